Source: an optimization exercise on an open RTL-to-GDS flow (aim: small area, a short achievable clock period and few clock cycles). Production flows keep margins and buffers that such runs may drop. Where RTL was checked, it was by simulation tests only, not by an equivalence proof against the original. The runs stand in the order in which they began. Some may have run side by side, so a run need not build on the results above it, and the first need not be the original design. Not every run is shown, and edits may drop behaviour that the tests do not exercise. Function not checked in runs 2 and 3: the RTL went through the layout flow alone. No activity file was given, so power comes from the tool's default toggle rates.

$ cat flow/run.sh
#!/bin/bash
# synth_recipe.tcl (not shown) runs the flow's synth.tcl, then flattens the netlist and writes it again
# the make line also repeats each setting of config.mk as NAME=value (left out here)
make -C /OpenROAD-flow-scripts/flow DESIGN_CONFIG=/design/flow/config.mk WORK_HOME=/design/flow/orfs CLKGATE_MAP_FILE= SYNTH_SCRIPT=/design/flow/synth_recipe.tcl finish
$ cat flow/config.mk
export PLATFORM = sky130hd
export DESIGN_NAME = processor
export DESIGN_NICKNAME = processor
export VERILOG_FILES = /design/flow/design.v
export SDC_FILE = /design/flow/constraint.sdc
export NUM_CORES = 4
export LEC_CHECK = 0
export CAP_MARGIN = 20
export CORE_MARGIN = 2
export CORE_UTILIZATION = 40
export SETUP_SLACK_MARGIN = 0.2
export SLEW_MARGIN = 20
$ cat flow/constraint.sdc
create_clock -name core_clock -period 11.0 [get_ports {clk}]
set_input_delay 2.2000 -clock core_clock [delete_from_list [all_inputs] [get_ports {clk}]]
set_output_delay 2.2000 -clock core_clock [all_outputs]
set_load 0.01 [all_outputs]
$ cat flow/design.v
`default_nettype none
module processor( input         clk, reset,
                  output [31:0] PC,
                  input  [31:0] instruction,
                  output        WE,
                  output [31:0] address_to_mem,
                  output [31:0] data_to_mem,
                  input  [31:0] data_from_mem
                );
    wire branchBlt,branchBeq,branchJal,branchJalr,regWrite,memToReg, ALUSrc;
    wire [2:0] ALUControl;
    wire [2:0] ImmControl;
    wire [31:0] res;  
    wire [31:0] rs1; 
    wire [31:0] immOp;
    wire zero;
    wire aSmaller;
    wire [31:0] srcB;
    wire [31:0] constFour = 4;
    wire [31:0] PCn;
    wire [31:0] PCPlus4;
    wire [31:0] sum2Out;
    wire [31:0] branchTarget;
    wire [31:0] mux5Out;
    wire branchJalx;
    wire branchOutcome;
    controlUnit cUnit (instruction,branchBlt,branchBeq,branchJal,branchJalr,regWrite,memToReg,WE,ALUControl,ALUSrc, ImmControl);
    soubor3Port reg3(instruction [19:15],instruction [24:20], instruction [11:7], 
                   clk, regWrite, 
                   res, 
                   rs1,data_to_mem);
    immDecode iDecode (instruction[31:7], ImmControl, immOp);
    alu32Bit alu(rs1, srcB, 
                ALUControl, 
                address_to_mem, 
                zero,
                aSmaller
               );
    branchJalxCirc branchJalxC (branchJal, branchJalr, branchJalx);
    branchOutcomeCirc branchOutcomeC (branchBlt, zero, aSmaller, branchBeq, branchJalx, branchOutcome);           
    multiplexor mux1 (PCPlus4,branchTarget,branchOutcome,PCn);          
    pcRegistr pcReg (clk,reset, PCn,  PC);
    multiplexor mux2 (data_to_mem,immOp,ALUSrc, srcB);
    multiplexor mux3 (sum2Out, address_to_mem, branchJalr, branchTarget);
    multiplexor mux4 (mux5Out,data_from_mem,memToReg, res);
    multiplexor mux5 (address_to_mem,PCPlus4, branchJalx, mux5Out);
    adder sum1 (constFour,PC,PCPlus4);
    adder sum2 (immOp, PC, sum2Out);
endmodule
module alu32Bit(  input [31:0] SrcA , SrcB, 
                  input [2:0] ALUControl, 
                  output reg [31:0] ALUResult, 
                  output reg Zero,
                  output reg aSmaller
               );
    always@(*) begin 
        ALUResult = 0;
        if (ALUControl == 0) ALUResult = SrcA + SrcB;
        if (ALUControl== 1) ALUResult = SrcA - SrcB;
        if (ALUControl== 2) ALUResult = SrcA & SrcB;
        if (ALUControl== 3) ALUResult = $unsigned(SrcA) >> SrcB;
        if (ALUControl== 4) begin
            ALUResult[31:24] = SrcA[31:24] + SrcB[31:24];
            ALUResult[23:16] = SrcA[23:16] + SrcB[23:16];
            ALUResult[15:8] = SrcA[15:8] + SrcB[15:8];
            ALUResult[7:0] = SrcA[7:0] + SrcB[7:0];
        end
        if (ALUControl== 5) begin
            ALUResult[31:24] = (SrcA[31:24] + SrcB[31:24])/2;
            ALUResult[23:16] = (SrcA[23:16] + SrcB[23:16])/2;
            ALUResult[15:8] = (SrcA[15:8] + SrcB[15:8])/2;
            ALUResult[7:0] = (SrcA[7:0] + SrcB[7:0])/2;
        end
        if (ALUResult == 0) Zero =1;
        else Zero = 0;
        if ($signed(SrcA) < $signed(SrcB)) aSmaller = 1;
        else aSmaller = 0;
    end
endmodule
module soubor3Port(input [4:0] A1 , A2, A3, 
                   input clk, WE3,
                   input [31:0] WD3, 
                   output reg [31:0] rd1,rd2
                  );
    reg [31:0] rf[31:1];
    always@(*) begin 
        if (A1 != 0 ) rd1 = rf[A1] ;
        else rd1 = 0;
        if (A2 != 0 ) rd2 = rf[A2];
        else rd2 = 0;
    end
    always@(posedge clk) begin 
        if (WE3 == 1 && A3 != 0) rf[A3] = WD3;
    end
endmodule
module pcRegistr (input clk, reset,
                  input [31:0] PCn, 
                  output reg [31:0] PC
                 );
    always@(posedge clk or posedge reset) begin 
        if (reset) PC <= 0;
        else PC <= PCn;
    end
endmodule
module controlUnit(input [31:0] instruction,
                   output reg branchBlt,
                   output reg branchBeq,
                   output reg branchJal,
                   output reg branchJalr,
                   output reg regWrite,
                   output reg memToReg,
                   output reg memWrite,
                   output reg [2:0] ALUControl,
                   output reg ALUSrc,
                   output reg [2:0] ImmControl  
                  );
    always@(*) begin 
        branchBeq <= 0;
        branchBlt <= 0;
        branchJal <= 0;
        branchJalr <= 0;
        regWrite <= 0;
        memToReg <= 0;
        memWrite <= 0;
        ALUControl <= 0;
        ALUSrc <= 0;
        ImmControl <= 0;
        if (instruction[6:0] == 7'b0110011) begin  
            branchBeq <= 0;
            branchBlt <= 0;
            branchJal <= 0;
            branchJalr <= 0;
            regWrite <= 1;
            memToReg <= 0;
            memWrite <= 0;
            ALUSrc <= 0;
            ImmControl <= 0;  
            if (instruction[31:25] == 7'b0000000 && instruction[14:12] == 3'b000) ALUControl <= 0;
            if (instruction[31:25] == 7'b0000000 && instruction[14:12] == 3'b111) ALUControl <= 2;
            if (instruction[31:25] == 7'b0100000 && instruction[14:12] == 3'b000) ALUControl <= 1;
            if (instruction[31:25] == 7'b0000000 && instruction[14:12] == 3'b101) ALUControl <= 3;
        end
        if (instruction[6:0] == 7'b0010011) begin  
            branchBeq <= 0;
            branchBlt <= 0;
            branchJal <= 0;
            branchJalr <= 0;
            regWrite <= 1;
            memToReg <= 0;
            memWrite <= 0;
            ALUControl <= 0;
            ALUSrc <= 1;
            ImmControl <= 1;
        end
        if (instruction[6:0] == 7'b1100011) begin  
            branchJal <= 0;
            branchJalr <= 0;
            regWrite <= 0;
            memToReg <= 0; 
            memWrite <= 0;
            ALUControl <= 1;
            ALUSrc <= 0;
            ImmControl <=3;
            if (instruction[14:12] == 3'b000) begin
                branchBeq <= 1;
                branchBlt <= 0;
            end
            if (instruction[14:12] == 3'b100) begin
                branchBeq <= 0;
                branchBlt <= 1;
            end
        end
        if (instruction[6:0] == 7'b0000011) begin  
             branchBeq <= 0;
            branchBlt <= 0;
            branchJal <= 0;
            branchJalr <= 0;
            regWrite <= 1;
            memToReg <= 1;
            memWrite <= 0;
            ALUControl <= 0;
            ALUSrc <= 1;
            ImmControl <= 1;
        end
        if (instruction[6:0] == 7'b0100011) begin  
            branchBeq <= 0;
            branchBlt <= 0;
            branchJal <= 0;
            branchJalr <= 0;
            regWrite <= 0;
            memToReg <= 1;
            memWrite <= 1;
            ALUControl <= 0;
            ALUSrc <= 1;
            ImmControl <= 2; 
        end
        if (instruction[6:0] == 7'b1101111) begin  
            branchBeq <= 0;
            branchBlt <= 0;
            branchJal <= 1;
            branchJalr <= 0;
            regWrite <= 1;
            memToReg <= 0;
            memWrite <= 0;
            ALUControl <= 0; 
            ALUSrc <= 0; 
            ImmControl <= 5; 
        end
        if (instruction[6:0] == 7'b1100111) begin  
            branchBeq <= 0;
            branchBlt <= 0;
            branchJal <= 0;
            branchJalr <= 1;
            regWrite <= 1;
            memToReg <= 0;
            memWrite <= 0;
            ALUControl <= 0;
            ALUSrc <= 1;
            ImmControl <= 1; 
        end
        if (instruction[6:0] == 7'b0001011) begin  
            branchBeq <= 0;
            branchBlt <= 0;
            branchJal <= 0;
            branchJalr <= 0;
            regWrite <= 1;
            memToReg <= 0;
            memWrite <= 0;
            ALUSrc <= 0;
            ImmControl <= 0; 
            if (instruction[31:25] == 7'b0000000 && instruction[14:12] == 3'b000) ALUControl <= 4;
            if (instruction[31:25] == 7'b0000000 && instruction[14:12] == 3'b001) ALUControl <= 5;
        end
    end
endmodule
module immDecode (input [24:0] immInstruction, 
                  input [2:0] immControl,
                  output reg[31:0] immOp);
    always@(*) begin 
        immOp = 0;
        if (immControl == 0) begin
            immOp = 0;
        end
        if (immControl == 1) begin
            immOp = 0;
            immOp[11:0] = immInstruction[24:13];
        end
        if (immControl == 2) begin
            immOp = 0;
            immOp[11:5] = immInstruction[24:18];
            immOp[4:0] = immInstruction[4:0];
        end
        if (immControl == 3) begin
            immOp = 0;
            immOp[12] = immInstruction[24];
            immOp[10:5] = immInstruction[23:18];
            immOp[4:1] = immInstruction[4:1];
            immOp[11] = immInstruction[0];
        end
        if (immControl == 4) begin
            immOp = 0;
            immOp[19:0] = immInstruction[24:5];
        end
        if (immControl == 5) begin
            immOp = 0;
            immOp[20] = immInstruction[24];
            immOp[10:1] = immInstruction[23:14];
            immOp[11] = immInstruction[13];
            immOp[19:12] = immInstruction[12:5];
        end
    end
endmodule
module multiplexor (input [31:0] in0, in1, 
             input select,
             output reg [31:0] out
            );
    always@(*) begin
        if (select == 1) out = in1;
        else out = in0;
    end
endmodule
module adder (input [31:0] in0, in1,
              output [31:0] out);
    assign out = in0 + in1;
endmodule
module branchJalxCirc (input branchJal, branchJalr,
              output branchJalx);
    assign branchJalx = branchJal | branchJalr;
endmodule
module branchOutcomeCirc (input branchBlt, ALUzero, ALUaSmaller, branchBeq, branchJalx,
                          output branchOutcome);
    assign branchOutcome = (branchBlt & ALUaSmaller) | ((branchBeq & ALUzero)| branchJalx);
endmodule
`default_nettype wire
==> reports/metrics.cfg, run 1 <==
[sta]
drv_slew = 0
final_hold_viol_count = 0
grt_setup_unrepaired = false
worstMarginPinSlew_ps = 1360
fin_ws_ps = 381
fmax_mhz = 94.2
period_share = 0.965
clock_skew_ps = 54.4
finalSetupViolCount = 0
period_needed_ps = 10620
slew_headroom = 0.0881
tns_ps = 0

[synthesis]
ys_warn_count = 6
syn_area_um2 = 57500
ys.flop_type = edfxtp_1
synthCells = 4160
synth-seq-area-share = 0.532
syn_nets = 4318
avgSynthCellArea_um2 = 13.8
synth_seq_cells = 1024
synth-async-reset-ratio = 0.0313
ys_types = 107
synth_edf_count = 992

[floorplan]
die_area_um2 = 147000
initial_core_util = 0.402
io-pin-count = 163
num_rows = 139
die_x_um = 383
core_um2 = 143000
dieHeight_um = 383

[pwr]
ir_drop_mv = 0.141
power_density_nw_per_um2 = 182
p_leak_nw = 23.0

[critical_path]
crit_buf_inv = 8
crit_type = input port to output pin
slowest_delay_ps = 600
cpMostUsedCell = buf_4
cp_cell_sequence = buf_6 -> buf_4 -> buf_4 -> nand3b_1 -> o221a_2 -> a22oi_1 -> o211ai_1 -> nor2_1 -> inv_1 -> ha_1 -> buf_4 -> nor2b_1 -> a21oi_1 -> a21oi_1 -> nor4_1 -> o21ai_0 -> buf_4 -> nand3_1 -> a21oi_1 -> a2111oi_0 -> buf_4 -> xnor2_1 -> o21ai_1 -> clkdlybuf4s50_1
critPathCaptureType = output pin
worstPathMaxFanout = 21
critPathLaunchType = input port
cp.arrival_ps = 8420
required_ps = 8800
cp_top_family = compound AO/OA/AOI/OAI gates
crit_slowest_cell = clkdlybuf4s50_1

[status]
run_status = timing/DRC/antenna clean

[clocking]
clock_path_buffers = 3
worstSkewPairLatency_ps = 760
cts_sinks = 1024
cts_tree = done
htreeDepth = 3
numCtsBuffers = 108
cts_root_buffer = clkbuf_16
clk_pin_slew_worst_paths_ps = 70

[layout]
nets = 4675
final_util = 0.469
area_growth_pct = 16.6
drive_above_1_share = 0.242
design_area_um2 = 67100
antenna_cells = 0

[drt]
drc = 0
wl_per_cell_um = 35.7
drtPass1Iterations = 6
vias_per_cell = 6.69
antenna_left = 0
vias = 43600
drt_wl_total_mm = 233
drtIter0Drc = 6440

[grt]
track_usage = 0.311
grt.overflow.total = 0
grt_max_degree = 65
grt_pass1_wl_mm = 322
grt_pass1_vias = 41800
antenna_found_initial = 5

[placement]
pre_cts_ws_ps = 280
place_hpwl_mm = 155
numPortBuffers = 162
gp_congestion = 0.987
place_area_um2 = 63500

[run]
drv_cap = 0

[hold_path]
hp-class = register to register

[flip-flops by register name, summed over array words and instances (netlist names)]
name and flops:
reg3.rf 992, pcReg.PC 32
[where the power goes]
group	switching (mW)	total, mW	leakage, nW	internal (mW)
clock network	1.60	3.64	1.69	2.04
registers	0.0899	4.99	9.25	4.90
logic	2.34	3.58	12.1	1.24
total	4.03	12.2	23.0	8.18
[worst paths after layout]
kind,from,end,slack (ps),cells past startpoint
max,instruction[21],address_to_mem[25],380,24
min,pcReg.PC[0],pcReg.PC[0],630,2
max reg2reg,reg3.rf[3][2],pcReg.PC[10],3680,32
min reg2reg,pcReg.PC[0],pcReg.PC[0],630,2
max in group asynchronous,reset,pcReg.PC[9],8800,3
min in group asynchronous,reset,pcReg.PC[28],1850,3
[synthesized netlist by cell type, types with 15 or more instances]
cell type,instances,share of area
a21o_1,35,0.0046
mux2_2,40,0.0078
nand3b_1,15,0.0020
o21bai_1,20,0.0026
inv_1,92,0.0060
clkbuf_1,136,0.0089
a21oi_1,170,0.015
a211oi_1,105,0.014
xnor2_1,61,0.0093
buf_6,31,0.0061
and2_1,29,0.0032
a31oi_1,30,0.0033
nand4_1,29,0.0032
a211o_1,19,0.0029
buf_4,40,0.0052
nor4_1,28,0.0030
o22ai_1,55,0.0060
a221oi_1,24,0.0037
buf_2,66,0.0057
buf_1,21,0.0014
dfrtp_1,32,0.014
nor2b_1,30,0.0033
o221ai_1,26,0.0040
nand3_1,71,0.0062
ha_1,86,0.019
nand2_1,222,0.014
nor2_1,277,0.018
mux4_2,372,0.15
o31ai_1,17,0.0022
o211ai_1,31,0.0040
edfxtp_1,992,0.52
nand2b_1,33,0.0036
or2_2,16,0.0017
xor2_1,32,0.0049
a22oi_1,49,0.0064
mux2i_1,285,0.050
or3_1,19,0.0021
a22o_1,36,0.0055
nor3_1,58,0.0050
o21ai_0,159,0.014
and3_1,29,0.0032
[placed cells by master (no fill, tap or decap), types with 20 or more instances in the layout]
master,synthesis,layout
mux4_2,372,372
o211ai_1,31,31
o21ai_0,159,126
nor4_1,28,25
a211oi_1,105,103
edfxtp_1,992,992
inv_1,92,92
a22oi_1,49,49
clkinv_1,1,23
a21oi_1,170,169
ha_1,86,86
buf_12,1,26
dfrtp_1,32,32
nand4_1,29,29
o21bai_1,20,20
o221ai_1,26,26
xnor2_1,61,61
xor2_1,32,32
clkdlybuf4s50_1,0,152
a221oi_1,24,24
and2_1,29,30
a22o_1,36,36
mux2_2,40,40
o22ai_1,55,54
a31oi_1,30,29
nor2_1,277,242
nand2_1,222,222
buf_4,40,364
nand3_1,71,71
o21ai_2,0,27
nand2b_1,33,33
clkbuf_16,0,109
nor2b_1,30,28
nor2_4,1,34
clkinv_2,0,25
and3_1,29,29
mux2i_1,285,284
nor3_1,58,56
a21o_1,35,35
[logic make-up after synthesis]
group	count (synthesis)	synth area share
fa+ha+maj	92	0.0208
xor+xnor	93	0.0142
compound gates	931	0.112
buf+inv	402	0.0364
flops	1024	0.532
simple gates	909	0.0772
mux	709	0.208
[through the flow]
| step | hold slack [ps] | instances | power, mW |
|---|---|---|---|
| 6_report | 633 | 6512 | 12.2 |
| 5_1_grt | 662 | 6512 | 12.6 |
| 4_1_cts | 617 | 6511 | 12.1 |
| 3_5_place_dp | 604 | 6309 | 8.56 |
| 3_3_place_gp | 587 | 6308 | 8.53 |
| 2_1_floorplan | 551 | 4160 | 6.82 |
[area by class of cell]
cell class,instances,area (µm²)
Clock inverter,76,701
Tap cell,1903,2380
Sequential cell,1024,30600
Multi-Input combinational cell,2734,25400
Clock buffer,126,2790
Timing Repair Buffer,551,4880
Inverter,98,374
Fill cell,12500,76000
[worst min-delay path: cells and delay by family, from the launching register on]
family,cells,cell delay [ps]
simple gates,1,70
compound gates,1,60
flops,1,470
[routing by layer]
layer | wire length [µm] | part of all wire | global-route usage | vias up
li1 | - | - | - | 17500
met1 | 85700 | 0.37 | 0.409 | 22200
met3 | 27900 | 0.12 | 0.0690 | 649
met4 | 14800 | 0.064 | 0.173 | 6
met2 | 104000 | 0.45 | 0.478 | 3199
met5 | 40 | 0.00017 | 0 | -
[timing repair]
action,CTS,global route
hold buffers,0,0
setup endpoints to repair,0,12
gates resized for setup,0,11
buffers inserted,0,1
Testbench counts, summed over its fixed seeds: cycles 44,715.
==> run 2: changes to the inputs <==
==> flow/design.v (replaced) <==
`default_nettype none
module processor( input         clk, reset,
                  output [31:0] PC,
                  input  [31:0] instruction,
                  output        WE,
                  output [31:0] address_to_mem,
                  output [31:0] data_to_mem,
                  input  [31:0] data_from_mem
                );
    reg  [31:0] pc_q;
    reg  [31:0] rf [1:31];
    reg  [31:0] a_e, b_e, pc_e;
    reg  [20:0] imm_e;
    reg  [4:0]  rd_e;
    reg         wen_e, load_e, store_e, beq_e, blt_e, jal_e, jalr_e;
    reg         sel_sum_e, sub_e, kill_e, sel_avg_e, sel_and_e, sel_srl_e, sel_addr_e;
    reg  [31:0] res_m, data_m;
    reg  [4:0]  rd_m;
    reg         wen_m, load_m, we_m;
    assign PC             = pc_q;
    assign WE             = we_m;
    assign address_to_mem = res_m;
    assign data_to_mem    = data_m;
    wire [6:0] op  = instruction[6:0];
    wire [2:0] f3  = instruction[14:12];
    wire [4:0] rs1 = instruction[19:15];
    wire [4:0] rs2 = instruction[24:20];
    wire [4:0] rd  = instruction[11:7];
    wire       f7z = instruction[31:25] == 7'b0000000;
    wire       f7s = instruction[31:25] == 7'b0100000;
    wire d_r    = op == 7'b0110011;
    wire d_v    = op == 7'b0001011;
    wire d_i    = op == 7'b0010011;
    wire d_l    = op == 7'b0000011;
    wire d_s    = op == 7'b0100011;
    wire d_b    = op == 7'b1100011;
    wire d_jal  = op == 7'b1101111;
    wire d_jalr = op == 7'b1100111;
    wire d_add  = d_r & f7z & (f3 == 3'b000);
    wire d_sub  = d_r & f7s & (f3 == 3'b000);
    wire d_and  = d_r & f7z & (f3 == 3'b111);
    wire d_srl  = d_r & f7z & (f3 == 3'b101);
    wire d_addv = d_v & f7z & (f3 == 3'b000);
    wire d_avgv = d_v & f7z & (f3 == 3'b001);
    wire d_beq  = d_b & (f3 == 3'b000);
    wire d_blt  = d_b & (f3 == 3'b100);
    wire d_use1 = d_r | d_v | d_i | d_l | d_s | d_b | d_jalr;
    wire d_use2 = d_r | d_v | d_s | d_b;
    wire d_wen  = (d_add | d_sub | d_and | d_srl | d_addv | d_avgv | d_i | d_l | d_jal | d_jalr)
                  & (rd != 5'd0);
    reg [20:0] d_imm;
    always @(*) begin
        if (d_s)        d_imm = {9'd0, instruction[31:25], instruction[11:7]};
        else if (d_b)   d_imm = {8'd0, instruction[31], instruction[7], instruction[30:25],
                                 instruction[11:8], 1'b0};
        else if (d_jal) d_imm = {instruction[31], instruction[19:12], instruction[20],
                                 instruction[30:21], 1'b0};
        else            d_imm = {9'd0, instruction[31:20]};
    end
    wire [31:0] bi = sub_e ? ~b_e : b_e;
    wire        pk = ~kill_e;
    wire [35:0] sx = {1'b0, a_e[31:24], pk, a_e[23:16], pk, a_e[15:8], pk, a_e[7:0]}
                   + {1'b0, bi[31:24], 1'b0, bi[23:16], 1'b0, bi[15:8], 1'b0, bi[7:0]}
                   + {35'd0, sub_e};
    wire [31:0] sum_r = {sx[34:27], sx[25:18], sx[16:9], sx[7:0]};
    wire [31:0] avg_r = {sx[35:28], sx[26:19], sx[17:10], sx[8:1]};
    wire [31:0] and_r = a_e & b_e;
    wire [31:0] srl_r = (|b_e[31:5]) ? 32'd0 : (a_e >> b_e[4:0]);
    wire [31:0] addr  = a_e + {20'd0, imm_e[11:0]};
    wire [31:0] link  = pc_e + 32'd4;
    wire [31:0] tgt   = pc_e + {11'd0, imm_e};
    wire [31:0] res_e = ({32{sel_sum_e}}  & sum_r)
                      | ({32{sel_avg_e}}  & avg_r)
                      | ({32{sel_and_e}}  & and_r)
                      | ({32{sel_srl_e}}  & srl_r)
                      | ({32{sel_addr_e}} & addr)
                      | ({32{jal_e | jalr_e}} & link);
    wire eq = a_e == b_e;
    wire lt = (a_e[31] ^ b_e[31]) ? a_e[31] : sx[34];
    wire redirect = (beq_e & eq) | (blt_e & lt) | jal_e | jalr_e;
    wire [31:0] target = jalr_e ? addr : tgt;
    wire [31:0] wb = load_m ? data_from_mem : res_m;
    always @(posedge clk) begin
        if (wen_m) rf[rd_m] <= wb;
    end
    wire [31:0] rf1 = (rs1 == 5'd0) ? 32'd0 : rf[rs1];
    wire [31:0] rf2 = (rs2 == 5'd0) ? 32'd0 : rf[rs2];
    wire hit1e = wen_e & (rd_e == rs1);
    wire hit2e = wen_e & (rd_e == rs2);
    wire hit1m = wen_m & (rd_m == rs1);
    wire hit2m = wen_m & (rd_m == rs2);
    wire [31:0] fwd1 = hit1e ? res_e : hit1m ? wb : rf1;
    wire [31:0] fwd2 = hit2e ? res_e : hit2m ? wb : rf2;
    wire stall = load_e & ((d_use1 & hit1e) | (d_use2 & hit2e));
    wire bubble = redirect | stall;
    always @(posedge clk or posedge reset) begin
        if (reset) begin
            pc_q <= 32'd0;
            wen_e <= 1'b0; load_e <= 1'b0; store_e <= 1'b0;
            beq_e <= 1'b0; blt_e <= 1'b0; jal_e <= 1'b0; jalr_e <= 1'b0;
            wen_m <= 1'b0; load_m <= 1'b0; we_m <= 1'b0;
        end else begin
            pc_q <= redirect ? target : stall ? pc_q : pc_q + 32'd4;
            wen_e   <= ~bubble & d_wen;
            load_e  <= ~bubble & d_l;
            store_e <= ~bubble & d_s;
            beq_e   <= ~bubble & d_beq;
            blt_e   <= ~bubble & d_blt;
            jal_e   <= ~bubble & d_jal;
            jalr_e  <= ~bubble & d_jalr;
            wen_m   <= wen_e;
            load_m  <= load_e;
            we_m    <= store_e;
        end
    end
    always @(posedge clk) begin
        a_e <= fwd1;
        b_e <= fwd2;
        pc_e <= pc_q;
        imm_e <= d_imm;
        rd_e <= rd;
        sel_sum_e  <= d_add | d_sub | d_addv | d_b;
        sub_e      <= d_sub | d_b;
        kill_e     <= d_addv | d_avgv;
        sel_avg_e  <= d_avgv;
        sel_and_e  <= d_and;
        sel_srl_e  <= d_srl;
        sel_addr_e <= d_i | d_l | d_s;
        res_m  <= res_e;
        data_m <= b_e;
        rd_m   <= rd_e;
    end
endmodule
`default_nettype wire
==> run 2 against run 1 <==
Effect of this change:
- synthesized cell count increased by 2.3%
- die area increased by 10%
- register-to-register slack improved by 2700 ps
- total power decreased by 3.3%
- non-clock buffer count decreased by 290
- global-route usage decreased by 3.3 points
- critical path depth decreased by 13
- sequential power increased by 7.6%
- fmax increased by 91%
- critical path type is now input port to register
- critical endpoint is now pc_q[13]
- largest cell class unchanged
- largest power group unchanged
==> reports/metrics.cfg, run 2 <==
[critical_path]
critPathCaptureType = register
crit_type = input port to register
crit_slowest_cell = a32o_1
endpoint = pc_q[13]
critPathLaunchType = input port
startpoint = instruction[16]
required_ps = 11680  ; +2880 ps
cp_cell_sequence = buf_8 -> buf_12 -> xor2_1 -> nor4_1 -> and3_2 -> buf_4 -> a32o_1 -> nor2_1 -> nand4_1 -> xnor2_1 -> mux2_1
slowest_delay_ps = 690  ; +90 ps
reg2reg_depth = 11  ; -66%
reg2reg_slack_ps = 6400  ; +2720 ps
r2r-end = a_e[31]
worstPathMaxFanout = 90  ; +330%
timing.rr.start = sub_e
cp.arrival_ps = 6230  ; -2190 ps

[synthesis]
synth-seq-area-share = 0.549  ; +0.0177
ys_types = 93  ; -13%
syn_nets = 4425  ; +2.5%
synth_fa_ha_area_frac = 0.0207  ; -0.0000930
synth_seq_cells = 1232  ; +20%
synthSimpleGateAreaFrac = 0.0619  ; -0.0153
synth_compound_area_frac = 0.0803  ; -0.0319
ys.flop_type = edfxtp_1
synthCells = 4256  ; +2.3%
synth_top_cell_area_share = 0.470  ; -0.0476
yosysTopAreaCell = edfxtp_1
synthMuxAreaShare = 0.238  ; +0.0298
synth_commonest_cells = 992 x edfxtp_1, 517 x mux4_2, 252 x mux2i_1
synth_top_family_by_area = multiplexers
synth_edf_count = 992  ; unchanged
synth_xor_area_frac = 0.0252  ; +0.0110
avgSynthCellArea_um2 = 14.9  ; +7.6%
synth.area.top_cells = edfxtp_1 47%, mux4_2 18%, dfxtp_1 6.3%
ys_warn_count = 1  ; -5
syn_area_um2 = 63400  ; +10%
synth-async-reset-ratio = 0.0341  ; +0.00284
yosysMostFrequentCell = edfxtp_1

[run]
drv_cap = 0  ; unchanged

[floorplan]
core_um2 = 158000  ; +10%
die_area_um2 = 162000  ; +10%
die_x_um = 402  ; +4.9%
dieHeight_um = 402  ; +4.9%
io-pin-count = 163  ; unchanged
initial_core_util = 0.401  ; -0.000556
num_rows = 146  ; +5.0%

[layout]
area.sequential_um2 = 34800  ; +14%
area_growth_pct = 13.2
nets = 4513  ; -3.5%
fillCellCount = 13900  ; +11%
final_common_cell = edfxtp_1
largest_reg_flops = 992  ; unchanged
drive_above_1_share = 0.224  ; -0.0182
mostFrequentLayoutCells = 992 x edfxtp_1, 517 x mux4_2, 252 x mux2i_1, 226 x a21oi_1, 212 x nor2_1
multi_input_area_um2 = 27300  ; +7.5%

[clocking]
htreeDepth = 4  ; +1
numCtsBuffers = 130  ; +20%
cts_hold_buffers = 0  ; unchanged
cts_tree = done
cts_resized = 0  ; unchanged
worstSkewPairLatency_ps = 810  ; +50 ps
clk_pin_slew_worst_paths_ps = 60  ; about the same
cts_sinks = 1232  ; +20%
cts_root_buffer = clkbuf_16
post-cts-setup-buffers = 0  ; unchanged
clock_path_buffers = 3  ; unchanged

[grt]
track_usage = 0.278  ; -0.0333
grt.overflow.total = 0  ; unchanged
grt_pass1_wl_mm = 318  ; -1.4%
grt_max_degree = 135  ; +110%
grt_pass1_vias = 41600  ; -0.49%
antenna_found_initial = 9  ; +4

[sta]
clock_skew_ps = 36.0  ; -18.4 ps
final_hold_viol_count = 0  ; unchanged
slew_headroom = 0.201  ; +0.113
tns_ps = 0  ; unchanged
finalSetupViolCount = 0  ; unchanged
worstMarginPinSlew_ps = 1170  ; -196 ps
grt_setup_unrepaired = false
drv_slew = 0  ; unchanged
fmax_mhz = 180  ; +91%
hold_slack_ps = 370  ; -263 ps
period_needed_ps = 5550  ; -5070 ps
period_share = 0.504  ; -0.461

[placement]
numPortBuffers = 162  ; unchanged
gp_congestion = 0.986  ; -0.11%
place_hpwl_mm = 143  ; -8.0%

[pwr]
ir_drop_mv = 0.164  ; +16%
power.total_mw = 11.8  ; -3.3%
power_density_nw_per_um2 = 165  ; -9.5%
p_leak_nw = 24.6  ; +6.8%

[drt]
antenna_left = 0  ; unchanged
drt_wl_total_mm = 228  ; -1.9%
vias = 42500  ; -2.4%
wl_per_cell_um = 34.9  ; -2.2%
drc = 0  ; unchanged
drtPass1Iterations = 6  ; unchanged
vias_per_cell = 6.51  ; -2.7%
drtIter0Drc = 5605  ; -13%

[hold_path]
hp-class = register to register

[status]
run_status = timing/DRC/antenna clean

[run 2: changes by cell type in the layout (fill, tap and decap cells not counted), sizes merged, moves of 40 or more]
cell / change
buf: -292
dfxtp: +198
mux4: +137
xor2: +78
a21oi: +60
o21ai: -59
nand2: -58
clkbuf: +42
inv: -40
[run 2: how the worst min path moves through the flow]
stage,from,endpoint,slack [ps],depth (start not counted)
2_1_floorplan,store_e,we_m,330,0
3_3_place_gp,store_e,we_m,330,0
3_5_place_dp,store_e,we_m,350,0
4_1_cts,store_e,we_m,370,0
5_1_grt,store_e,we_m,380,0
6_report,store_e,we_m,370,0
[run 2: routing by layer]
layer,track usage,routed length [µm]
met1,0.365,88700
met2,0.446,108000
met3,0.0572,21100
met4,0.122,10300
met5,0,27
[run 2: where the power goes]
group | total [mW] | leakage, nW | switching (mW) | internal, mW
registers | 5.37 | 11.6 | 0.251 | 5.11
clock network | 4.53 | 2.13 | 1.93 | 2.60
logic | 1.91 | 10.9 | 1.12 | 0.788
[run 2: layout make-up]
type,count,area share
antenna,11,0.000384
sequential,1232,0.485
inverter,52,0.00274
timing repair buffer,261,0.0341
tap,2072,0.0361
clock buffer,166,0.0493
clock inverter,75,0.0113
multi-input combinational,2667,0.381
[run 2: cells by family after synthesis]
| kind of cell | after synthesis |
|---|---|
| AO/OA/AOI/OAI | 748 |
| flip-flops | 1232 |
| XOR/XNOR | 182 |
| adder cells (fa/ha/maj) | 103 |
| multiplexers | 847 |
| buffers and inverters | 357 |
| AND/OR/NAND/NOR | 787 |
[run 2: worst max-delay path: cells and delay by family]
family | cells | cell delay, ps
buf+inv | 3 | 1380
simple gates | 4 | 1190
compound gates | 1 | 690
mux | 1 | 280
xor+xnor | 2 | 240
[run 2: stage by stage]
stage	setup slack [ps]	util	std cells	cell area (µm²)
finish	5450	0.454	6536	71700
global route	5350	0.454	6525	71700
CTS	5600	0.454	6523	71700
detailed placement	4760	0.427	6282	67300
global placement	4530	0.426	6277	67200
floorplan	6590	-	4256	63400
==> run 3: changes to the inputs <==
--- a/flow/config.mk
+++ b/flow/config.mk
@@ -10,3 +10,3 @@
 export CORE_UTILIZATION = 40
-export SETUP_SLACK_MARGIN = 0.2
+export SETUP_SLACK_MARGIN = 5
 export SLEW_MARGIN = 20
==> run 3 against run 2 <==
Effect of this change:
- non-clock buffer count did not move
- design area did not move
- combinational power barely moved
- count of clock-buffer cells in the layout did not move
- cell count did not move
- setup slack did not move
- sequential power barely moved
- area after synthesis did not move
- first-iteration DRC count did not move
==> reports/metrics.cfg, run 3 <==
[status]
run_status = timing/DRC/antenna clean

[synthesis]
synth_edf_count = 992  ; unchanged
synth_top_cell_area_share = 0.470  ; unchanged
avgSynthCellArea_um2 = 14.9  ; unchanged
ys_warn_count = 1  ; unchanged
yosysMostFrequentCell = edfxtp_1
syn_nets = 4425  ; unchanged
yosysTopAreaCell = edfxtp_1
ys.flop_type = edfxtp_1
synth.area.top_cells = edfxtp_1 47%, mux4_2 18%, dfxtp_1 6.3%
ys_types = 93  ; unchanged
synth-async-reset-ratio = 0.0341  ; unchanged
synthCells = 4256  ; unchanged
synth_seq_cells = 1232  ; unchanged
synth_commonest_cells = 992 x edfxtp_1, 517 x mux4_2, 252 x mux2i_1
syn_area_um2 = 63400  ; unchanged
synth-seq-area-share = 0.549  ; unchanged

[drt]
vias_per_cell = 6.51  ; unchanged
routed.top_layer = met5
drt_wl_total_mm = 228  ; unchanged
drtPass1Iterations = 6  ; unchanged
vias = 42500  ; unchanged
met2_length_mm = 108  ; unchanged
drtIter0Drc = 5605  ; unchanged
wl_per_cell_um = 34.9  ; unchanged
drc = 0  ; unchanged
antenna_left = 0  ; unchanged
routed-wl-met3_mm = 21.1  ; unchanged
wl_met1_mm = 88.7  ; unchanged

[placement]
pre_cts_ws_ps = 4760  ; unchanged
place_inst = 6282  ; unchanged
gp_congestion = 0.986  ; unchanged
place_hpwl_mm = 143  ; unchanged
numPortBuffers = 162  ; unchanged

[pwr]
p_leak_nw = 24.6  ; unchanged
power_density_nw_per_um2 = 165  ; unchanged
ir_drop_mv = 0.164  ; unchanged

[floorplan]
core_um2 = 158000  ; unchanged
die_x_um = 402  ; unchanged
initial_core_util = 0.401  ; unchanged
num_rows = 146  ; unchanged
io-pin-count = 163  ; unchanged
die_area_um2 = 162000  ; unchanged
dieHeight_um = 402  ; unchanged

[clocking]
clk_pin_slew_worst_paths_ps = 60  ; about the same
htreeDepth = 4  ; unchanged
worstSkewPairLatency_ps = 810  ; about the same
cts_tree = done
clock_path_buffers = 3  ; unchanged
post-cts-setup-buffers = 0  ; unchanged
cts_sinks = 1232  ; unchanged
cts_resized = 0  ; unchanged
cts_hold_buffers = 0  ; unchanged
cts_root_buffer = clkbuf_16
numCtsBuffers = 130  ; unchanged

[layout]
largest_reg_flops = 992  ; unchanged
area_growth_pct = 13.2  ; unchanged
final_cells = 6536  ; unchanged
drive_above_1_share = 0.224  ; unchanged
final_common_cell = edfxtp_1
mostFrequentLayoutCells = 992 x edfxtp_1, 517 x mux4_2, 252 x mux2i_1, 226 x a21oi_1, 212 x nor2_1
nets = 4513  ; unchanged

[grt]
grt.overflow.total = 0  ; unchanged
track_usage = 0.278  ; unchanged
grt_pass1_wl_mm = 318  ; unchanged
grt_max_degree = 135  ; unchanged
antenna_found_initial = 9  ; unchanged
grt_pass1_vias = 41600  ; unchanged

[sta]
fin_ws_ps = 5450  ; unchanged
grt_setup_unrepaired = false
period_needed_ps = 5550  ; unchanged
tns_ps = 0  ; unchanged
worstMarginPinSlew_ps = 1170  ; unchanged
final_hold_viol_count = 0  ; unchanged
drv_slew = 0  ; unchanged
slew_headroom = 0.201  ; unchanged
hold_slack_ps = 370  ; unchanged
finalSetupViolCount = 0  ; unchanged
clock_skew_ps = 36.0  ; unchanged
period_share = 0.504  ; unchanged
fmax_mhz = 180  ; unchanged

[critical_path]
worstPathMaxFanout = 90  ; unchanged
critPathCaptureType = register
crit_type = input port to register
required_ps = 11680  ; about the same
cp.arrival_ps = 6230  ; about the same
critPathLaunchType = input port

[run]
drv_cap = 0  ; unchanged

[hold_path]
hp-class = register to register

-- run 3: cell counts after synthesis --
No cell type changed its count.
-- run 3: stage by stage --
step / total power, mW / util / area (µm²)
2_1_floorplan: 6.60 / - / 63400
3_3_place_gp: 7.32 / 0.426 / 67200
3_5_place_dp: 7.32 / 0.427 / 67300
4_1_cts: 11.8 / 0.454 / 71700
5_1_grt: 12.1 / 0.454 / 71700
6_report: 11.8 / 0.454 / 71700
-- run 3: routing by layer --
metal / vias up / GRT usage
li1: 17500 / -
met1: 22200 / 0.365
met2: 2368 / 0.446
met3: 451 / 0.0572
met4: 4 / 0.122
met5: - / 0
-- run 3: final cells by class --
class / count / area [µm²]
Clock inverter: 75 / 807
Clock buffer: 166 / 3530
Antenna cell: 11 / 27.5
Fill cell: 13900 / 86100
Inverter: 52 / 196
Tap cell: 2072 / 2590
Timing Repair Buffer: 261 / 2450
Multi-Input combinational cell: 2667 / 27300
Sequential cell: 1232 / 34800
-- run 3: logic make-up (layout without fill, tap and decap cells) --
logic type      count (synthesis)  after routing  synth area share
mux                           847            847             0.238
other cells                     0             11                 0
buf+inv                       357            554            0.0252
compound gates                748            748            0.0803
xor+xnor                      182            182            0.0252
flops                        1232           1232             0.549
simple gates                  787            787            0.0619
fa+ha+maj                     103            103            0.0207
-- run 3: power by group --
part	internal [mW]	switching, mW
clock network	2.60	1.93
logic	0.788	1.12
registers	5.11	0.251
-- run 3: worst paths after layout --
kind	startpoint	end	slack (ps)	depth (start not counted)
worst max-delay path	instruction[16]	pc_q[13]	5450	11
worst min-delay path	store_e	we_m	370	0
worst max register to register	sub_e	a_e[31]	6400	11
worst min register to register	store_e	we_m	370	0
max in group asynchronous	reset	load_m	8560	2
min in group asynchronous	reset	pc_q[3]	1880	2
-- run 3: worst max-delay path, stage by stage --
cell     delay, ps
buf_8          450
buf_12         480
xor2_1         170
nor4_1         400
and3_2         240
buf_4          450
a32o_1         690
nor2_1         350
nand4_1        200
xnor2_1         70
mux2_1         280
==> run 4: changes to the inputs <==
--- a/flow/design.v
+++ b/flow/design.v
@@ -11,6 +11,6 @@
     reg  [31:0] rf [1:31];
-    reg  [31:0] a_e, b_e, pc_e;
-    reg  [20:0] imm_e;
+    reg  [31:0] a_e, b_e, alt_e;
+    reg  [11:0] imm_e;
     reg  [4:0]  rd_e;
-    reg         wen_e, load_e, store_e, beq_e, blt_e, jal_e, jalr_e;
+    reg         wen_e, load_e, store_e, br_e, beq_e, blt_e, jal_e, jalr_e, pred_e;
     reg         sel_sum_e, sub_e, kill_e, sel_avg_e, sel_and_e, sel_srl_e, sel_addr_e;
@@ -50,16 +50,19 @@
                   & (rd != 5'd0);
-    reg [20:0] d_imm;
-    always @(*) begin
-        if (d_s)        d_imm = {9'd0, instruction[31:25], instruction[11:7]};
-        else if (d_b)   d_imm = {8'd0, instruction[31], instruction[7], instruction[30:25],
-                                 instruction[11:8], 1'b0};
-        else if (d_jal) d_imm = {instruction[31], instruction[19:12], instruction[20],
-                                 instruction[30:21], 1'b0};
-        else            d_imm = {9'd0, instruction[31:20]};
-    end
+    wire [11:0] d_imm = d_s ? {instruction[31:25], instruction[11:7]} : instruction[31:20];
+    wire [20:0] f_off = instruction[3]
+                      ? {instruction[31], instruction[19:12], instruction[20], instruction[30:21], 1'b0}
+                      : {8'd0, instruction[31], instruction[7], instruction[30:25], instruction[11:8], 1'b0};
+    wire [31:0] f_tgt, f_pc4;
+    pfx_add #(32) u_tgt (.a(pc_q), .b({11'd0, f_off}), .cin(1'b0), .s(f_tgt), .cout());
+    pfx_add #(30) u_pc4 (.a(pc_q[31:2]), .b(30'd1), .cin(1'b0), .s(f_pc4[31:2]), .cout());
+    assign f_pc4[1:0] = pc_q[1:0];
+    wire        d_pred = d_jal | (d_b & instruction[31]);
+    wire [31:0] d_alt  = (d_b & ~d_pred) ? f_tgt : f_pc4;
     wire [31:0] bi = sub_e ? ~b_e : b_e;
     wire        pk = ~kill_e;
-    wire [35:0] sx = {1'b0, a_e[31:24], pk, a_e[23:16], pk, a_e[15:8], pk, a_e[7:0]}
-                   + {1'b0, bi[31:24], 1'b0, bi[23:16], 1'b0, bi[15:8], 1'b0, bi[7:0]}
-                   + {35'd0, sub_e};
+    wire [35:0] sx;
+    pfx_add #(35) u_sum (
+        .a({a_e[31:24], pk, a_e[23:16], pk, a_e[15:8], pk, a_e[7:0]}),
+        .b({bi[31:24], 1'b0, bi[23:16], 1'b0, bi[15:8], 1'b0, bi[7:0]}),
+        .cin(sub_e), .s(sx[34:0]), .cout(sx[35]));
     wire [31:0] sum_r = {sx[34:27], sx[25:18], sx[16:9], sx[7:0]};
@@ -68,5 +71,5 @@
     wire [31:0] srl_r = (|b_e[31:5]) ? 32'd0 : (a_e >> b_e[4:0]);
-    wire [31:0] addr  = a_e + {20'd0, imm_e[11:0]};
-    wire [31:0] link  = pc_e + 32'd4;
-    wire [31:0] tgt   = pc_e + {11'd0, imm_e};
+    wire [31:0] addr;
+    pfx_add #(32) u_addr (.a(a_e), .b({20'd0, imm_e}), .cin(1'b0), .s(addr), .cout());
+    wire [31:0] link  = alt_e;
     wire [31:0] res_e = ({32{sel_sum_e}}  & sum_r)
@@ -79,4 +82,5 @@
     wire lt = (a_e[31] ^ b_e[31]) ? a_e[31] : sx[34];
-    wire redirect = (beq_e & eq) | (blt_e & lt) | jal_e | jalr_e;
-    wire [31:0] target = jalr_e ? addr : tgt;
+    wire taken    = (beq_e & eq) | (blt_e & lt);
+    wire redirect = (br_e & (taken ^ pred_e)) | jalr_e;
+    wire [31:0] target = jalr_e ? addr : alt_e;
     wire [31:0] wb = load_m ? data_from_mem : res_m;
@@ -85,4 +89,12 @@
     end
-    wire [31:0] rf1 = (rs1 == 5'd0) ? 32'd0 : rf[rs1];
-    wire [31:0] rf2 = (rs2 == 5'd0) ? 32'd0 : rf[rs2];
+    reg  [31:0] rf1, rf2;
+    integer k;
+    always @(*) begin
+        rf1 = 32'd0;
+        rf2 = 32'd0;
+        for (k = 1; k < 32; k = k + 1) begin
+            rf1 = rf1 | ({32{rs1 == k}} & rf[k]);
+            rf2 = rf2 | ({32{rs2 == k}} & rf[k]);
+        end
+    end
     wire hit1e = wen_e & (rd_e == rs1);
@@ -98,7 +110,7 @@
             pc_q <= 32'd0;
-            wen_e <= 1'b0; load_e <= 1'b0; store_e <= 1'b0;
-            beq_e <= 1'b0; blt_e <= 1'b0; jal_e <= 1'b0; jalr_e <= 1'b0;
+            wen_e <= 1'b0; load_e <= 1'b0; store_e <= 1'b0; br_e <= 1'b0;
+            beq_e <= 1'b0; blt_e <= 1'b0; jal_e <= 1'b0; jalr_e <= 1'b0; pred_e <= 1'b0;
             wen_m <= 1'b0; load_m <= 1'b0; we_m <= 1'b0;
         end else begin
-            pc_q <= redirect ? target : stall ? pc_q : pc_q + 32'd4;
+            pc_q <= redirect ? target : stall ? pc_q : d_pred ? f_tgt : f_pc4;
             wen_e   <= ~bubble & d_wen;
@@ -106,2 +118,3 @@
             store_e <= ~bubble & d_s;
+            br_e    <= ~bubble & d_b;
             beq_e   <= ~bubble & d_beq;
@@ -110,2 +123,3 @@
             jalr_e  <= ~bubble & d_jalr;
+            pred_e  <= ~bubble & d_pred;
             wen_m   <= wen_e;
@@ -118,3 +132,3 @@
         b_e <= fwd2;
-        pc_e <= pc_q;
+        alt_e <= d_alt;
         imm_e <= d_imm;
@@ -133,2 +147,32 @@
 endmodule
+module pfx_add #(parameter N = 32) (
+    input  [N-1:0] a, b,
+    input          cin,
+    output [N-1:0] s,
+    output         cout
+);
+    localparam L = (N > 32) ? 6 : (N > 16) ? 5 : (N > 8) ? 4 : (N > 4) ? 3 : 2;
+    wire [(L+1)*N-1:0] gg, pp;
+    wire [N-1:0] p0 = a ^ b;
+    wire [N-1:0] g0 = a & b;
+    assign gg[N-1:0] = {g0[N-1:1], g0[0] | (p0[0] & cin)};
+    assign pp[N-1:0] = p0;
+    genvar l, i;
+    generate
+        for (l = 0; l < L; l = l + 1) begin : lv
+            for (i = 0; i < N; i = i + 1) begin : bt
+                if ((i >> l) & 1) begin : cmb
+                    assign gg[(l+1)*N+i] = gg[l*N+i] | (pp[l*N+i] & gg[l*N+((i>>l)<<l)-1]);
+                    assign pp[(l+1)*N+i] = pp[l*N+i] & pp[l*N+((i>>l)<<l)-1];
+                end else begin : pass
+                    assign gg[(l+1)*N+i] = gg[l*N+i];
+                    assign pp[(l+1)*N+i] = pp[l*N+i];
+                end
+            end
+        end
+    endgenerate
+    wire [N-1:0] c = gg[L*N +: N];
+    assign s    = p0 ^ {c[N-2:0], cin};
+    assign cout = c[N-1];
+endmodule
 `default_nettype wire
==> flow/flow/run.sh (new file) <==
#!/bin/bash
# Layout flow: the standard synthesis, unchanged; then the standard ORFS
# place-and-route with these changes:
#  - timing repair aims below the clock period (setup margin), so the layout
#    is sized for speed; the clock, I/O delays and loads stay as given;
#  - resizing may change a cell's footprint, so port buffers can be sized;
#  - port buffers are plain buffers rather than the default delay-cell buffer.
set -euo pipefail
MARGIN=${MARGIN:-7.4}
bash standard.sh synth > synth.log 2>&1
bash standard.sh \
  SETUP_SLACK_MARGIN=$MARGIN \
  MATCH_CELL_FOOTPRINT=0 \
  "BUFFER_PORTS_ARGS=-buffer_cell sky130_fd_sc_hd__buf_2" \
  TNS_END_PERCENT=${TNS:-20} \
  finish > pnr.log 2>&1
==> flow/standard.sh (new file) <==
#!/bin/bash
# synth_recipe.tcl (not shown) runs the flow's synth.tcl, then flattens the netlist and writes it again
# the make line also repeats each setting of config.mk as NAME=value (left out here)
make -C /OpenROAD-flow-scripts/flow DESIGN_CONFIG=/design/flow/config.mk WORK_HOME=/design/flow/orfs CLKGATE_MAP_FILE= SYNTH_SCRIPT=/design/flow/synth_recipe.tcl "${@:-finish}"
--- a/flow/config.mk
+++ b/flow/config.mk
@@ -10,3 +10,3 @@
 export CORE_UTILIZATION = 40
-export SETUP_SLACK_MARGIN = 5
+export SETUP_SLACK_MARGIN = 0.2
 export SLEW_MARGIN = 20
removed: flow/run.sh
==> run 4 against run 3 <==
Effect of this change:
- count of clock-buffer cells in the layout grew 14
- clock power down 3%
- synthesized cell count is 13% higher
- critical endpoint is now b_e[14]
- largest power group unchanged
==> reports/metrics.cfg, run 4 <==
[grt]
antenna_found_initial = 19  ; +10
grt_pass1_wl_mm = 401  ; +26%
track_usage = 0.396  ; +0.118
grt_pass1_vias = 48200  ; +16%
grt.overflow.total = 0  ; unchanged
grt_max_degree = 53  ; -61%

[placement]
numPortBuffers = 162  ; unchanged
gp_congestion = 0.998  ; +1.2%
place_inst = 6687  ; +6.4%
place_hpwl_mm = 171  ; +20%

[sta]
grt_setup_unrepaired = true
period_needed_ps = 4300  ; -1250 ps
fmax_mhz = 233  ; +29%
period_share = 0.391  ; -0.113
clock_skew_ps = 35.5  ; -0.539 ps
final_hold_viol_count = 0  ; unchanged
tns_ps = 0  ; unchanged
drv_slew = 0  ; unchanged
worstMarginPinSlew_ps = 1200  ; +37.3 ps
slew_headroom = 0.196  ; -0.00453
finalSetupViolCount = 0  ; unchanged

[drt]
drc = 0  ; unchanged
antenna_left = 0  ; unchanged
drtIter0Drc = 12600  ; +130%
vias = 53400  ; +26%
wl_per_cell_um = 43.1  ; +23%
vias_per_cell = 7.39  ; +14%
routed-wl-met3_mm = 52.9  ; +150%
wl_met1_mm = 98.8  ; +11%
drtPass1Iterations = 28  ; +22
met2_length_mm = 126  ; +17%
routed.top_layer = met5
drt_wl_total_mm = 311  ; +36%

[layout]
area_growth_pct = 23.5
final_cells = 7224  ; +11%
nets = 5369  ; +19%
final_common_cell = edfxtp_1
largest_reg_flops = 992  ; unchanged
drive_above_1_share = 0.238  ; +0.0145
mostFrequentLayoutCells = 992 x edfxtp_1, 848 x a22oi_1, 564 x nand2_1, 253 x buf_4, 165 x dfxtp_1

[status]
run_status = timing/DRC/antenna clean

[floorplan]
num_rows = 139  ; -4.8%
dieHeight_um = 384  ; -4.4%
die_x_um = 384  ; -4.4%
core_um2 = 144000  ; -9.0%
initial_core_util = 0.403  ; +0.00154
io-pin-count = 163  ; unchanged
die_area_um2 = 148000  ; -8.5%

[pwr]
power_density_nw_per_um2 = 170  ; +3.3%
p_leak_nw = 26.7  ; +8.9%
ir_drop_mv = 0.167  ; +2.1%

[critical_path]
slowest_delay_ps = 570  ; -120 ps
crit_slowest_cell = a221o_2
required_ps = 11670  ; about the same
cp_cell_sequence = buf_12 -> xor2_1 -> ha_1 -> o211ai_1 -> o21ai_4 -> buf_4 -> o2111a_2 -> nor2_4 -> fa_1 -> inv_2 -> a222oi_1 -> o211ai_1 -> a221o_2 -> mux2_4
crit_type = register to register
critPathCaptureType = register
cpMostUsedCell = o211ai_1
critPathLaunchType = register
worstPathMaxFanout = 7  ; -92%
cp.arrival_ps = 4970  ; -1260 ps

[synthesis]
syn_nets = 4983  ; +13%
synth.area.top_cells = edfxtp_1 51%, a22oi_1 11%, dfxtp_1 6.5%
ys.flop_type = edfxtp_1
yosysTopAreaCell = edfxtp_1
synth_edf_count = 992  ; unchanged
syn_area_um2 = 57900  ; -8.6%
yosysMostFrequentCell = edfxtp_1
synthCells = 4804  ; +13%
synth_commonest_cells = 992 x edfxtp_1, 881 x a22oi_1, 570 x nand2_1
synth-async-reset-ratio = 0.0359  ; +0.00183
synth-seq-area-share = 0.599  ; +0.0496
synth_seq_cells = 1225  ; -0.57%
ys_warn_count = 1  ; unchanged
synth_top_cell_area_share = 0.515  ; +0.0444
avgSynthCellArea_um2 = 12.1  ; -19%
ys_types = 90  ; -3.2%

[clocking]
clock_path_buffers = 3  ; unchanged
clk_pin_slew_worst_paths_ps = 60  ; about the same
cts_hold_buffers = 0  ; unchanged
cts_tree = done
cts_root_buffer = clkbuf_16
cts_sinks = 1225  ; -0.57%
numCtsBuffers = 130  ; unchanged
worstSkewPairLatency_ps = 790  ; -20 ps
htreeDepth = 4  ; unchanged

[hold_path]
hp-class = register to register

[run]
drv_cap = 0  ; unchanged

run 4: cell types whose count changed in the layout (fill, tap and decap cells not counted), sizes merged, moves of 55 or more:
cell / before / now
nand2: 164 / 570
clkdlybuf4s50: 152 / 0
a22oi: 33 / 881
a222oi: 5 / 79
a21oi: 230 / 99
mux2i: 252 / 101
mux4: 517 / 23
buf: 107 / 563
nor4: 35 / 90
run 4: per-stage QoR:
step,hold WS (ps),power [mW],setup WS [ps],utilization,cell area (µm²)
after floorplan,331,6.57,6320,-,58100
after global placement,377,7.39,5230,0.429,61700
after detailed placement,371,7.40,5260,0.430,61800
after CTS,384,11.9,6930,0.476,68300
after global routing,386,12.4,6820,0.497,71400
final,389,12.2,6700,0.498,71500
run 4: logic make-up after synthesis:
kind of cell | count (synthesis) | synth area share
and+or+nand+nor | 1292 | 0.105
muxes | 189 | 0.0391
buffers and inverters | 435 | 0.0290
AOI/OAI and AO/OA | 1417 | 0.182
adders and majority gates | 113 | 0.0261
xor gates and xnor gates | 133 | 0.0201
DFF | 1225 | 0.599
run 4: metal layers:
metal / track usage / vias up
li1: - / 19800
met3: 0.166 / 1900
met5: 0.00520 / -
met1: 0.465 / 25500
met2: 0.569 / 6144
met4: 0.310 / 26
run 4: final timing paths:
path	startpoint	end	slack [ps]	cells after the start
setup / recovery	sub_e	b_e[14]	6700	14
max in group asynchronous	reset	load_m	8860	3
hold reg to reg	store_e	we_m	390	0
min in group asynchronous	reset	pc_q[13]	1600	3
hold / removal	store_e	we_m	390	0
setup reg to reg	sub_e	b_e[14]	6700	14
run 4: report_power, final:
group / switching (mW) / internal [mW] / total, mW
Combinational: 1.35 / 0.882 / 2.23
Clock: 1.93 / 2.48 / 4.41
Sequential: 0.367 / 5.14 / 5.51
run 4: layout make-up:
class,count,area [µm²]
inverters,99,372
clock inverters,59,571
repair buffers,584,5860
well taps,1903,2380
diodes,24,60.1
clock buffers,180,3580
flip-flops and latches,1225,34700
fillers,12500,72200
multi-input cells,3150,23900
run 4: repair_timing:
item	in CTS	in global routing
gates cloned	12	16
endpoints found under the setup margin	194	192
pin swaps	64	95
setup buffers	101	145
gates resized for setup	366	346
run 4: worst max-delay path: cells and delay by family (launching register included):
family / cells / cell delay (ps)
AO/OA/AOI/OAI: 6 / 2010
adder cells (fa/ha/maj): 2 / 830
flip-flops: 1 / 400
buffers and inverters: 3 / 360
multiplexers: 1 / 330
XOR/XNOR: 1 / 170
AND/OR/NAND/NOR: 1 / 70
Testbench counts for the RTL of run 4, summed over its fixed seeds: cycles 47,396.
==> run 5: changes to the inputs <==
==> flow/design.v (replaced) <==
`default_nettype none
module processor( input         clk, reset,
                  output [31:0] PC,
                  input  [31:0] instruction,
                  output        WE,
                  output [31:0] address_to_mem,
                  output [31:0] data_to_mem,
                  input  [31:0] data_from_mem
                );
    reg  [12:0] pc_lo;
    reg  [31:13] pc_hb;
    reg  [7:0]  pc_dh;
    reg         pc_c;
    reg  [31:0] rf [1:31];
    reg  [31:0] a_e, b_e, pc_e;
    reg         fa_e, fb_e, fwa_e, fwb_e;
    reg  [31:0] wb_w;
    reg  [12:0] imm_e;
    reg  [4:0]  rd_e;
    reg         sq_e;      
    reg         wen_q, load_q, store_q, br_q, beq_q, blt_q, jal_q, jalr_q, pred_e;
    wire        wen_e = wen_q & ~sq_e, load_e = load_q & ~sq_e, store_e = store_q & ~sq_e;
    wire        br_e = br_q & ~sq_e, beq_e = beq_q & ~sq_e, blt_e = blt_q & ~sq_e;
    wire        jal_e = jal_q & ~sq_e, jalr_e = jalr_q & ~sq_e;
    reg         sel_sum_e, sub_e, kill_e, sel_avg_e, sel_and_e, sel_srl_e, sel_addr_e;
    reg  [31:0] res_m, data_m;
    reg  [4:0]  rd_m;
    reg         wen_m, load_m, we_m;
    assign PC             = {pc_hb, pc_lo};
    assign WE             = we_m;
    assign address_to_mem = res_m;
    assign data_to_mem    = data_m;
    wire [6:0] op  = instruction[6:0];
    wire [2:0] f3  = instruction[14:12];
    wire [4:0] rs1 = instruction[19:15];
    wire [4:0] rs2 = instruction[24:20];
    wire [4:0] rd  = instruction[11:7];
    wire       f7z = instruction[31:25] == 7'b0000000;
    wire       f7s = instruction[31:25] == 7'b0100000;
    wire d_r    = op == 7'b0110011;
    wire d_v    = op == 7'b0001011;
    wire d_i    = op == 7'b0010011;
    wire d_l    = op == 7'b0000011;
    wire d_s    = op == 7'b0100011;
    wire d_b    = op == 7'b1100011;
    wire d_jal  = op == 7'b1101111;
    wire d_jalr = op == 7'b1100111;
    wire d_add  = d_r & f7z & (f3 == 3'b000);
    wire d_sub  = d_r & f7s & (f3 == 3'b000);
    wire d_and  = d_r & f7z & (f3 == 3'b111);
    wire d_srl  = d_r & f7z & (f3 == 3'b101);
    wire d_addv = d_v & f7z & (f3 == 3'b000);
    wire d_avgv = d_v & f7z & (f3 == 3'b001);
    wire d_beq  = d_b & (f3 == 3'b000);
    wire d_blt  = d_b & (f3 == 3'b100);
    wire d_use1 = d_r | d_v | d_i | d_l | d_s | d_b | d_jalr;
    wire d_use2 = d_r | d_v | d_s | d_b;
    wire d_wen  = (d_add | d_sub | d_and | d_srl | d_addv | d_avgv | d_i | d_l | d_jal | d_jalr)
                  & (rd != 5'd0);
    wire [12:0] d_imm = d_s ? {1'b0, instruction[31:25], instruction[11:7]}
                      : d_b ? {instruction[31], instruction[7], instruction[30:25], instruction[11:8], 1'b0}
                      : {1'b0, instruction[31:20]};
    wire [20:0] f_offj = {instruction[31], instruction[19:12], instruction[20], instruction[30:21], 1'b0};
    wire [12:0] f_offb = {instruction[31], instruction[7], instruction[30:25], instruction[11:8], 1'b0};
    wire [31:13] pc_hi  = pc_hb + {11'd0, pc_dh} + {18'd0, pc_c};
    wire [13:0] lo_j = {1'b0, pc_lo} + {1'b0, f_offj[12:0]};
    wire [13:0] lo_b = {1'b0, pc_lo} + {1'b0, f_offb};
    wire [13:0] lo_4 = {1'b0, pc_lo} + 14'd4;
    wire        d_predb = d_b & instruction[31];
    wire        d_pred  = d_jal | d_predb;
    wire [31:0] opa = fa_e ? res_m : fwa_e ? wb_w : a_e;
    wire [31:0] opb = fb_e ? res_m : fwb_e ? wb_w : b_e;
    wire [31:0] bi = sub_e ? ~opb : opb;
    wire        pk = ~kill_e;
    wire [35:0] sx = {1'b0, opa[31:24], pk, opa[23:16], pk, opa[15:8], pk, opa[7:0]}
                   + {1'b0, bi[31:24], 1'b0, bi[23:16], 1'b0, bi[15:8], 1'b0, bi[7:0]}
                   + {35'd0, sub_e};
    wire [31:0] sum_r = {sx[34:27], sx[25:18], sx[16:9], sx[7:0]};
    wire [31:0] avg_r = {sx[35:28], sx[26:19], sx[17:10], sx[8:1]};
    wire [31:0] and_r = opa & opb;
    wire [31:0] srl_r = (|opb[31:5]) ? 32'd0 : (opa >> opb[4:0]);
    wire [31:0] addr  = opa + {19'd0, imm_e};
    wire [31:0] link  = pc_e + 32'd4;
    wire [31:0] btgt  = pc_e + {19'd0, imm_e};
    wire [31:0] res_e = ({32{sel_sum_e}}  & sum_r)
                      | ({32{sel_avg_e}}  & avg_r)
                      | ({32{sel_and_e}}  & and_r)
                      | ({32{sel_srl_e}}  & srl_r)
                      | ({32{sel_addr_e}} & addr)
                      | ({32{jal_e | jalr_e}} & link);
    wire eq = opa == opb;
    wire lt = (opa[31] ^ opb[31]) ? opa[31] : sx[34];
    wire taken    = (beq_e & eq) | (blt_e & lt);
    wire redirect = (br_e & (taken ^ pred_e)) | jalr_e;
    wire [31:0] target = jalr_e ? addr : pred_e ? link : btgt;
    wire [31:0] wb = load_m ? data_from_mem : res_m;
    always @(posedge clk) begin
        if (wen_m) rf[rd_m] <= wb;
    end
    reg  [31:0] rf1, rf2;
    integer k;
    always @(*) begin
        rf1 = 32'd0;
        rf2 = 32'd0;
        for (k = 1; k < 32; k = k + 1) begin
            rf1 = rf1 | ({32{rs1 == k}} & rf[k]);
            rf2 = rf2 | ({32{rs2 == k}} & rf[k]);
        end
    end
    wire hit1e = wen_e & (rd_e == rs1);
    wire hit2e = wen_e & (rd_e == rs2);
    wire hit1m = wen_m & (rd_m == rs1);
    wire hit2m = wen_m & (rd_m == rs2);
    wire stall = load_e & (hit1e | hit2e);
    always @(posedge clk or posedge reset) begin
        if (reset) begin
            pc_lo <= 13'd0;
            pc_hb <= 19'd0;
            pc_dh <= 8'd0;
            pc_c  <= 1'b0;
            sq_e <= 1'b0;
            wen_q <= 1'b0; load_q <= 1'b0; store_q <= 1'b0; br_q <= 1'b0;
            beq_q <= 1'b0; blt_q <= 1'b0; jal_q <= 1'b0; jalr_q <= 1'b0; pred_e <= 1'b0;
            wen_m <= 1'b0; load_m <= 1'b0; we_m <= 1'b0;
        end else begin
            if (redirect) begin
                pc_lo <= target[12:0];
                pc_hb <= target[31:13];
                pc_dh <= 8'd0;
                pc_c  <= 1'b0;
            end else if (!stall) begin
                pc_lo <= d_jal ? lo_j[12:0] : d_predb ? lo_b[12:0] : lo_4[12:0];
                pc_hb <= pc_hi;
                pc_dh <= d_jal ? f_offj[20:13] : 8'd0;
                pc_c  <= d_jal ? lo_j[13] : d_predb ? lo_b[13] : lo_4[13];
            end
            sq_e    <= redirect;
            wen_q   <= ~stall & d_wen;
            load_q  <= ~stall & d_l;
            store_q <= ~stall & d_s;
            br_q    <= ~stall & d_b;
            beq_q   <= ~stall & d_beq;
            blt_q   <= ~stall & d_blt;
            jal_q   <= ~stall & d_jal;
            jalr_q  <= ~stall & d_jalr;
            pred_e  <= ~stall & d_pred;
            wen_m   <= wen_e;
            load_m  <= load_e;
            we_m    <= store_e;
        end
    end
    always @(posedge clk) begin
        a_e <= rf1;
        b_e <= rf2;
        fa_e <= hit1e;
        fb_e <= hit2e;
        fwa_e <= hit1m;
        fwb_e <= hit2m;
        wb_w <= wb;
        pc_e <= {pc_hi, pc_lo};
        imm_e <= d_imm;
        rd_e <= rd;
        sel_sum_e  <= d_add | d_sub | d_addv | d_b;
        sub_e      <= d_sub | d_b;
        kill_e     <= d_addv | d_avgv;
        sel_avg_e  <= d_avgv;
        sel_and_e  <= d_and;
        sel_srl_e  <= d_srl;
        sel_addr_e <= d_i | d_l | d_s;
        res_m  <= res_e;
        data_m <= opb;
        rd_m   <= rd_e;
    end
endmodule
`default_nettype wire
--- a/flow/flow/run.sh
+++ b/flow/flow/run.sh
@@ -6,5 +6,8 @@
 #  - resizing may change a cell's footprint, so port buffers can be sized;
-#  - port buffers are plain buffers rather than the default delay-cell buffer.
+#  - port buffers are plain buffers rather than the default delay-cell buffer;
+#  - larger clock-tree sink clusters (fewer clock buffers).
+# Each step's full log is in synth.log / pnr.log here and orfs/logs/.
 set -euo pipefail
-MARGIN=${MARGIN:-7.4}
+MARGIN=7.4
+TNS=100
 bash standard.sh synth > synth.log 2>&1
@@ -14,3 +17,5 @@
   "BUFFER_PORTS_ARGS=-buffer_cell sky130_fd_sc_hd__buf_2" \
-  TNS_END_PERCENT=${TNS:-20} \
+  TNS_END_PERCENT=$TNS \
+  CTS_CLUSTER_SIZE=20 \
+  CTS_CLUSTER_DIAMETER=80 \
   finish > pnr.log 2>&1
==> run 5 against run 4 <==
Effect of this change:
- sequential share of layout area grew 2.2 points
- cell count shrank 2.4%
- area after synthesis grew 2.3%
- total power shrank 5.7%
- combinational power grew 22%
- register-to-register slack gained 20 ps
- count of clock-buffer cells in the layout shrank 55
- wire length shrank 4.5%
- die area grew 2.3%
- core utilization shrank 2.0 points
- design area shrank 1.5%
==> reports/metrics.cfg, run 5 <==
[critical_path]
crit_slowest_cell = o21ai_1
required_ps = 11650  ; -20 ps
crit_buf_inv = 1  ; -2
cp_cell_sequence = buf_12 -> mux2i_1 -> o21ai_1 -> ha_1 -> a21o_1 -> a221o_1 -> a21o_1 -> a21oi_4 -> or2_4 -> mux2_4 -> mux2_4 -> or3_1 -> o211ai_2
slowest_delay_ps = 710  ; +140 ps
crit_type = register to register
critPathLaunchType = register
critPathCaptureType = register
worstPathMaxFanout = 7  ; unchanged
cp_top_family = compound AO/OA/AOI/OAI gates
cp.arrival_ps = 4930  ; -40 ps

[layout]
final_util = 0.478  ; -0.0198
design_area_um2 = 70400  ; -1.5%
drive_above_1_share = 0.226  ; -0.0121
nets = 5234  ; -2.5%
area_growth_pct = 18.8
mostFrequentLayoutCells = 992 x edfxtp_1, 566 x a22oi_1, 256 x nand2_1, 193 x nand3_1, 192 x dfxtp_1
final_common_cell = edfxtp_1
largest_reg_flops = 992  ; unchanged

[floorplan]
die_area_um2 = 151000  ; +2.3%
core_um2 = 147000  ; +2.5%
die_x_um = 389  ; +1.1%
num_rows = 141  ; +1.4%
io-pin-count = 163  ; unchanged
initial_core_util = 0.402  ; -0.000859
dieHeight_um = 389  ; +1.1%

[run]
drv_cap = 0  ; unchanged

[synthesis]
synthCells = 4801  ; -0.062%
synth_edf_count = 992  ; unchanged
avgSynthCellArea_um2 = 12.3  ; +2.4%
synth-seq-area-share = 0.602  ; +0.00312
synth_seq_cells = 1272  ; +3.8%
ys_warn_count = 1  ; unchanged
synth_commonest_cells = 992 x edfxtp_1, 589 x a22oi_1, 280 x nor2_1
synth.area.top_cells = edfxtp_1 50%, dfxtp_1 7.6%, a22oi_1 7.5%
synth-async-reset-ratio = 0.0425  ; +0.00653
syn_area_um2 = 59200  ; +2.3%
synth_top_cell_area_share = 0.503  ; -0.0117
ys.flop_type = edfxtp_1
yosysMostFrequentCell = edfxtp_1
syn_nets = 4990  ; +0.14%
ys_types = 77  ; -14%
yosysTopAreaCell = edfxtp_1

[grt]
use_met1 = 0.464  ; -0.00154
grt.overflow.total = 0  ; unchanged
grt_pass1_wl_mm = 396  ; -1.3%
grt_busiest_layer = met2
grt_max_degree = 64  ; +21%
track_usage = 0.377  ; -0.0191
grt.met3_usage = 0.139  ; -0.0266
grt_pass1_vias = 48500  ; +0.67%
antenna_found_initial = 16  ; -3
use_met2 = 0.543  ; -0.0267

[sta]
final_hold_viol_count = 0  ; unchanged
tns_ps = 0  ; unchanged
clock_skew_ps = 65.4  ; +29.9 ps
finalSetupViolCount = 0  ; unchanged
fmax_mhz = 234  ; +0.43%
slew_headroom = 0.232  ; +0.0355
grt_setup_unrepaired = true
period_needed_ps = 4280  ; -18.4 ps
fin_ws_ps = 6720  ; +18.4 ps
worstMarginPinSlew_ps = 1150  ; -50.4 ps
period_share = 0.389  ; -0.00167
drv_slew = 0  ; unchanged

[clocking]
cts_tree = done
worstSkewPairLatency_ps = 760  ; -30 ps
htreeDepth = 3  ; -1
clk_pin_slew_worst_paths_ps = 80  ; +20 ps
numCtsBuffers = 78  ; -40%
clock_path_buffers = 3  ; unchanged
cts_hold_buffers = 0  ; unchanged
cts_sinks = 1272  ; +3.8%
cts_root_buffer = clkbuf_16

[pwr]
ir_drop_mv = 0.113  ; -32%
power_density_nw_per_um2 = 163  ; -4.2%
p_leak_nw = 24.4  ; -8.8%

[drt]
drc = 0  ; unchanged
wl_per_cell_um = 42.2  ; -2.2%
drtIter0Drc = 11300  ; -10%
vias = 52000  ; -2.6%
drt_wl_total_mm = 298  ; -4.5%
vias_per_cell = 7.37  ; -0.23%
antenna_left = 0  ; unchanged
drtPass1Iterations = 14  ; -50%

[hold_path]
hp-class = register to register

[placement]
gp_congestion = 1.04  ; +3.9%
numPortBuffers = 162  ; unchanged
pre_cts_ws_ps = 5470  ; +208 ps
place_area_um2 = 63700  ; +3.1%
place_hpwl_mm = 161  ; -5.5%

[status]
run_status = timing/DRC/antenna clean

[run 5: repair_timing]
item / in CTS / in global routing
buffers inserted: 122 / 52
resized for setup: 453 / 139
endpoints found under the setup margin: 179 / 132
endpoints found under the hold margin: 0 / 0
pin swaps: 83 / 57
cloned: 24 / 4
[run 5: cell type report]
class	instances	area (µm²)
inverters	76	299
diodes	16	40.0
multi-input cells	3137	24900
fillers	13000	76900
clock buffers	125	2130
flip-flops and latches	1272	35800
repair buffers	478	4540
repair inverters	2	10.0
well taps	1930	2410
clock inverters	18	246
[run 5: path summary, 6_finish.rpt]
path                            startpoint       end  slack [ps]  cells past startpoint
worst max-delay path                 fwa_e  pc_lo[1]        6720                     13
worst min-delay path               rd_e[4]   rd_m[4]         410                      0
worst max register to register       fwa_e  pc_lo[1]        6720                     13
worst min register to register     rd_e[4]   rd_m[4]         410                      0
max in group asynchronous            reset  pc_lo[2]        8750                      3
min in group asynchronous            reset      we_m        1680                      3
[run 5: cells by family (layout without fill, tap and decap cells)]
family                   Yosys count  after routing  synth area share
buffers and inverters            402            699            0.0266
adder cells (fa/ha/maj)          123            123            0.0269
flip-flops                      1272           1272             0.602
other                              0             16                 0
multiplexers                     162            170            0.0286
XOR/XNOR                         207            207            0.0306
AO/OA/AOI/OAI                   1488           1488             0.190
AND/OR/NAND/NOR                 1147           1149            0.0950
[run 5: per-stage QoR]
step / std cells / hold slack (ps) / power [mW]
floorplan: 4801 / 375 / 7.06
global route: 7038 / 422 / 11.7
detailed placement: 6693 / 394 / 7.91
global placement: 6693 / 382 / 7.91
finish: 7054 / 407 / 11.5
CTS: 6982 / 408 / 11.3
[run 5: where the power goes]
| part | switching [mW] | internal, mW |
|---|---|---|
| Sequential | 0.262 | 5.33 |
| Combinational | 1.66 | 1.07 |
| Clock | 1.74 | 1.40 |
| Total | 3.67 | 7.79 |
[run 5: per-layer routing]
layer / vias up / routed length [µm]
met4: 18 / 27800
met3: 1525 / 48300
met2: 5457 / 122000
met1: 25200 / 99500
li1: 19800 / -
met5: - / 263
Testbench counts for the RTL of run 5, summed over its fixed seeds: cycles 47,429.
==> run 6: changes to the inputs <==
--- a/flow/design.v
+++ b/flow/design.v
@@ -15,4 +15,3 @@
     reg  [31:0] a_e, b_e, pc_e;
-    reg         fa_e, fb_e, fwa_e, fwb_e;
-    reg  [31:0] wb_w;
+    reg         fa_e, fb_e;
     reg  [12:0] imm_e;
@@ -70,4 +69,4 @@
     wire        d_pred  = d_jal | d_predb;
-    wire [31:0] opa = fa_e ? res_m : fwa_e ? wb_w : a_e;
-    wire [31:0] opb = fb_e ? res_m : fwb_e ? wb_w : b_e;
+    wire [31:0] opa = fa_e ? res_m : a_e;
+    wire [31:0] opb = fb_e ? res_m : b_e;
     wire [31:0] bi = sub_e ? ~opb : opb;
@@ -152,9 +151,6 @@
     always @(posedge clk) begin
-        a_e <= rf1;
-        b_e <= rf2;
+        a_e <= hit1m ? wb : rf1;
+        b_e <= hit2m ? wb : rf2;
         fa_e <= hit1e;
         fb_e <= hit2e;
-        fwa_e <= hit1m;
-        fwb_e <= hit2m;
-        wb_w <= wb;
         pc_e <= {pc_hi, pc_lo};
--- a/flow/flow/run.sh
+++ b/flow/flow/run.sh
@@ -10,4 +10,4 @@
 set -euo pipefail
-MARGIN=7.4
-TNS=100
+MARGIN=6.7
+TNS=5
 bash standard.sh synth > synth.log 2>&1
==> run 6 against run 5 <==
Effect of this change:
- count of clock-buffer cells in the layout is 2 lower
- sequential power fell by 1%
- cell count decreased by 3.4%
- critical path type is now input port to register
- register-to-register slack lost 150 ps
- global-route usage shrank 0.092 points
- setup slack lost 290 ps
- first-iteration DRC count grew 14%
- wire length decreased by 1.2%
- via count fell by 1.2%
==> reports/metrics.cfg, run 6 <==
[status]
run_status = timing/DRC/antenna clean

[synthesis]
yosysMostFrequentCell = edfxtp_1
yosysTopAreaCell = edfxtp_1
ys_types = 89  ; +16%
synth-seq-area-share = 0.596  ; -0.00613
synthCells = 4686  ; -2.4%
synth_top_cell_area_share = 0.507  ; +0.00457
ys.flop_type = edfxtp_1
avgSynthCellArea_um2 = 12.5  ; +1.5%
synth_commonest_cells = 992 x edfxtp_1, 339 x a221oi_1, 321 x a22o_1
synth.area.top_cells = edfxtp_1 51%, dfxtp_1 6.5%, a221oi_1 5.1%
syn_nets = 4875  ; -2.3%
synth_seq_cells = 1238  ; -2.7%
syn_area_um2 = 58700  ; -0.90%
synth-async-reset-ratio = 0.0436  ; +0.00117
ys_warn_count = 1  ; unchanged
synth_edf_count = 992  ; unchanged

[layout]
drive_above_1_share = 0.157  ; -0.0695
final_cells = 6816  ; -3.4%
multi_input_area_um2 = 23300  ; -6.8%
mostFrequentLayoutCells = 992 x edfxtp_1, 338 x a221oi_1, 321 x a22o_1, 281 x a22oi_1, 202 x nand2_1
final_common_cell = edfxtp_1
area_growth_pct = 12.7
fillCellCount = 13100  ; +1.1%
area.sequential_um2 = 35000  ; -2.1%
largest_reg_flops = 992  ; unchanged
nets = 5016  ; -4.2%

[critical_path]
critPathCaptureType = register
cp_cell_sequence = buf_2 -> nand2b_2 -> nor2_4 -> buf_4 -> a22o_1 -> a221oi_1 -> nand4_1 -> nor3_1 -> a21oi_1
required_ps = 11580  ; -70 ps
worstPathMaxFanout = 22  ; +15
cp_top_family = simple AND/OR/NAND/NOR gates
reg2reg_slack_ps = 6570  ; -150 ps
crit_slowest_cell = nor3_1
slowest_delay_ps = 660  ; -50 ps
timing.rr.start = fb_e
crit_buf_inv = 2  ; +1
cp.arrival_ps = 5150  ; +220 ps
crit_type = input port to register
r2r-end = res_m[18]
critPathLaunchType = input port
reg2reg_depth = 12  ; -1

[clocking]
cts_root_buffer = clkbuf_16
worstSkewPairLatency_ps = 780  ; +20 ps
numCtsBuffers = 78  ; unchanged
htreeDepth = 3  ; unchanged
cts_hold_buffers = 0  ; unchanged
cts_tree = done
clk_pin_slew_worst_paths_ps = 90  ; about the same
clock_path_buffers = 3  ; unchanged
cts_sinks = 1238  ; -2.7%

[sta]
tns_ps = 0  ; unchanged
period_needed_ps = 4570  ; +290 ps
final_hold_viol_count = 0  ; unchanged
clock_skew_ps = 77.7  ; +12.3 ps
drv_slew = 0  ; unchanged
grt_setup_unrepaired = true
fmax_mhz = 219  ; -6.3%
fin_ws_ps = 6430  ; -290 ps
worstMarginPinSlew_ps = 1200  ; +42.8 ps
finalSetupViolCount = 0  ; unchanged
slew_headroom = 0.203  ; -0.0285
period_share = 0.415  ; +0.0264

[drt]
drt_wl_total_mm = 294  ; -1.2%
drc = 0  ; unchanged
wl_per_cell_um = 43.1  ; +2.3%
drtIter0Drc = 12900  ; +14%
vias = 51400  ; -1.2%
drtPass1Iterations = 13  ; -1
vias_per_cell = 7.54  ; +2.3%
antenna_left = 0  ; unchanged

[floorplan]
core_um2 = 146000  ; -1.1%
initial_core_util = 0.403  ; +0.000675
num_rows = 140  ; -0.71%
dieHeight_um = 387  ; -0.45%
die_x_um = 387  ; -0.45%
io-pin-count = 163  ; unchanged
die_area_um2 = 150000  ; -0.89%

[hold_path]
holdPathStages = 0  ; unchanged
holdCritStartpoint = rd_e[4]
min_to = rd_m[4]
hp-class = register to register

[pwr]
ir_drop_mv = 0.125  ; +11%
p_leak_nw = 22.9  ; -6.1%
power_density_nw_per_um2 = 170  ; +4.7%

[grt]
grt_pass1_wl_mm = 394  ; -0.52%
antenna_found_initial = 8  ; -8
track_usage = 0.376  ; -0.000915
grt_pass1_vias = 47600  ; -1.9%
grt_max_degree = 65  ; +1.6%
grt.overflow.total = 0  ; unchanged

[placement]
pre_cts_ws_ps = 5170  ; -295 ps
numPortBuffers = 162  ; unchanged
gp_congestion = 1.02  ; -2.0%
place_inst = 6596  ; -1.4%
place_hpwl_mm = 171  ; +6.0%

[run]
drv_cap = 0  ; unchanged

[run 6: changes by cell type in the layout (fill, tap and decap cells not counted), moves of 50 or more]
cell / previous run / this run
a22oi_1: 566 / 281
buf_12: 58 / 8
nor3_1: 35 / 92
a221oi_2: 102 / 1
a22o_1: 162 / 321
a21oi_1: 101 / 175
a221oi_1: 66 / 338
nand2_1: 256 / 202
nand3_1: 193 / 94
[run 6: timing repair]
action | CTS | global route
endpoints found under the setup margin | 117 | 115
pin swaps | 14 | 17
cloned | 4 | 1
buffers inserted | 29 | 33
gates resized for setup | 68 | 52
[run 6: power breakdown]
group	internal (mW)	leakage (nW)	switching, mW
combinational	0.936	10.1	1.65
sequential	5.21	11.7	0.309
clock	1.42	1.18	1.75
total	7.57	22.9	3.71
[run 6: area by class of cell]
| class | instances | area share |
|---|---|---|
| repair inverters | 1 | 0.000113 |
| multi-input cells | 3044 | 0.352 |
| clock inverters | 21 | 0.00535 |
| diodes | 8 | 0.000303 |
| flip-flops and latches | 1238 | 0.529 |
| repair buffers | 371 | 0.0396 |
| clock buffers | 123 | 0.0324 |
| inverters | 93 | 0.00545 |
| well taps | 1917 | 0.0363 |
[run 6: worst max path at each step]
stage	from	to	slack (ps)	cells after the start
6_report	instruction[18]	a_e[13]	6430	9
5_1_grt	fb_e	res_m[21]	6490	15
4_1_cts	instruction[20]	b_e[24]	6510	9
3_5_place_dp	fb_e	pc_hb[22]	5170	17
3_3_place_gp	instruction[4]	pc_lo[8]	5210	11
2_1_floorplan	instruction[18]	pc_lo[10]	6680	11
[run 6: logic make-up after synthesis]
family	after synthesis	synth area share
AO/OA/AOI/OAI	1536	0.204
XOR/XNOR	204	0.0304
adder cells (fa/ha/maj)	123	0.0271
buffers and inverters	405	0.0269
flip-flops	1238	0.596
multiplexers	165	0.0301
AND/OR/NAND/NOR	1015	0.0852
[run 6: per-stage QoR]
stage / instance area, µm² / total power, mW / hold WS [ps] / util
after floorplan: 58700 / 7.05 / 375 / -
after global placement: 62500 / 7.99 / 393 / 0.429
after detailed placement: 62500 / 7.99 / 386 / 0.429
after CTS: 65600 / 11.1 / 402 / 0.450
after global routing: 66100 / 11.6 / 416 / 0.454
final: 66100 / 11.3 / 407 / 0.454
[run 6: routing by layer]
metal / part of all wire / wire length [µm] / global-route usage
met1: 0.33 / 98100 / 0.455
met2: 0.42 / 123000 / 0.560
met3: 0.16 / 47500 / 0.151
met4: 0.084 / 24600 / 0.226
met5: 0.0016 / 463 / 0.0220
Testbench counts for the RTL of run 6, summed over its fixed seeds: cycles 47,429.
==> run 7: changes to the inputs <==
--- a/flow/flow/run.sh
+++ b/flow/flow/run.sh
@@ -10,3 +10,3 @@
 set -euo pipefail
-MARGIN=6.7
+MARGIN=7.0
 TNS=5
==> run 7 against run 6 <==
Effect of this change:
- core utilization up 0.38 points
- register-to-register slack lost 40 ps
- first-iteration DRC count down 6.5%
- wire length up 0.52%
- still clean on timing, DRC and antenna
==> reports/metrics.cfg, run 7 <==
[synthesis]
synth_seq_cells = 1238  ; unchanged
synthCells = 4686  ; unchanged
synth-seq-area-share = 0.596  ; unchanged
synth-async-reset-ratio = 0.0436  ; unchanged
synth_edf_count = 992  ; unchanged
synth.area.top_cells = edfxtp_1 51%, dfxtp_1 6.5%, a221oi_1 5.1%
syn_nets = 4875  ; unchanged
avgSynthCellArea_um2 = 12.5  ; unchanged
ys_types = 89  ; unchanged
yosysTopAreaCell = edfxtp_1
yosysMostFrequentCell = edfxtp_1
syn_area_um2 = 58700  ; unchanged
ys_warn_count = 1  ; unchanged
synth_commonest_cells = 992 x edfxtp_1, 339 x a221oi_1, 321 x a22o_1
ys.flop_type = edfxtp_1
synth_top_cell_area_share = 0.507  ; unchanged

[grt]
antenna_found_initial = 14  ; +6
track_usage = 0.380  ; +0.00468
grt.overflow.total = 0  ; unchanged
grt_pass1_vias = 48200  ; +1.2%
grt_pass1_wl_mm = 398  ; +1.1%
grt_max_degree = 65  ; unchanged

[layout]
area_growth_pct = 13.6
final_util = 0.458  ; +0.00381
drive_above_1_share = 0.166  ; +0.00947
largest_reg_flops = 992  ; unchanged
mostFrequentLayoutCells = 992 x edfxtp_1, 339 x a221oi_1, 321 x a22o_1, 281 x a22oi_1, 201 x nand2_1
fillCellCount = 13100  ; -0.50%
design_area_um2 = 66700  ; +0.84%
final_cells = 6832  ; +0.23%
area.sequential_um2 = 35000  ; about the same
multi_input_area_um2 = 23500  ; +1.2%
nets = 5036  ; +0.40%
final_common_cell = edfxtp_1

[status]
run_status = timing/DRC/antenna clean

[placement]
gp_congestion = 1.01  ; -0.69%
place_hpwl_mm = 170  ; -0.43%
place_inst = 6598  ; +0.030%
place_area_um2 = 62600  ; +0.11%
numPortBuffers = 162  ; unchanged
pre_cts_ws_ps = 5230  ; +57.5 ps

[sta]
finalSetupViolCount = 0  ; unchanged
fin_ws_ps = 6310  ; -117 ps
slew_headroom = 0.159  ; -0.0444
tns_ps = 0  ; unchanged
grt_setup_unrepaired = true
drv_slew = 0  ; unchanged
period_share = 0.426  ; +0.0106
worstMarginPinSlew_ps = 1250  ; +53.3 ps
fmax_mhz = 213  ; -2.5%
period_needed_ps = 4690  ; +117 ps
clock_skew_ps = 59.6  ; -18.1 ps
final_hold_viol_count = 0  ; unchanged
hold_slack_ps = 394  ; -13.2 ps

[clocking]
clk_pin_slew_worst_paths_ps = 80  ; about the same
numCtsBuffers = 79  ; +1.3%
worstSkewPairLatency_ps = 740  ; -40 ps
cts_root_buffer = clkbuf_16
cts_sinks = 1238  ; unchanged
htreeDepth = 3  ; unchanged
clock_path_buffers = 3  ; unchanged
cts_tree = done

[drt]
drc = 0  ; unchanged
wl_per_cell_um = 43.3  ; +0.29%
antenna_left = 0  ; unchanged
vias = 51700  ; +0.50%
vias_per_cell = 7.56  ; +0.27%
drtIter0Drc = 12100  ; -6.5%
drt_wl_total_mm = 296  ; +0.52%
drtPass1Iterations = 14  ; +1

[run]
drv_cap = 0  ; unchanged

[critical_path]
startpoint = instruction[16]
cp.arrival_ps = 5220  ; +70 ps
required_ps = 11540  ; -40 ps
critPathCaptureType = register
critPathLaunchType = input port
worstPathMaxFanout = 16  ; -27%
crit_type = input port to register
timing.rr.start = fa_e

[floorplan]
dieHeight_um = 387  ; unchanged
io-pin-count = 163  ; unchanged
num_rows = 140  ; unchanged
die_area_um2 = 150000  ; unchanged
die_x_um = 387  ; unchanged
core_um2 = 146000  ; unchanged
initial_core_util = 0.403  ; unchanged

[pwr]
ir_drop_mv = 0.140  ; +12%
p_leak_nw = 23.1  ; +0.92%
power_density_nw_per_um2 = 171  ; about the same
power.total_mw = 11.4  ; +0.86%

[hold_path]
hp-class = register to register
holdCritStartpoint = rd_e[0]

[run 7: cell counts after synthesis]
Identical to the previous run, type by type.
[run 7: cell families after synthesis]
logic type / count (synthesis) / share of synthesized area
compound gates: 1536 / 0.204
xor+xnor: 204 / 0.0304
fa+ha+maj: 123 / 0.0271
buf+inv: 405 / 0.0269
flops: 1238 / 0.596
mux: 165 / 0.0301
simple gates: 1015 / 0.0852
[run 7: worst paths after layout]
| kind | end | slack (ps) | cells after the start |
|---|---|---|---|
| max | a_e[28] | 6310 | 10 |
| min | rd_m[0] | 390 | 0 |
| max reg2reg | res_m[26] | 6530 | 14 |
| min reg2reg | rd_m[0] | 390 | 0 |
| max in group asynchronous | load_m | 8680 | 3 |
| min in group asynchronous | pc_c | 1730 | 3 |
[run 7: per-layer routing]
metal,part of all wire,GRT usage,vias up,wire length (µm)
met4,0.092,0.256,22,27100
li1,-,-,19500,-
met1,0.33,0.451,24700,97000
met5,0.0013,0.0137,-,395
met3,0.16,0.169,1769,48700
met2,0.41,0.554,5707,122000
[run 7: layout make-up]
class / count / share of cell area
antenna: 8 / 0.000300
inverter: 93 / 0.00535
clock buffer: 118 / 0.0329
multi-input combinational: 3043 / 0.353
clock inverter: 23 / 0.00506
tap: 1917 / 0.0360
sequential: 1238 / 0.525
timing repair inverter: 1 / 0.000113
timing repair buffer: 391 / 0.0429
[run 7: worst max-delay path, stage by stage]
cell and delay [ps]:
buf_2 290, nand3_1 420, nor2_4 440, buf_4 420, buf_4 460, a22o_1 190, a221oi_1 40, nand3_1 120
nor3_1 110, a21oi_1 480
[run 7: report_power, final]
| group | internal [mW] | total, mW | leakage (nW) | switching (mW) |
|---|---|---|---|---|
| Combinational | 0.987 | 2.65 | 10.2 | 1.67 |
| Sequential | 5.21 | 5.52 | 11.7 | 0.313 |
| Clock | 1.46 | 3.20 | 1.21 | 1.73 |
| Total | 7.66 | 11.4 | 23.1 | 3.71 |
[run 7: what timing repair did]
| item | CTS | global route |
|---|---|---|
| pin swaps | 36 | 23 |
| buffers inserted | 53 | 25 |
| gates resized for setup | 96 | 78 |
| hold buffers | 0 | 0 |
| cloned | 6 | 0 |
| setup endpoints to repair | 135 | 131 |
==> run 8: changes to the inputs <==
--- a/flow/flow/run.sh
+++ b/flow/flow/run.sh
@@ -10,4 +10,4 @@
 set -euo pipefail
-MARGIN=7.0
-TNS=5
+MARGIN=7.4
+TNS=100
 bash standard.sh synth > synth.log 2>&1
==> run 8 against run 7 <==
Effect of this change:
- largest cell class unchanged
- highest routed layer unchanged
- sequential share of layout area is 5.3 points lower
- critical path depth is 5 higher
- still clean
- worst hold slack better by 8.2 ps
==> reports/metrics.cfg, run 8 <==
[status]
run_status = timing/DRC/antenna clean

[floorplan]
dieHeight_um = 387  ; unchanged
die_area_um2 = 150000  ; unchanged
core_um2 = 146000  ; unchanged
die_x_um = 387  ; unchanged
io-pin-count = 163  ; unchanged
num_rows = 140  ; unchanged
initial_core_util = 0.403  ; unchanged

[sta]
worstMarginPinSlew_ps = 1220  ; -27.7 ps
final_hold_viol_count = 0  ; unchanged
slew_headroom = 0.186  ; +0.0272
tns_ps = 0  ; unchanged
grt_setup_unrepaired = true
drv_slew = 0  ; unchanged
fin_ws_ps = 6850  ; +539 ps
period_needed_ps = 4150  ; -539 ps
period_share = 0.377  ; -0.0490
clock_skew_ps = 72.8  ; +13.2 ps
fmax_mhz = 241  ; +13%
finalSetupViolCount = 0  ; unchanged

[run]
drv_cap = 0  ; unchanged

[critical_path]
cp.arrival_ps = 4730  ; -490 ps
critPathLaunchType = register
worstPathMaxFanout = 19  ; +3
critPathCaptureType = register
required_ps = 11590  ; +50 ps
reg2reg_depth = 15  ; +1
reg2reg_slack_ps = 6850  ; +320 ps
crit_type = register to register

[grt]
grt_pass1_wl_mm = 423  ; +6.3%
grt_pass1_vias = 49700  ; +3.2%
antenna_found_initial = 24  ; +10
track_usage = 0.409  ; +0.0286
grt_max_degree = 55  ; -15%
grt.overflow.total = 0  ; unchanged

[layout]
nets = 5346  ; +6.2%
design_area_um2 = 74400  ; +11%
mostFrequentLayoutCells = 992 x edfxtp_1, 320 x a22o_1, 309 x buf_4, 271 x a22oi_1, 206 x a221oi_2
largest_reg_flops = 992  ; unchanged
multi_input_area_um2 = 26500  ; +12%
area.sequential_um2 = 35100  ; +0.25%
drive_above_1_share = 0.304  ; +0.137
fillCellCount = 12300  ; -5.8%
final_common_cell = edfxtp_1
area_growth_pct = 26.7

[synthesis]
synthCells = 4686  ; unchanged
yosysTopAreaCell = edfxtp_1
synth_top_family_by_area = compound AO/OA/AOI/OAI gates
synth_compound_area_frac = 0.204  ; unchanged
ys.flop_type = edfxtp_1
yosysMostFrequentCell = edfxtp_1
synth_top_cell_area_share = 0.507  ; unchanged
synth_seq_cells = 1238  ; unchanged
synth-async-reset-ratio = 0.0436  ; unchanged
synth_commonest_cells = 992 x edfxtp_1, 339 x a221oi_1, 321 x a22o_1
syn_area_um2 = 58700  ; unchanged
avgSynthCellArea_um2 = 12.5  ; unchanged
synth_xor_area_frac = 0.0304  ; unchanged
synthSimpleGateAreaFrac = 0.0852  ; unchanged
ys_types = 89  ; unchanged
ys_warn_count = 1  ; unchanged
synthMuxAreaShare = 0.0301  ; unchanged
synth_fa_ha_area_frac = 0.0271  ; unchanged
synth_edf_count = 992  ; unchanged
synth.area.top_cells = edfxtp_1 51%, dfxtp_1 6.5%, a221oi_1 5.1%
synth-seq-area-share = 0.596  ; unchanged
syn_nets = 4875  ; unchanged

[drt]
drc = 0  ; unchanged
antenna_left = 0  ; unchanged
drtPass1Iterations = 16  ; +2
drtIter0Drc = 13100  ; +8.5%
drt_wl_total_mm = 330  ; +12%
vias_per_cell = 7.70  ; +1.8%
vias = 55200  ; +6.8%
wl_per_cell_um = 46.0  ; +6.3%

[hold_path]
hp-class = register to register
holdPathStages = 0  ; unchanged

[clocking]
clock_path_buffers = 3  ; unchanged
clk_pin_slew_worst_paths_ps = 80  ; about the same
cts_root_buffer = clkbuf_16
cts_hold_buffers = 0  ; unchanged
cts_sinks = 1238  ; unchanged
cts_tree = done
worstSkewPairLatency_ps = 760  ; +20 ps
numCtsBuffers = 79  ; unchanged
htreeDepth = 3  ; unchanged

[placement]
pre_cts_ws_ps = 5100  ; -133 ps
place_area_um2 = 63900  ; +2.0%
numPortBuffers = 162  ; unchanged
place_hpwl_mm = 173  ; +1.8%
gp_congestion = 1.03  ; +2.1%

[pwr]
ir_drop_mv = 0.125  ; -11%
power_density_nw_per_um2 = 161  ; -5.6%
p_leak_nw = 26.2  ; +13%

run 8: metrics by stage:
stage | hold slack [ps] | util | power [mW] | std cells
2_1_floorplan | 375 | - | 7.17 | 4686
3_3_place_gp | 398 | 0.438 | 8.13 | 6585
3_5_place_dp | 388 | 0.438 | 8.12 | 6585
4_1_cts | 404 | 0.487 | 11.6 | 6975
5_1_grt | 426 | 0.510 | 12.2 | 7144
6_report | 402 | 0.510 | 12.0 | 7164
run 8: final timing paths:
check | to | startpoint
worst max register to register | res_m[28] | fa_e
min in group asynchronous | pc_hb[21] | reset
worst max-delay path | res_m[28] | fa_e
worst min register to register | rd_m[0] | rd_e[0]
max in group asynchronous | pc_hb[27] | reset
worst min-delay path | rd_m[0] | rd_e[0]
run 8: worst max-delay path: stages, from the launching register on:
cell and delay [ps]:
dfxtp_4 430, clkbuf_16 260, mux2_2 480, ha_2 410, nand2_1 120, or3_4 420, a211oi_4 220, buf_6 160
buf_4 110, buf_6 100, o211ai_1 160, a21oi_2 310, o21ai_2 110, xnor2_2 150, a221o_1 310, a221o_1 270
run 8: kinds of logic after synthesis:
logic type,count (synthesis)
compound gates,1536
flops,1238
simple gates,1015
buf+inv,405
xor+xnor,204
mux,165
fa+ha+maj,123
run 8: timing repair:
action                                  CTS  global route
endpoints found under the setup margin  186           130
pin swaps                               123           175
buffers inserted                        221           144
resized for setup                       529           321
cloned                                   23            20
run 8: routing by layer:
| metal | GRT usage | share of wire | up-vias | wire, µm |
|---|---|---|---|---|
| li1 | - | - | 20100 | - |
| met1 | 0.480 | 0.33 | 26500 | 108000 |
| met2 | 0.574 | 0.39 | 6329 | 129000 |
| met3 | 0.189 | 0.17 | 2132 | 56300 |
| met4 | 0.318 | 0.11 | 26 | 35800 |
| met5 | 0.0313 | 0.0017 | - | 560 |
run 8: layout make-up:
type                    count  share of cell area
repair buffers            697               0.100
clock inverters            26             0.00481
inverters                  93             0.00539
diodes                     25            0.000841
multi-input cells        3045               0.356
clock buffers             120              0.0288
flip-flops and latches   1238               0.472
well taps                1917              0.0323
repair inverters            3            0.000286
run 8: power by group:
| part | total (mW) | internal, mW | switching (mW) | leakage, nW |
|---|---|---|---|---|
| clock network | 3.21 | 1.43 | 1.78 | 1.18 |
| logic | 3.24 | 1.28 | 1.96 | 13.4 |
| registers | 5.52 | 5.22 | 0.300 | 11.6 |
==> run 9: changes to the inputs <==
--- a/flow/flow/run.sh
+++ b/flow/flow/run.sh
@@ -11,3 +11,3 @@
 MARGIN=7.4
-TNS=100
+TNS=20
 bash standard.sh synth > synth.log 2>&1
==> run 9 against run 8 <==
Effect of this change:
- total power is 4.8% lower
- register-to-register slack got worse by 80 ps
- fmax decreased by 2.8%
- critical path depth shrank 5
- wire length decreased by 12%
- synthesized cell count unchanged
==> reports/metrics.cfg, run 9 <==
[status]
run_status = timing/DRC/antenna clean

[sta]
fmax_mhz = 234  ; -2.8%
period_share = 0.388  ; +0.0110
slew_headroom = 0.226  ; +0.0397
tns_ps = 0  ; unchanged
period_needed_ps = 4270  ; +121 ps
worstMarginPinSlew_ps = 1160  ; -59.5 ps
clock_skew_ps = 63.4  ; -9.45 ps
grt_setup_unrepaired = true
final_hold_viol_count = 0  ; unchanged
drv_slew = 0  ; unchanged
finalSetupViolCount = 0  ; unchanged

[grt]
grt_max_degree = 60  ; +9.1%
grt.overflow.total = 0  ; unchanged
grt.met3_usage = 0.151  ; -0.0382
grt_pass1_vias = 48100  ; -3.2%
track_usage = 0.369  ; -0.0397
antenna_found_initial = 7  ; -71%
grt_pass1_wl_mm = 389  ; -8.2%
use_met1 = 0.447  ; -0.0337
use_met2 = 0.545  ; -0.0299
grt_busiest_layer = met2

[drt]
vias_per_cell = 7.50  ; -2.6%
antenna_left = 0  ; unchanged
drtIter0Drc = 11500  ; -12%
wl_per_cell_um = 42.2  ; -8.3%
drt_wl_total_mm = 290  ; -12%
vias = 51600  ; -6.4%
drtPass1Iterations = 15  ; -1
drc = 0  ; unchanged

[synthesis]
synth-async-reset-ratio = 0.0436  ; unchanged
ys_warn_count = 1  ; unchanged
ys.flop_type = edfxtp_1
synth.area.top_cells = edfxtp_1 51%, dfxtp_1 6.5%, a221oi_1 5.1%
synth-seq-area-share = 0.596  ; unchanged
synth_commonest_cells = 992 x edfxtp_1, 339 x a221oi_1, 321 x a22o_1
synth_seq_cells = 1238  ; unchanged
yosysTopAreaCell = edfxtp_1
avgSynthCellArea_um2 = 12.5  ; unchanged
synthCells = 4686  ; unchanged
synth_edf_count = 992  ; unchanged
syn_area_um2 = 58700  ; unchanged
syn_nets = 4875  ; unchanged
yosysMostFrequentCell = edfxtp_1
synth_top_cell_area_share = 0.507  ; unchanged
ys_types = 89  ; unchanged

[layout]
area_growth_pct = 15.6
area.sequential_um2 = 35000  ; -0.24%
largest_reg_flops = 992  ; unchanged
nets = 5088  ; -4.8%
final_common_cell = edfxtp_1
mostFrequentLayoutCells = 992 x edfxtp_1, 331 x a221oi_1, 321 x a22o_1, 279 x a22oi_1, 196 x nand2_1
drive_above_1_share = 0.186  ; -0.117
multi_input_area_um2 = 23900  ; -9.7%
fillCellCount = 13000  ; +5.5%

[critical_path]
startpoint = instruction[20]
crit_buf_inv = 3  ; -1
slowest_delay_ps = 570  ; +90 ps
cp.arrival_ps = 4870  ; +140 ps
crit_type = input port to register
crit_cells = 10  ; -5
cp_cell_sequence = buf_2 -> inv_1 -> or3_1 -> nor2_4 -> clkbuf_8 -> a22o_1 -> a221oi_1 -> nand4_1 -> nor3_1 -> a21oi_2
critPathLaunchType = input port
worstPathMaxFanout = 32  ; +13
crit_slowest_cell = or3_1
timing.rr.start = fa_e
cp_top_family = simple AND/OR/NAND/NOR gates
required_ps = 11600  ; about the same
critPathCaptureType = register
reg2reg_depth = 14  ; -1

[placement]
numPortBuffers = 162  ; unchanged
place_hpwl_mm = 164  ; -5.2%
gp_congestion = 1.01  ; -1.5%

[hold_path]
hp-class = register to register
holdPathStages = 0  ; unchanged
holdCritStartpoint = rd_e[0]

[floorplan]
io-pin-count = 163  ; unchanged
die_x_um = 387  ; unchanged
dieHeight_um = 387  ; unchanged
core_um2 = 146000  ; unchanged
die_area_um2 = 150000  ; unchanged
initial_core_util = 0.403  ; unchanged
num_rows = 140  ; unchanged

[pwr]
power_density_nw_per_um2 = 168  ; +4.3%
p_sw_mw = 3.72  ; -8.2%
pwr-share-seq = 0.485  ; +0.024
power.total_mw = 11.4  ; -4.8%
p_sw_frac = 0.326  ; -0.0120
pwr-share-clk = 0.271  ; +0.003
combPwrFrac = 0.244  ; -0.027
internal_power_mw = 7.68  ; -3.1%
ir_drop_mv = 0.131  ; +4.6%
p_leak_nw = 23.5  ; -10%

[clocking]
cts_tree = done
htreeDepth = 3  ; unchanged
numCtsBuffers = 76  ; -3.8%
worstSkewPairLatency_ps = 750  ; about the same
cts_root_buffer = clkbuf_16
cts_sinks = 1238  ; unchanged
clock_path_buffers = 3  ; unchanged
clk_pin_slew_worst_paths_ps = 90  ; about the same

[run]
drv_cap = 0  ; unchanged

-- run 9: logic make-up after synthesis --
logic type	after synthesis	synth area share
XOR/XNOR	204	0.0304
multiplexers	165	0.0301
AND/OR/NAND/NOR	1015	0.0852
buffers and inverters	405	0.0269
flip-flops	1238	0.596
AO/OA/AOI/OAI	1536	0.204
adder cells (fa/ha/maj)	123	0.0271
-- run 9: metrics by stage --
step | util | hold slack (ps) | setup slack (ps) | instances | cell area, µm²
floorplan | - | 375 | 6970 | 4686 | 59200
global placement | 0.431 | 386 | 5250 | 6595 | 62800
detailed placement | 0.431 | 387 | 5150 | 6595 | 62800
CTS | 0.455 | 403 | 6780 | 6803 | 66400
global route | 0.466 | 417 | 6730 | 6878 | 67900
finish | 0.466 | 404 | 6730 | 6883 | 67900
-- run 9: layout make-up --
cell class | instances | area share
sequential | 1238 | 0.516
multi-input combinational | 3044 | 0.352
timing repair buffer | 442 | 0.0558
tap | 1917 | 0.0353
clock buffer | 119 | 0.0309
inverter | 93 | 0.00542
clock inverter | 20 | 0.00422
timing repair inverter | 4 | 0.000645
antenna | 6 | 0.000221
-- run 9: repair_timing --
| action | 4_1_cts | 5_1_grt |
|---|---|---|
| pin swaps | 43 | 41 |
| setup endpoints to repair | 182 | 186 |
| resized for setup | 121 | 192 |
| setup buffers | 61 | 68 |
| hold buffers | 0 | 0 |
| cloned | 8 | 6 |
-- run 9: final timing paths --
kind	to	slack [ps]
max	b_e[8]	6730
min	rd_m[0]	400
max reg2reg	res_m[26]	6770
min reg2reg	rd_m[0]	400
max in group asynchronous	pc_hb[21]	8750
min in group asynchronous	pc_lo[6]	1700
-- run 9: layer usage --
metal,share of wire,wire length (µm)
met5,0.00081,236
met4,0.091,26400
met3,0.16,46600
met2,0.41,120000
met1,0.33,97000
-- run 9: power groups by stage --
stage               Sequential, mW  Combinational, mW  Clock [mW]
global route                  5.54               2.92        3.23
floorplan                     5.50               1.61           0
detailed placement            5.61               2.39           0
CTS                           5.51               2.59        3.06
global placement              5.61               2.38           0
finish                        5.53               2.78        3.09

-- static timing again, ports no longer ideal --
In the flow no input, the clock included, has a driving cell. The finished layouts below were timed again as built, in two steps. Step 1: set_driving_cell puts a clkbuf_16 on clk and a buf_2 on each other input, an assumption about the parent block. Step 2 also shifts input and output timing later by t, the mid clock arrival at the registers, as if the neighbouring blocks saw the same clock. Slacks: ideal / step 1 / step 2; pairs: ideal / step 1.
run	shift t [ns]	setup WS [ns]	cell pins on the clock port's net
run 1	0.822	0.381 / 0.338 / 0.338	1
run 2	0.880	5.455 / 5.458 / 4.578	1
run 3	0.880	5.455 / 5.458 / 4.578	1
run 4	0.855	6.702 / 6.702 / 5.894	1
run 5	0.807	6.720 / 6.720 / 6.237	1
run 6	0.817	6.430 / 6.480 / 5.664	1
run 7	0.800	6.313 / 6.376 / 5.576	1
run 8	0.806	6.852 / 6.852 / 6.253	1
run 9	0.805	6.731 / 6.757 / 5.951	1
After both steps every run listed still meets setup and hold.
